From an optimization exercise on the open Yosys and OpenROAD flow, aimed at a short achievable clock period and few clock cycles; shortcuts taken in it are not production practice.
Function was checked by simulation only, so behaviour that the tests miss may differ from the original.
Order is by start time. A run may have started before the one above it ended, and the first run may already hold edits.
The series may have gaps, and a smaller design here may also do less where the tests do not look.

**flow/constraint.sdc**
```tcl
create_clock -name core_clock -period 9.0 [get_ports {clk}]
set_input_delay 1.8000 -clock core_clock [delete_from_list [all_inputs] [get_ports {clk}]]
set_output_delay 1.8000 -clock core_clock [all_outputs]
set_load 0.01 [all_outputs]
```
**flow/design.v**
```verilog
module alu (
    input [31:0] src1,
    input [31:0] src2,
    input [4:0] op,
    output [31:0] alu_result
);
    wire [31:0] sum  = src1 + src2;
    wire [31:0] diff = src1 - src2;
    wire [31:0] shr  = src1 >> src2[4:0];
    assign alu_result = ({32{op[0]}} & sum)
                      | ({32{op[1]}} & diff)
                      | ({32{op[2]}} & (src1 & src2))
                      | ({32{op[3]}} & (src1 | src2))
                      | ({32{op[4]}} & shr);
endmodule
module control_unit (
    input [31:0] instruction,
    output reg RegWrite,
    output reg MemRead,
    output reg MemWrite,
    output reg Branch,
    output reg ALUSrc,
    output reg [4:0] ALUOp,      
    output reg uses_rs1,
    output reg uses_rs2          
);
    localparam R_TYPE = 7'b0110011;
    localparam I_TYPE_LOAD = 7'b0000011;
    localparam I_TYPE_ALU = 7'b0010011;
    localparam S_TYPE = 7'b0100011;
    localparam B_TYPE = 7'b1100011;
    wire [6:0] opcode = instruction[6:0];
    wire [2:0] funct3 = instruction[14:12];
    wire [6:0] funct7 = instruction[31:25];
    always @(*) begin
        RegWrite = 1'b0;
        MemRead = 1'b0;
        MemWrite = 1'b0;
        Branch = 1'b0;
        ALUSrc = 1'b0;
        ALUOp = 5'b00001;
        uses_rs1 = 1'b0;
        uses_rs2 = 1'b0;
        case (opcode)
            R_TYPE: begin
                RegWrite = 1'b1;
                uses_rs1 = 1'b1;
                uses_rs2 = 1'b1;
                case ({funct7, funct3})
                    10'b0100000_000: ALUOp = 5'b00010;
                    10'b0000000_110: ALUOp = 5'b01000;
                    10'b0000000_111: ALUOp = 5'b00100;
                    10'b0000000_101: ALUOp = 5'b10000;
                    default: ALUOp = 5'b00001;
                endcase
            end
            I_TYPE_LOAD: begin
                RegWrite = 1'b1;
                MemRead = 1'b1;
                ALUSrc = 1'b1;
                uses_rs1 = 1'b1;
            end
            I_TYPE_ALU: begin
                RegWrite = 1'b1;
                ALUSrc = 1'b1;
                uses_rs1 = 1'b1;
                if (funct3 == 3'b111) ALUOp = 5'b00100;
            end
            S_TYPE: begin
                MemWrite = 1'b1;
                ALUSrc = 1'b1;
                uses_rs1 = 1'b1;
            end
            B_TYPE: begin
                if (instruction[19:15] != instruction[24:20]) begin
                    Branch = 1'b1;
                    uses_rs1 = 1'b1;
                    uses_rs2 = 1'b1;
                end
            end
            default: begin
            end
        endcase
    end
endmodule
module register_file (
    input clk,
    input rst,
    input RegWrite,
    input [4:0] rs1_addr,
    input [4:0] rs2_addr,
    input [4:0] rd_addr,
    input [31:0] write_data,
    output [31:0] rs1_data,
    output [31:0] rs2_data
);
    reg [31:0] registers[1:31];
    integer i;
    assign rs1_data = (rs1_addr != 5'b00000) ? registers[rs1_addr] : 32'b0;
    assign rs2_data = (rs2_addr != 5'b00000) ? registers[rs2_addr] : 32'b0;
    always @(posedge clk or posedge rst) begin
        if (rst) begin
            for (i = 1; i < 32; i = i + 1) begin
                registers[i] <= 32'b0;
            end
        end else if (RegWrite && (rd_addr != 5'b00000)) begin
            registers[rd_addr] <= write_data;
        end
    end
endmodule
module immediate_generator (
    input [31:0] instruction,
    output [31:0] immediate,
    output [12:1] branch_offset
);
    wire is_store = (instruction[6:0] == 7'b0100011);
    assign immediate = {{20{instruction[31]}}, instruction[31:25],
                        is_store ? instruction[11:7] : instruction[24:20]};
    assign branch_offset = {instruction[31], instruction[7], instruction[30:25], instruction[11:8]};
endmodule
module forwarding_unit (
    input [4:0] rs_addr,
    input ID_EX_wr,               
    input [4:0] ID_EX_rd_addr,
    input EX_MEM_wr,              
    input [4:0] EX_MEM_rd_addr,
    output fwd_mem,
    output fwd_wb
);
    assign fwd_mem = ID_EX_wr && (ID_EX_rd_addr == rs_addr);
    assign fwd_wb  = !fwd_mem && EX_MEM_wr && (EX_MEM_rd_addr == rs_addr);
endmodule
module hazard_detection_unit (
    input ID_EX_load_wr,         
    input [4:0] ID_EX_rd_addr,
    input uses_rs1,
    input uses_rs2,
    input [4:0] rs1_addr,
    input [4:0] rs2_addr,
    output stall
);
    assign stall = ID_EX_load_wr &&
                   ((uses_rs1 && (ID_EX_rd_addr == rs1_addr)) ||
                    (uses_rs2 && (ID_EX_rd_addr == rs2_addr)));
endmodule
module processor (
    input clk,
    input rst,
    output [31:0] imem_addr,
    input  [31:0] imem_rdata,
    output [31:0] dmem_addr,
    output [15:0] dmem_wdata,
    output        dmem_we,
    input  [15:0] dmem_rdata
);
    reg [11:1] pc;
    reg [11:1] IF_ID_pc;
    reg [31:0] IF_ID_instruction;
    reg IF_ID_valid;
    reg [31:0] ID_EX_a, ID_EX_b;
    reg [15:0] ID_EX_sdata;
    reg ID_EX_fa_mem, ID_EX_fa_wb, ID_EX_fb_mem, ID_EX_fb_wb, ID_EX_fs_mem, ID_EX_fs_wb;
    reg [4:0] ID_EX_op;
    reg [4:0] ID_EX_rd_addr;
    reg [11:1] ID_EX_target;
    reg ID_EX_wr, ID_EX_load, ID_EX_store, ID_EX_branch;
    reg [31:0] EX_MEM_alu_result;
    reg [15:0] EX_MEM_sdata;
    reg [4:0] EX_MEM_rd_addr;
    reg EX_MEM_wr, EX_MEM_load, EX_MEM_store;
    reg [31:0] MEM_WB_result;
    reg [4:0] MEM_WB_rd_addr;
    reg MEM_WB_wr;
    wire stall;
    wire branch_taken;
    wire [31:0] f_instr = imem_rdata;
    wire f_uncond = (f_instr[6:0] == 7'b1100011) && (f_instr[19:15] == f_instr[24:20]);
    wire [11:1] f_offset = {f_instr[7], f_instr[30:25], f_instr[11:8]};
    always @(posedge clk or posedge rst) begin
        if (rst) begin
            pc <= 11'b0;
        end else if (branch_taken) begin
            pc <= ID_EX_target;
        end else if (!stall) begin
            pc <= f_uncond ? pc + f_offset : pc + 11'd2;
        end
    end
    assign imem_addr = {20'b0, pc, 1'b0};
    always @(posedge clk or posedge rst) begin
        if (rst) begin
            IF_ID_valid <= 1'b0;
        end else if (branch_taken) begin
            IF_ID_valid <= 1'b0;
        end else if (!stall) begin
            IF_ID_valid <= 1'b1;
        end
    end
    always @(posedge clk) begin
        if (!stall) begin
            IF_ID_pc <= pc;
            IF_ID_instruction <= f_instr;
        end
    end
    wire [4:0] rs1_addr = IF_ID_instruction[19:15];
    wire [4:0] rs2_addr = IF_ID_instruction[24:20];
    wire [4:0] rd_addr  = IF_ID_instruction[11:7];
    wire RegWrite, MemRead, MemWrite, Branch, ALUSrc, uses_rs1, uses_rs2;
    wire [4:0] ALUOp;
    control_unit cu (
        .instruction(IF_ID_instruction),
        .RegWrite(RegWrite),
        .MemRead(MemRead),
        .MemWrite(MemWrite),
        .Branch(Branch),
        .ALUSrc(ALUSrc),
        .ALUOp(ALUOp),
        .uses_rs1(uses_rs1),
        .uses_rs2(uses_rs2)
    );
    wire [31:0] immediate;
    wire [12:1] branch_offset;
    immediate_generator imm_gen (
        .instruction(IF_ID_instruction),
        .immediate(immediate),
        .branch_offset(branch_offset)
    );
    wire [31:0] rs1_data_raw, rs2_data_raw;
    register_file rf (
        .clk(clk),
        .rst(rst),
        .RegWrite(MEM_WB_wr),
        .rs1_addr(rs1_addr),
        .rs2_addr(rs2_addr),
        .rd_addr(MEM_WB_rd_addr),
        .write_data(MEM_WB_result),
        .rs1_data(rs1_data_raw),
        .rs2_data(rs2_data_raw)
    );
    wire [31:0] rs1_data = (MEM_WB_wr && (MEM_WB_rd_addr == rs1_addr)) ? MEM_WB_result : rs1_data_raw;
    wire [31:0] rs2_data = (MEM_WB_wr && (MEM_WB_rd_addr == rs2_addr)) ? MEM_WB_result : rs2_data_raw;
    hazard_detection_unit hdu (
        .ID_EX_load_wr(ID_EX_load && ID_EX_wr),
        .ID_EX_rd_addr(ID_EX_rd_addr),
        .uses_rs1(uses_rs1 && IF_ID_valid),
        .uses_rs2(uses_rs2 && IF_ID_valid),
        .rs1_addr(rs1_addr),
        .rs2_addr(rs2_addr),
        .stall(stall)
    );
    wire fa_mem, fa_wb, f2_mem, f2_wb;
    forwarding_unit fu1 (
        .rs_addr(rs1_addr),
        .ID_EX_wr(ID_EX_wr), .ID_EX_rd_addr(ID_EX_rd_addr),
        .EX_MEM_wr(EX_MEM_wr), .EX_MEM_rd_addr(EX_MEM_rd_addr),
        .fwd_mem(fa_mem), .fwd_wb(fa_wb)
    );
    forwarding_unit fu2 (
        .rs_addr(rs2_addr),
        .ID_EX_wr(ID_EX_wr), .ID_EX_rd_addr(ID_EX_rd_addr),
        .EX_MEM_wr(EX_MEM_wr), .EX_MEM_rd_addr(EX_MEM_rd_addr),
        .fwd_mem(f2_mem), .fwd_wb(f2_wb)
    );
    wire d_bubble = branch_taken || stall || !IF_ID_valid;
    always @(posedge clk or posedge rst) begin
        if (rst) begin
            ID_EX_wr <= 1'b0;
            ID_EX_load <= 1'b0;
            ID_EX_store <= 1'b0;
            ID_EX_branch <= 1'b0;
        end else begin
            ID_EX_wr <= !d_bubble && RegWrite && (rd_addr != 5'b00000);
            ID_EX_load <= !d_bubble && MemRead;
            ID_EX_store <= !d_bubble && MemWrite;
            ID_EX_branch <= !d_bubble && Branch;
        end
    end
    always @(posedge clk) begin
        ID_EX_a <= rs1_data;
        ID_EX_b <= ALUSrc ? immediate : rs2_data;
        ID_EX_sdata <= rs2_data[15:0];
        ID_EX_fa_mem <= fa_mem;
        ID_EX_fa_wb <= fa_wb;
        ID_EX_fb_mem <= f2_mem && !ALUSrc;
        ID_EX_fb_wb <= f2_wb && !ALUSrc;
        ID_EX_fs_mem <= f2_mem;
        ID_EX_fs_wb <= f2_wb;
        ID_EX_op <= ALUOp;
        ID_EX_rd_addr <= rd_addr;
        ID_EX_target <= IF_ID_pc + branch_offset[11:1];
    end
    wire [31:0] src1 = ID_EX_fa_mem ? EX_MEM_alu_result :
                       ID_EX_fa_wb  ? MEM_WB_result : ID_EX_a;
    wire [31:0] src2 = ID_EX_fb_mem ? EX_MEM_alu_result :
                       ID_EX_fb_wb  ? MEM_WB_result : ID_EX_b;
    wire [15:0] sdata = ID_EX_fs_mem ? (EX_MEM_load ? dmem_rdata : EX_MEM_alu_result[15:0]) :
                        ID_EX_fs_wb  ? MEM_WB_result[15:0] : ID_EX_sdata;
    wire [31:0] alu_result;
    alu alu_inst (
        .src1(src1),
        .src2(src2),
        .op(ID_EX_op),
        .alu_result(alu_result)
    );
    assign branch_taken = ID_EX_branch && (src1 == src2);
    always @(posedge clk or posedge rst) begin
        if (rst) begin
            EX_MEM_wr <= 1'b0;
            EX_MEM_load <= 1'b0;
            EX_MEM_store <= 1'b0;
        end else begin
            EX_MEM_wr <= ID_EX_wr;
            EX_MEM_load <= ID_EX_load;
            EX_MEM_store <= ID_EX_store;
        end
    end
    always @(posedge clk) begin
        EX_MEM_alu_result <= alu_result;
        EX_MEM_sdata <= sdata;
        EX_MEM_rd_addr <= ID_EX_rd_addr;
    end
    assign dmem_addr = EX_MEM_alu_result;
    assign dmem_wdata = EX_MEM_sdata;
    assign dmem_we = EX_MEM_store;
    always @(posedge clk or posedge rst) begin
        if (rst) begin
            MEM_WB_wr <= 1'b0;
        end else begin
            MEM_WB_wr <= EX_MEM_wr;
        end
    end
    always @(posedge clk) begin
        MEM_WB_result <= EX_MEM_load ? {{16{dmem_rdata[15]}}, dmem_rdata} : EX_MEM_alu_result;
        MEM_WB_rd_addr <= EX_MEM_rd_addr;
    end
endmodule
```
**flow/run.sh**
```bash
#!/bin/bash
# synth_recipe.tcl (not shown) runs the flow's synth.tcl, then flattens the netlist and writes it again
# the make line also repeats each setting of config.mk as NAME=value (left out here)
make -C /OpenROAD-flow-scripts/flow DESIGN_CONFIG=/design/flow/config.mk WORK_HOME=/design/flow/orfs CLKGATE_MAP_FILE= SYNTH_SCRIPT=/design/flow/synth_recipe.tcl finish
```
**flow/config.mk**
```make
export PLATFORM = sky130hd
export DESIGN_NAME = processor
export DESIGN_NICKNAME = processor
export VERILOG_FILES = /design/flow/design.v
export SDC_FILE = /design/flow/constraint.sdc
export NUM_CORES = 4
export LEC_CHECK = 0
export CAP_MARGIN = 20
export CORE_MARGIN = 2
export CORE_UTILIZATION = 40
export SLEW_MARGIN = 20
```
==> results of run 1 <==
-- final cells by class --
class,count,area [µm²]
inverters,139,526
flip-flops and latches,1252,30600
clock inverters,58,738
fillers,15300,88700
clock buffers,195,4000
well taps,2175,2720
repair buffers,283,2450
diodes,21,52.6
multi-input cells,4193,32800
-- cell families after synthesis --
group,share of synthesized area [%]
flip-flops,46.7
XOR/XNOR,0.990
other,0.00573
AND/OR/NAND/NOR,8.30
multiplexers,19.3
adder cells (fa/ha/maj),2.34
buffers and inverters,4.33
AO/OA/AOI/OAI,18.1
-- metrics by stage --
| step | hold WS, ps | worst slack [ps] | cell area [µm²] | cells | setup TNS, ps |
|---|---|---|---|---|---|
| finish | 361 | 3430 | 73900 | 8316 | 0 |
| floorplan | 331 | -6750 | 65600 | 6154 | -6827040 |
| global route | 350 | 3210 | 73900 | 8296 | 0 |
| detailed placement | 335 | 3540 | 69100 | 8042 | 0 |
| global placement | 338 | 3550 | 69100 | 8042 | 0 |
| CTS | 351 | 3530 | 73800 | 8295 | 0 |
-- sequential cells by signal, summed over array words and instances (netlist names), 11 cells and up --
name               count
IF_ID_pc              11
EX_MEM_alu_result     32
pc                    11
MEM_WB_result         32
ID_EX_b               32
ID_EX_target          11
EX_MEM_sdata          16
ID_EX_a               32
ID_EX_sdata           16
rf.registers         992
IF_ID_instruction     32
-- critical path, delay by kind of cell (launching register included) --
kind | cells | cell delay, ps
flip-flops | 1 | 310
adder cells (fa/ha/maj) | 1 | 530
multiplexers | 1 | 260
AO/OA/AOI/OAI | 8 | 2460
buffers and inverters | 3 | 1550
AND/OR/NAND/NOR | 2 | 370
-- metal layers --
layer | wire, µm | track usage (%)
met1 | 113000 | 44.0
met5 | 105 | 0.144
met2 | 127000 | 51.2
met4 | 24300 | 22.8
met3 | 44700 | 15.4
-- path summary, 6_finish.rpt --
kind	endpoint	slack, ps	depth (start not counted)
worst max-delay path	EX_MEM_alu_result[29]	3430	15
worst min-delay path	EX_MEM_store	360	0
worst max register to register	EX_MEM_alu_result[29]	3430	15
worst min register to register	EX_MEM_store	360	0
max in group asynchronous	rf.registers[14][19]	5370	4
min in group asynchronous	rf.registers[7][1]	1550	2
-- layout by cell type (no fill, tap or decap), types with 43 or more instances in the layout --
cell type / synthesis / routed
mux2i_1: 125 / 125
dfrtp_1: 1012 / 1012
nand2_1: 504 / 493
mux2_2: 1010 / 1010
nand4_1: 94 / 94
dfxtp_1: 197 / 183
clkdlybuf4s50_1: 0 / 109
a221oi_1: 61 / 61
a21oi_1: 231 / 231
nor3_1: 52 / 51
o21a_1: 51 / 51
a22o_1: 49 / 49
a22oi_1: 798 / 798
buf_4: 23 / 170
inv_1: 137 / 135
clkbuf_16: 0 / 138
nor4_1: 62 / 59
nand3_1: 99 / 95
nor2_1: 223 / 147
ha_1: 116 / 116
xnor2_1: 49 / 49
o21ai_0: 199 / 198
edfxtp_1: 43 / 43
nor2_4: 0 / 74
==> impl_metrics.env, run 1 <==
export IMPL_synth_cell_types=87
export IMPL_synth_top_area_share_pct=38.7
export IMPL_grt_overflow_total=0
export IMPL_rsz0062_at_grt="no"
export IMPL_layout_nets=6175
export IMPL_crit_slowest_cell="clkinv_1"
export IMPL_cts_max_level=4
export IMPL_hold_buffers=0
export IMPL_synth_edf_count=43
export IMPL_clkTransAtPathRegs_ps=70
export IMPL_critPathKind="reg2reg"
export IMPL_gp_congestion=0.963
export IMPL_cts_tree="done"
export IMPL_cts_buffers=136
export IMPL_clock_latency_ps=820
export IMPL_start_util_pct=40.3
export IMPL_grt_pass1_wl_um=428000
export IMPL_clock_sinks=1252
export IMPL_ys_seq_area_share_pct=46.7
export IMPL_vias=58200
export IMPL_synth_common_cells="1012 x dfrtp_1, 1010 x mux2_2, 798 x a22oi_1"
export IMPL_viasPerCell=6.99
export IMPL_fp_coreArea_mm2=0.163
export IMPL_syn_avg_cell_area_um2=10.7
export IMPL_die_width_um=409
export IMPL_finalWirelength_um=309000
export IMPL_synth_area_leaders="dfrtp_1 39%, mux2_2 17%, a22oi_1 9.1%"
export IMPL_ys_warn_count=4
export IMPL_slew_headroom_pct=18.5
export IMPL_clock_path_buffers=3
export IMPL_ant_nets=0
export IMPL_async_flop_share_pct=80.8
export IMPL_ioPinCount=131
export IMPL_drv_slew=0
export IMPL_critPathArrivalTime_ps=6300
export IMPL_yosys_register_bits=1252
export IMPL_drt_pass1_iterations=12
export IMPL_hold_class="reg2reg"
export IMPL_endpoint_kind="register"
export IMPL_dp_hpwl_um=173000
export IMPL_gr_usage_all_layers_pct=35.8
export IMPL_fin_skew_ps=28.5
export IMPL_worstPathRequired_ps=9730
export IMPL_grt_max_degree=180
export IMPL_finalCritPeriodShare_pct=61.9
export IMPL_grt_pass1_vias=55300
export IMPL_drive_gt1_share_pct=25.5
export IMPL_maxCapViolCount=0
export IMPL_final_hold_violation_count=0
export IMPL_critPathMaxStageDelay_ps=670
export IMPL_syn_inst=6134
export IMPL_row_count=148
export IMPL_crit_start="ID_EX_fb_wb"
export IMPL_synth_most_common_cell="dfrtp_1"
export IMPL_die_h_um=409
export IMPL_antenna_found_initial=13
export IMPL_final_min_clock_period_ps=5570
export IMPL_post_cts_buffers=0
export IMPL_worst_slew_pin_slew_ps=1220
export IMPL_critPathMaxFanout=36
export IMPL_portBuffers=109
export IMPL_max_freq_ghz=0.180
export IMPL_drtIter0Drc=9925
export IMPL_reg2reg_from="ID_EX_fb_wb"
export IMPL_crit_chain="buf_4 -> mux2i_1 -> o21a_1 -> buf_4 -> clkinv_1 -> ha_1 -> a211oi_1 -> o21ai_0 -> nand4_1 -> a31oi_2 -> a41oi_1 -> nor2_1 -> a2111oi_0 -> a211oi_1 -> a22oi_2"
export IMPL_ctsRootBufferMaster="clkbuf_16"
export IMPL_outcome="complete, no violations"
export IMPL_worstSetupStartpointType="register"
export IMPL_setup_viol_count_final=0
export IMPL_wire_per_inst_um=37.2
export IMPL_die_area_mm2=0.167
export IMPL_worst_hold_startpoint="ID_EX_store"
export IMPL_area_delta_synth_final_pct=12.9
export IMPL_fin_util_pct=45.5
export IMPL_synth_flop_cell="dfrtp_1"
export IMPL_syn_cell_area_mm2=0.0655
export IMPL_cts_resized=0
export IMPL_synth_top_area_cell="dfrtp_1"
export IMPL_drc=0
Testbench counts, summed over its fixed seeds: cycles 30,477.
Power of run 1 is not shown: the default activity estimate is doubtful for this run.
==> run 2, diff against run 1 <==
--- a/flow/design.v
+++ b/flow/design.v
@@ -2,15 +2,14 @@
     input [31:0] src1,
     input [31:0] src2,
-    input [4:0] op,
-    output [31:0] alu_result
+    input sub,
+    input [2:0] op,
+    output [31:0] sum,
+    output [31:0] other
 );
-    wire [31:0] sum  = src1 + src2;
-    wire [31:0] diff = src1 - src2;
-    wire [31:0] shr  = src1 >> src2[4:0];
-    assign alu_result = ({32{op[0]}} & sum)
-                      | ({32{op[1]}} & diff)
-                      | ({32{op[2]}} & (src1 & src2))
-                      | ({32{op[3]}} & (src1 | src2))
-                      | ({32{op[4]}} & shr);
+    assign sum = src1 + (src2 ^ {32{sub}}) + {31'b0, sub};
+    wire [31:0] shr = src1 >> src2[4:0];
+    assign other = ({32{op[0]}} & (src1 & src2))
+                 | ({32{op[1]}} & (src1 | src2))
+                 | ({32{op[2]}} & shr);
 endmodule
 module control_unit (
@@ -21,5 +20,7 @@
     output reg Branch,
     output reg ALUSrc,
-    output reg [4:0] ALUOp,      
+    output reg ALUSum,           
+    output reg ALUSub,
+    output reg [2:0] ALUOp,      
     output reg uses_rs1,
     output reg uses_rs2          
@@ -39,5 +40,7 @@
         Branch = 1'b0;
         ALUSrc = 1'b0;
-        ALUOp = 5'b00001;
+        ALUSum = 1'b1;
+        ALUSub = 1'b0;
+        ALUOp = 3'b000;
         uses_rs1 = 1'b0;
         uses_rs2 = 1'b0;
@@ -48,9 +51,9 @@
                 uses_rs2 = 1'b1;
                 case ({funct7, funct3})
-                    10'b0100000_000: ALUOp = 5'b00010;
-                    10'b0000000_110: ALUOp = 5'b01000;
-                    10'b0000000_111: ALUOp = 5'b00100;
-                    10'b0000000_101: ALUOp = 5'b10000;
-                    default: ALUOp = 5'b00001;
+                    10'b0100000_000: ALUSub = 1'b1;
+                    10'b0000000_110: begin ALUSum = 1'b0; ALUOp = 3'b010; end
+                    10'b0000000_111: begin ALUSum = 1'b0; ALUOp = 3'b001; end
+                    10'b0000000_101: begin ALUSum = 1'b0; ALUOp = 3'b100; end
+                    default: begin end
                 endcase
             end
@@ -65,5 +68,5 @@
                 ALUSrc = 1'b1;
                 uses_rs1 = 1'b1;
-                if (funct3 == 3'b111) ALUOp = 5'b00100;
+                if (funct3 == 3'b111) begin ALUSum = 1'b0; ALUOp = 3'b001; end
             end
             S_TYPE: begin
@@ -160,16 +163,17 @@
     reg [31:0] ID_EX_a, ID_EX_b;
     reg [15:0] ID_EX_sdata;
-    reg ID_EX_fa_mem, ID_EX_fa_wb, ID_EX_fb_mem, ID_EX_fb_wb, ID_EX_fs_mem, ID_EX_fs_wb;
-    reg [4:0] ID_EX_op;
+    reg ID_EX_fa_ms, ID_EX_fa_mo, ID_EX_fa_wb, ID_EX_fb_ms, ID_EX_fb_mo, ID_EX_fb_wb;
+    reg ID_EX_fs_mem, ID_EX_fs_wb;
+    reg ID_EX_sum, ID_EX_sub;
+    reg [2:0] ID_EX_op;
     reg [4:0] ID_EX_rd_addr;
     reg [11:1] ID_EX_target;
     reg ID_EX_wr, ID_EX_load, ID_EX_store, ID_EX_branch;
-    reg [31:0] EX_MEM_alu_result;
+    reg [31:0] EX_MEM_sum, EX_MEM_other;
+    reg EX_MEM_sel_sum;
     reg [15:0] EX_MEM_sdata;
     reg [4:0] EX_MEM_rd_addr;
     reg EX_MEM_wr, EX_MEM_load, EX_MEM_store;
     reg [31:0] MEM_WB_result;
-    reg [4:0] MEM_WB_rd_addr;
-    reg MEM_WB_wr;
     wire stall;
     wire branch_taken;
@@ -206,5 +210,6 @@
     wire [4:0] rd_addr  = IF_ID_instruction[11:7];
     wire RegWrite, MemRead, MemWrite, Branch, ALUSrc, uses_rs1, uses_rs2;
-    wire [4:0] ALUOp;
+    wire ALUSum, ALUSub;
+    wire [2:0] ALUOp;
     control_unit cu (
         .instruction(IF_ID_instruction),
@@ -214,4 +219,6 @@
         .Branch(Branch),
         .ALUSrc(ALUSrc),
+        .ALUSum(ALUSum),
+        .ALUSub(ALUSub),
         .ALUOp(ALUOp),
         .uses_rs1(uses_rs1),
@@ -225,18 +232,17 @@
         .branch_offset(branch_offset)
     );
-    wire [31:0] rs1_data_raw, rs2_data_raw;
+    wire [31:0] rs1_data, rs2_data;
+    wire [31:0] mem_result;
     register_file rf (
         .clk(clk),
         .rst(rst),
-        .RegWrite(MEM_WB_wr),
+        .RegWrite(EX_MEM_wr),
         .rs1_addr(rs1_addr),
         .rs2_addr(rs2_addr),
-        .rd_addr(MEM_WB_rd_addr),
-        .write_data(MEM_WB_result),
-        .rs1_data(rs1_data_raw),
-        .rs2_data(rs2_data_raw)
+        .rd_addr(EX_MEM_rd_addr),
+        .write_data(mem_result),
+        .rs1_data(rs1_data),
+        .rs2_data(rs2_data)
     );
-    wire [31:0] rs1_data = (MEM_WB_wr && (MEM_WB_rd_addr == rs1_addr)) ? MEM_WB_result : rs1_data_raw;
-    wire [31:0] rs2_data = (MEM_WB_wr && (MEM_WB_rd_addr == rs2_addr)) ? MEM_WB_result : rs2_data_raw;
     hazard_detection_unit hdu (
         .ID_EX_load_wr(ID_EX_load && ID_EX_wr),
@@ -279,26 +285,34 @@
         ID_EX_b <= ALUSrc ? immediate : rs2_data;
         ID_EX_sdata <= rs2_data[15:0];
-        ID_EX_fa_mem <= fa_mem;
+        ID_EX_fa_ms <= fa_mem && ID_EX_sum;
+        ID_EX_fa_mo <= fa_mem && !ID_EX_sum;
         ID_EX_fa_wb <= fa_wb;
-        ID_EX_fb_mem <= f2_mem && !ALUSrc;
+        ID_EX_fb_ms <= f2_mem && ID_EX_sum && !ALUSrc;
+        ID_EX_fb_mo <= f2_mem && !ID_EX_sum && !ALUSrc;
         ID_EX_fb_wb <= f2_wb && !ALUSrc;
         ID_EX_fs_mem <= f2_mem;
         ID_EX_fs_wb <= f2_wb;
+        ID_EX_sum <= ALUSum;
+        ID_EX_sub <= ALUSub;
         ID_EX_op <= ALUOp;
         ID_EX_rd_addr <= rd_addr;
         ID_EX_target <= IF_ID_pc + branch_offset[11:1];
     end
-    wire [31:0] src1 = ID_EX_fa_mem ? EX_MEM_alu_result :
-                       ID_EX_fa_wb  ? MEM_WB_result : ID_EX_a;
-    wire [31:0] src2 = ID_EX_fb_mem ? EX_MEM_alu_result :
-                       ID_EX_fb_wb  ? MEM_WB_result : ID_EX_b;
-    wire [15:0] sdata = ID_EX_fs_mem ? (EX_MEM_load ? dmem_rdata : EX_MEM_alu_result[15:0]) :
+    wire [31:0] src1 = ID_EX_fa_ms ? EX_MEM_sum :
+                       ID_EX_fa_mo ? EX_MEM_other :
+                       ID_EX_fa_wb ? MEM_WB_result : ID_EX_a;
+    wire [31:0] src2 = ID_EX_fb_ms ? EX_MEM_sum :
+                       ID_EX_fb_mo ? EX_MEM_other :
+                       ID_EX_fb_wb ? MEM_WB_result : ID_EX_b;
+    wire [15:0] sdata = ID_EX_fs_mem ? mem_result[15:0] :
                         ID_EX_fs_wb  ? MEM_WB_result[15:0] : ID_EX_sdata;
-    wire [31:0] alu_result;
+    wire [31:0] alu_sum, alu_other;
     alu alu_inst (
         .src1(src1),
         .src2(src2),
+        .sub(ID_EX_sub),
         .op(ID_EX_op),
-        .alu_result(alu_result)
+        .sum(alu_sum),
+        .other(alu_other)
     );
     assign branch_taken = ID_EX_branch && (src1 == src2);
@@ -315,21 +329,17 @@
     end
     always @(posedge clk) begin
-        EX_MEM_alu_result <= alu_result;
+        EX_MEM_sum <= alu_sum;
+        EX_MEM_other <= alu_other;
+        EX_MEM_sel_sum <= ID_EX_sum;
         EX_MEM_sdata <= sdata;
         EX_MEM_rd_addr <= ID_EX_rd_addr;
     end
-    assign dmem_addr = EX_MEM_alu_result;
+    assign dmem_addr = EX_MEM_sum;
     assign dmem_wdata = EX_MEM_sdata;
     assign dmem_we = EX_MEM_store;
-    always @(posedge clk or posedge rst) begin
-        if (rst) begin
-            MEM_WB_wr <= 1'b0;
-        end else begin
-            MEM_WB_wr <= EX_MEM_wr;
-        end
-    end
+    assign mem_result = EX_MEM_load    ? {{16{dmem_rdata[15]}}, dmem_rdata} :
+                        EX_MEM_sel_sum ? EX_MEM_sum : EX_MEM_other;
     always @(posedge clk) begin
-        MEM_WB_result <= EX_MEM_load ? {{16{dmem_rdata[15]}}, dmem_rdata} : EX_MEM_alu_result;
-        MEM_WB_rd_addr <= EX_MEM_rd_addr;
+        MEM_WB_result <= mem_result;
     end
 endmodule
--- a/flow/config.mk
+++ b/flow/config.mk
@@ -9,3 +9,4 @@
 export CORE_MARGIN = 2
 export CORE_UTILIZATION = 40
+export SETUP_SLACK_MARGIN = 5
 export SLEW_MARGIN = 20
==> run 2 against run 1 <==
Still clean on timing, DRC and antenna. Cell area down 3.8%. Non-clock buffer count up 24. Core utilization is 0.76 points higher. Final cell count increased by 5.1%. Critical path depth fell by 7. Die area decreased by 5.4%. Clock-buffer cell count grew 6. Global-route usage rose by 0.17 points.
==> impl_metrics.env, run 2 <==
export IMPL_synth_flop_cell="dfrtp_1"
export IMPL_synth_xor_area_share_pct=1.48
export IMPL_worst_slew_pin_slew_ps=1250
export IMPL_max_freq_ghz=0.250
export IMPL_worst_hold_startpoint="ID_EX_store"
export IMPL_portBuffers=109
export IMPL_fin_skew_ps=32.1
export IMPL_setup_viol_count_final=0
export IMPL_start_util_pct=40.3
export IMPL_endpoint_kind="register"
export IMPL_vias=58900
export IMPL_muxShareOfSynthArea_pct=2.80
export IMPL_synth_top_family_by_area="compound AO/OA/AOI/OAI gates"
export IMPL_synth_edf_count=43
export IMPL_grt_overflow_total=0
export IMPL_reg2reg_slack_ps=4990
export IMPL_worstPathRequired_ps=9630
export IMPL_ff2ff_path_depth=8
export IMPL_synth_top_area_cell="dfrtp_1"
export IMPL_maxCapViolCount=0
export IMPL_area_delta_synth_final_pct=14.8
export IMPL_clock_path_buffers=3
export IMPL_syn_avg_cell_area_um2=9.23
export IMPL_drive_gt1_share_pct=9.96
export IMPL_critPathKind="reg2reg"
export IMPL_dp_cells=8430
export IMPL_die_width_um=398
export IMPL_drtIter0Drc=10500
export IMPL_finalCritPeriodShare_pct=44.5
export IMPL_whs_ps=364
export IMPL_hold_depth=0
export IMPL_min_to="EX_MEM_store"
export IMPL_gr_usage_all_layers_pct=36.0
export IMPL_ant_nets=0
export IMPL_syn_cell_area_mm2=0.0620
export IMPL_slew_headroom_pct=16.6
export IMPL_cts_max_level=4
export IMPL_ys_warn_count=4
export IMPL_yosys_area_share_simple_pct=13.0
export IMPL_critPathMaxStageDelay_ps=750
export IMPL_drt_pass1_iterations=13
export IMPL_critPathArrivalTime_ps=4630
export IMPL_final_common_cell="nand2_1"
export IMPL_drv_slew=0
export IMPL_hold_buffers=0
export IMPL_grt_pass1_wl_um=409000
export IMPL_largest_register_ff_count=992
export IMPL_crit_chain="nand2_1 -> nor2_4 -> buf_4 -> a22o_1 -> a221oi_1 -> nand4_1 -> nor3_1 -> o21ai_0"
export IMPL_hold_class="reg2reg"
export IMPL_clock_latency_ps=820
export IMPL_worstReg2RegEnd="ID_EX_b[26]"
export IMPL_synth_area_leaders="dfrtp_1 41%, o21ai_0 9.0%, dfxtp_1 7.3%"
export IMPL_synth_top_area_share_pct=40.8
export IMPL_gp_congestion=0.948
export IMPL_worstSetupStartpointType="register"
export IMPL_drc=0
export IMPL_final_hold_violation_count=0
export IMPL_grt_max_degree=178
export IMPL_ioPinCount=131
export IMPL_crit_slowest_cell="nor3_1"
export IMPL_reg2reg_from="IF_ID_instruction[24]"
export IMPL_mostFrequentLayoutCells="1110 x nand2_1, 1092 x o21ai_0, 1010 x dfrtp_1"
export IMPL_top_register="rf.registers"
export IMPL_yosys_register_bits=1281
export IMPL_rsz0062_at_grt="yes"
export IMPL_critPathMaxFanout=22
export IMPL_setup_tns_ps=0
export IMPL_synth_most_common_cell="nand2_1"
export IMPL_cts_tree="done"
export IMPL_die_area_mm2=0.158
export IMPL_die_h_um=398
export IMPL_dp_hpwl_um=162000
export IMPL_outcome="complete, no violations"
export IMPL_wire_per_inst_um=33.5
export IMPL_synth_compound_area_share_pct=25.2
export IMPL_cts_buffers=140
export IMPL_ctsRootBufferMaster="clkbuf_16"
export IMPL_clkTransAtPathRegs_ps=60
export IMPL_ys_seq_area_share_pct=50.3
export IMPL_fp_coreArea_mm2=0.154
export IMPL_clock_sinks=1281
export IMPL_finalWirelength_um=293000
export IMPL_syn_inst=6710
export IMPL_nFillCells=14600
export IMPL_ff_latch_area_mm2=0.0312
export IMPL_grt_pass1_vias=54600
export IMPL_final_min_clock_period_ps=4010
export IMPL_layout_nets=6737
export IMPL_row_count=144
export IMPL_viasPerCell=6.73
export IMPL_multi_input_area_mm2=0.0292
export IMPL_synth_common_cells="1133 x nand2_1, 1119 x o21ai_0, 1011 x dfrtp_1"
export IMPL_synth_cell_types=68
export IMPL_yosys_area_share_adder_pct=2.42
export IMPL_final_cells=8743
export IMPL_antenna_found_initial=22
export IMPL_async_flop_share_pct=78.9
==> run 2: cell count changes after synthesis, moves of 37 or more <==
cell,previous run,this run
mux2_2,1010,25
o21ai_0,199,1119
nand2_1,504,1133
a22oi_1,798,573
a22o_1,49,176
a221oi_1,61,174
clkbuf_1,443,548
a21oi_1,231,159
nand3_1,99,167
buf_2,58,5
o21a_1,51,8
nor2b_1,16,58
nor4_1,62,20
a222oi_1,37,74
==> run 2: final cells by class <==
class                      instances  area share (%)
clock inverter                    56           0.845
timing repair buffer             307            4.10
antenna                           15          0.0528
sequential                      1281            43.8
tap                             2044            3.60
inverter                         153           0.813
clock buffer                     201            5.75
multi-input combinational       4686            41.0
==> run 2: kinds of logic (layout without fill, tap and decap cells) <==
group,count (synthesis),count (layout)
simple gates,1862,1862
flops,1281,1281
compound gates,2411,2411
fa+ha+maj,118,118
other cells,1,36
xor+xnor,105,105
buf+inv,763,717
mux,169,169
==> run 2: repair_timing <==
action	CTS	global route
pin swaps	5	13
setup buffers	6	27
gates cloned	1	6
setup endpoints to repair	54	14
gates resized for setup	48	51
==> run 2: worst max-delay path by stage <==
stage | from | endpoint | slack [ps] | depth (start not counted)
after floorplan | rst | EX_MEM_load | -6730 | 1
after global placement | ID_EX_fb_wb | EX_MEM_sum[28] | 3770 | 16
after detailed placement | ID_EX_fb_wb | EX_MEM_sum[28] | 3790 | 16
after CTS | ID_EX_fb_wb | EX_MEM_sum[28] | 4950 | 16
after global routing | ID_EX_fb_wb | EX_MEM_sum[31] | 4990 | 20
final | IF_ID_instruction[24] | ID_EX_b[26] | 4990 | 8
==> run 2: routing by layer <==
layer | global-route usage [%] | vias up | wire, µm
met2 | 50.9 | 4944 | 121000
met3 | 14.7 | 1416 | 42600
met5 | 0.182 | - | 230
met1 | 45.4 | 28400 | 108000
met4 | 22.7 | 26 | 21600
li1 | - | 24100 | -
==> run 2: critical path, delay by kind of cell, from the launching register on <==
| family | cells | cell delay (ps) |
|---|---|---|
| flops | 1 | 610 |
| simple gates | 4 | 1950 |
| compound gates | 3 | 790 |
| buf+inv | 1 | 430 |
==> run 2: metrics by stage <==
stage	instance area, µm²	setup slack [ps]	util [%]
after global placement	65500	3770	42.5
after global routing	71100	4990	46.2
after floorplan	62000	-6730	-
after CTS	70400	4950	45.8
final	71100	4990	46.2
after detailed placement	65500	3790	42.5
Testbench counts for the RTL of run 2, summed over its fixed seeds: cycles 30,477.
Power of run 2 is not shown: the default activity estimate is doubtful for this run.
==> run 3, diff against run 2 <==
--- a/flow/design.v
+++ b/flow/design.v
@@ -2,14 +2,17 @@
     input [31:0] src1,
     input [31:0] src2,
-    input sub,
+    input [4:0] shamt,
     input [2:0] op,
-    output [31:0] sum,
     output [31:0] other
 );
-    assign sum = src1 + (src2 ^ {32{sub}}) + {31'b0, sub};
-    wire [31:0] shr = src1 >> src2[4:0];
-    assign other = ({32{op[0]}} & (src1 & src2))
-                 | ({32{op[1]}} & (src1 | src2))
-                 | ({32{op[2]}} & shr);
+    wire [31:0] shr = src1 >> shamt;
+    wire [31:0] logic_res;
+    genvar i;
+    generate
+        for (i = 0; i < 32; i = i + 1) begin : lg
+            assign logic_res[i] = src2[i] ? ((src1[i] & op[0]) | op[1]) : (src1[i] & op[1]);
+        end
+    endgenerate
+    assign other = logic_res | ({32{op[2]}} & shr);
 endmodule
 module control_unit (
@@ -76,5 +79,8 @@
             end
             B_TYPE: begin
-                if (instruction[19:15] != instruction[24:20]) begin
+                if ((instruction[19:15] != instruction[24:20]) ||
+                    (instruction[7] != instruction[31]) ||
+                    (instruction[30] != instruction[31]) ||
+                    (instruction[29] != instruction[31])) begin
                     Branch = 1'b1;
                     uses_rs1 = 1'b1;
@@ -91,15 +97,21 @@
     input rst,
     input RegWrite,
-    input [4:0] rs1_addr,
-    input [4:0] rs2_addr,
+    input [31:0] rs1_sel,
+    input [31:0] rs2_sel,
     input [4:0] rd_addr,
     input [31:0] write_data,
-    output [31:0] rs1_data,
-    output [31:0] rs2_data
+    output reg [31:0] rs1_data,
+    output reg [31:0] rs2_data
 );
     reg [31:0] registers[1:31];
     integer i;
-    assign rs1_data = (rs1_addr != 5'b00000) ? registers[rs1_addr] : 32'b0;
-    assign rs2_data = (rs2_addr != 5'b00000) ? registers[rs2_addr] : 32'b0;
+    always @(*) begin
+        rs1_data = 32'b0;
+        rs2_data = 32'b0;
+        for (i = 1; i < 32; i = i + 1) begin
+            rs1_data = rs1_data | ({32{rs1_sel[i]}} & registers[i]);
+            rs2_data = rs2_data | ({32{rs2_sel[i]}} & registers[i]);
+        end
+    end
     always @(posedge clk or posedge rst) begin
         if (rst) begin
@@ -114,11 +126,9 @@
 module immediate_generator (
     input [31:0] instruction,
-    output [31:0] immediate,
-    output [12:1] branch_offset
+    output [31:0] immediate
 );
     wire is_store = (instruction[6:0] == 7'b0100011);
     assign immediate = {{20{instruction[31]}}, instruction[31:25],
                         is_store ? instruction[11:7] : instruction[24:20]};
-    assign branch_offset = {instruction[31], instruction[7], instruction[30:25], instruction[11:8]};
 endmodule
 module forwarding_unit (
@@ -128,9 +138,9 @@
     input EX_MEM_wr,              
     input [4:0] EX_MEM_rd_addr,
-    output fwd_mem,
-    output fwd_wb
+    output dist1,
+    output dist2
 );
-    assign fwd_mem = ID_EX_wr && (ID_EX_rd_addr == rs_addr);
-    assign fwd_wb  = !fwd_mem && EX_MEM_wr && (EX_MEM_rd_addr == rs_addr);
+    assign dist1 = ID_EX_wr && (ID_EX_rd_addr == rs_addr);
+    assign dist2 = EX_MEM_wr && (EX_MEM_rd_addr == rs_addr);
 endmodule
 module hazard_detection_unit (
@@ -157,17 +167,21 @@
     input  [15:0] dmem_rdata
 );
-    reg [11:1] pc;
+    wire [11:1] pc;
+    wire [11:1] f_target;
     reg [11:1] IF_ID_pc;
+    reg [11:1] IF_ID_target;      
     reg [31:0] IF_ID_instruction;
+    reg [31:0] IF_ID_rs1_sel, IF_ID_rs2_sel;    
     reg IF_ID_valid;
     reg [31:0] ID_EX_a, ID_EX_b;
+    reg [31:0] ID_EX_cmp;         
+    reg [4:0] ID_EX_shamt;        
     reg [15:0] ID_EX_sdata;
-    reg ID_EX_fa_ms, ID_EX_fa_mo, ID_EX_fa_wb, ID_EX_fb_ms, ID_EX_fb_mo, ID_EX_fb_wb;
-    reg ID_EX_fs_mem, ID_EX_fs_wb;
-    reg ID_EX_sum, ID_EX_sub;
+    reg ID_EX_sdata_late;         
+    reg ID_EX_sum, ID_EX_sub, ID_EX_sum0;
     reg [2:0] ID_EX_op;
     reg [4:0] ID_EX_rd_addr;
     reg [11:1] ID_EX_target;
-    reg ID_EX_wr, ID_EX_load, ID_EX_store, ID_EX_branch;
+    reg ID_EX_wr, ID_EX_load, ID_EX_store, ID_EX_branch, ID_EX_kill;
     reg [31:0] EX_MEM_sum, EX_MEM_other;
     reg EX_MEM_sel_sum;
@@ -175,19 +189,16 @@
     reg [4:0] EX_MEM_rd_addr;
     reg EX_MEM_wr, EX_MEM_load, EX_MEM_store;
-    reg [31:0] MEM_WB_result;
     wire stall;
     wire branch_taken;
-    wire [31:0] f_instr = imem_rdata;
-    wire f_uncond = (f_instr[6:0] == 7'b1100011) && (f_instr[19:15] == f_instr[24:20]);
-    wire [11:1] f_offset = {f_instr[7], f_instr[30:25], f_instr[11:8]};
-    always @(posedge clk or posedge rst) begin
-        if (rst) begin
-            pc <= 11'b0;
-        end else if (branch_taken) begin
-            pc <= ID_EX_target;
-        end else if (!stall) begin
-            pc <= f_uncond ? pc + f_offset : pc + 11'd2;
-        end
-    end
+    fetch_unit fetch (
+        .clk(clk),
+        .rst(rst),
+        .instruction(imem_rdata),
+        .branch_taken(branch_taken),
+        .branch_target(ID_EX_target),
+        .stall(stall),
+        .pc(pc),
+        .target(f_target)
+    );
     assign imem_addr = {20'b0, pc, 1'b0};
     always @(posedge clk or posedge rst) begin
@@ -203,5 +214,8 @@
         if (!stall) begin
             IF_ID_pc <= pc;
-            IF_ID_instruction <= f_instr;
+            IF_ID_target <= f_target;
+            IF_ID_instruction <= imem_rdata;
+            IF_ID_rs1_sel <= 32'b1 << imem_rdata[19:15];
+            IF_ID_rs2_sel <= 32'b1 << imem_rdata[24:20];
         end
     end
@@ -226,9 +240,7 @@
     );
     wire [31:0] immediate;
-    wire [12:1] branch_offset;
     immediate_generator imm_gen (
         .instruction(IF_ID_instruction),
-        .immediate(immediate),
-        .branch_offset(branch_offset)
+        .immediate(immediate)
     );
     wire [31:0] rs1_data, rs2_data;
@@ -238,6 +250,6 @@
         .rst(rst),
         .RegWrite(EX_MEM_wr),
-        .rs1_addr(rs1_addr),
-        .rs2_addr(rs2_addr),
+        .rs1_sel(IF_ID_rs1_sel),
+        .rs2_sel(IF_ID_rs2_sel),
         .rd_addr(EX_MEM_rd_addr),
         .write_data(mem_result),
@@ -254,10 +266,12 @@
         .stall(stall)
     );
-    wire fa_mem, fa_wb, f2_mem, f2_wb;
+    wire [31:0] alu_sum, alu_other;
+    wire [31:0] ex_result = ID_EX_sum ? alu_sum : alu_other;
+    wire dist1_rs1, dist2_rs1, dist1_rs2, dist2_rs2;
     forwarding_unit fu1 (
         .rs_addr(rs1_addr),
         .ID_EX_wr(ID_EX_wr), .ID_EX_rd_addr(ID_EX_rd_addr),
         .EX_MEM_wr(EX_MEM_wr), .EX_MEM_rd_addr(EX_MEM_rd_addr),
-        .fwd_mem(fa_mem), .fwd_wb(fa_wb)
+        .dist1(dist1_rs1), .dist2(dist2_rs1)
     );
     forwarding_unit fu2 (
@@ -265,7 +279,11 @@
         .ID_EX_wr(ID_EX_wr), .ID_EX_rd_addr(ID_EX_rd_addr),
         .EX_MEM_wr(EX_MEM_wr), .EX_MEM_rd_addr(EX_MEM_rd_addr),
-        .fwd_mem(f2_mem), .fwd_wb(f2_wb)
+        .dist1(dist1_rs2), .dist2(dist2_rs2)
     );
-    wire d_bubble = branch_taken || stall || !IF_ID_valid;
+    wire [31:0] op1 = dist1_rs1 ? ex_result :
+                      dist2_rs1 ? mem_result : rs1_data;
+    wire [31:0] op2 = dist1_rs2 ? ex_result :
+                      dist2_rs2 ? mem_result : rs2_data;
+    wire d_bubble = stall || !IF_ID_valid;
     always @(posedge clk or posedge rst) begin
         if (rst) begin
@@ -274,4 +292,5 @@
             ID_EX_store <= 1'b0;
             ID_EX_branch <= 1'b0;
+            ID_EX_kill <= 1'b0;
         end else begin
             ID_EX_wr <= !d_bubble && RegWrite && (rd_addr != 5'b00000);
@@ -279,42 +298,50 @@
             ID_EX_store <= !d_bubble && MemWrite;
             ID_EX_branch <= !d_bubble && Branch;
+            ID_EX_kill <= branch_taken;
         end
     end
+    wire [31:0] op2_eff = ALUSrc ? immediate : (op2 ^ {32{ALUSub}});
     always @(posedge clk) begin
-        ID_EX_a <= rs1_data;
-        ID_EX_b <= ALUSrc ? immediate : rs2_data;
-        ID_EX_sdata <= rs2_data[15:0];
-        ID_EX_fa_ms <= fa_mem && ID_EX_sum;
-        ID_EX_fa_mo <= fa_mem && !ID_EX_sum;
-        ID_EX_fa_wb <= fa_wb;
-        ID_EX_fb_ms <= f2_mem && ID_EX_sum && !ALUSrc;
-        ID_EX_fb_mo <= f2_mem && !ID_EX_sum && !ALUSrc;
-        ID_EX_fb_wb <= f2_wb && !ALUSrc;
-        ID_EX_fs_mem <= f2_mem;
-        ID_EX_fs_wb <= f2_wb;
+        ID_EX_a <= op1;
+        ID_EX_b <= op2_eff;
+        ID_EX_sum0 <= op1[0] ^ op2_eff[0] ^ ALUSub;
+        ID_EX_cmp <= op2;
+        ID_EX_shamt <= op2[4:0];
+        ID_EX_sdata <= op2[15:0];
+        ID_EX_sdata_late <= dist1_rs2 && ID_EX_load;
         ID_EX_sum <= ALUSum;
         ID_EX_sub <= ALUSub;
         ID_EX_op <= ALUOp;
         ID_EX_rd_addr <= rd_addr;
-        ID_EX_target <= IF_ID_pc + branch_offset[11:1];
+        ID_EX_target <= IF_ID_target;
     end
-    wire [31:0] src1 = ID_EX_fa_ms ? EX_MEM_sum :
-                       ID_EX_fa_mo ? EX_MEM_other :
-                       ID_EX_fa_wb ? MEM_WB_result : ID_EX_a;
-    wire [31:0] src2 = ID_EX_fb_ms ? EX_MEM_sum :
-                       ID_EX_fb_mo ? EX_MEM_other :
-                       ID_EX_fb_wb ? MEM_WB_result : ID_EX_b;
-    wire [15:0] sdata = ID_EX_fs_mem ? mem_result[15:0] :
-                        ID_EX_fs_wb  ? MEM_WB_result[15:0] : ID_EX_sdata;
-    wire [31:0] alu_sum, alu_other;
+    reg [32:0] kg [0:6];
+    reg [32:0] kt [0:6];
+    integer l, k;
+    always @(*) begin
+        kg[0] = {ID_EX_a & ID_EX_b, ID_EX_sub};
+        kt[0] = {ID_EX_a | ID_EX_b, 1'b0};
+        for (l = 0; l < 6; l = l + 1) begin
+            for (k = 0; k < 33; k = k + 1) begin
+                if (k >= (1 << l)) begin
+                    kg[l+1][k] = kg[l][k] | (kt[l][k] & kg[l][k - (1 << l)]);
+                    kt[l+1][k] = kt[l][k] & kt[l][k - (1 << l)];
+                end else begin
+                    kg[l+1][k] = kg[l][k];
+                    kt[l+1][k] = kt[l][k];
+                end
+            end
+        end
+    end
+    assign alu_sum = {ID_EX_a[31:1] ^ (ID_EX_b[31:1] ^ kg[6][31:1]), ID_EX_sum0};
     alu alu_inst (
-        .src1(src1),
-        .src2(src2),
-        .sub(ID_EX_sub),
+        .src1(ID_EX_a),
+        .src2(ID_EX_b),
+        .shamt(ID_EX_shamt),
         .op(ID_EX_op),
-        .sum(alu_sum),
         .other(alu_other)
     );
-    assign branch_taken = ID_EX_branch && (src1 == src2);
+    assign branch_taken = ID_EX_branch && !ID_EX_kill && (ID_EX_a == ID_EX_cmp);
+    wire [15:0] sdata = ID_EX_sdata_late ? mem_result[15:0] : ID_EX_sdata;
     always @(posedge clk or posedge rst) begin
         if (rst) begin
@@ -323,7 +350,7 @@
             EX_MEM_store <= 1'b0;
         end else begin
-            EX_MEM_wr <= ID_EX_wr;
-            EX_MEM_load <= ID_EX_load;
-            EX_MEM_store <= ID_EX_store;
+            EX_MEM_wr <= ID_EX_wr && !ID_EX_kill;
+            EX_MEM_load <= ID_EX_load && !ID_EX_kill;
+            EX_MEM_store <= ID_EX_store && !ID_EX_kill;
         end
     end
@@ -340,6 +367,40 @@
     assign mem_result = EX_MEM_load    ? {{16{dmem_rdata[15]}}, dmem_rdata} :
                         EX_MEM_sel_sum ? EX_MEM_sum : EX_MEM_other;
-    always @(posedge clk) begin
-        MEM_WB_result <= mem_result;
+endmodule
+module fetch_unit (
+    input clk,
+    input rst,
+    input [31:0] instruction,
+    input branch_taken,
+    input [11:1] branch_target,
+    input stall,
+    output reg [11:1] pc,
+    output [11:1] target         
+);
+    wire uncond = (instruction[6:0] == 7'b1100011) &&
+                  (instruction[19:15] == instruction[24:20]);
+    wire short_offset = (instruction[7] == instruction[31]) &&
+                        (instruction[30] == instruction[31]) &&
+                        (instruction[29] == instruction[31]);
+    wire fast = uncond && short_offset;
+    wire [9:1] offset = {instruction[29:25], instruction[11:8]};
+    wire [9:0] low_sum = {1'b0, pc[9:1]} + {1'b0, offset};
+    wire [11:10] hi_same = pc[11:10];
+    wire [11:10] hi_up   = pc[11:10] + 2'd1;
+    wire [11:10] hi_down = pc[11:10] - 2'd1;
+    wire [11:10] hi = (low_sum[9] == offset[9]) ? hi_same :
+                      low_sum[9] ? hi_up : hi_down;
+    wire [11:1] fast_target = {hi, low_sum[8:0]};
+    wire [11:10] hi_full = pc[11:10] + {instruction[7], instruction[30]} + {1'b0, low_sum[9]};
+    assign target = {hi_full, low_sum[8:0]};
+    wire [11:1] pc_plus_2 = pc + 11'd2;
+    always @(posedge clk or posedge rst) begin
+        if (rst) begin
+            pc <= 11'b0;
+        end else if (branch_taken) begin
+            pc <= branch_target;
+        end else if (!stall) begin
+            pc <= fast ? fast_target : pc_plus_2;
+        end
     end
 endmodule
==> flow/flow/run.sh (new file) <==
#!/bin/bash
# Layout flow: the standard synthesis unchanged, then the standard ORFS
# steps with three settings changed:
#  - port buffers are buf_4 cells (buffer_ports picks a slow delay cell
#    otherwise);
#  - repair may resize cells to any footprint;
#  - repair_timing aims for a 6.5 ns setup margin, i.e. works on every path
#    longer than 2.5 ns.
# Each step's full output goes to a log file in this folder.
set -euo pipefail
bash standard.sh synth > synth.log 2>&1
bash standard.sh "BUFFER_PORTS_ARGS=-buffer_cell sky130_fd_sc_hd__buf_4" \
    MATCH_CELL_FOOTPRINT=0 SETUP_SLACK_MARGIN=6.5 finish > layout.log 2>&1
==> flow/standard.sh (new file) <==
#!/bin/bash
# synth_recipe.tcl (not shown) runs the flow's synth.tcl, then flattens the netlist and writes it again
# the make line also repeats each setting of config.mk as NAME=value (left out here)
make -C /OpenROAD-flow-scripts/flow DESIGN_CONFIG=/design/flow/config.mk WORK_HOME=/design/flow/orfs CLKGATE_MAP_FILE= SYNTH_SCRIPT=/design/flow/synth_recipe.tcl "${@:-finish}"
--- a/flow/config.mk
+++ b/flow/config.mk
@@ -9,4 +9,4 @@
 export CORE_MARGIN = 2
 export CORE_UTILIZATION = 40
-export SETUP_SLACK_MARGIN = 5
 export SLEW_MARGIN = 20
+export SYNTH_HIERARCHICAL = 1
removed: flow/run.sh
==> run 3 against run 2 <==
Cell area increased by 20%. Core utilization increased by 5.4 points. Synthesized cell count decreased by 16%. Die area increased by 7.1%. Final cell count decreased by 3.6%. Largest cell class is now multi-input combinational cells. Highest routed layer unchanged.
==> impl_metrics.env, run 3 <==
export IMPL_worstPathRequired_ps=7200
export IMPL_path_delay_family="flip-flops"
export IMPL_viasPerCell=7.35
export IMPL_grt_pass1_wl_um=466000
export IMPL_antenna_found_initial=32
export IMPL_clock_path_buffers=3
export IMPL_drive_gt1_share_pct=44.7
export IMPL_mostFrequentLayoutCells="1002 x mux2_2, 1000 x dfrtp_1, 732 x a22oi_1"
export IMPL_syn_avg_cell_area_um2=11.7
export IMPL_hold_class="reg2reg"
export IMPL_largest_register_ff_count=992
export IMPL_worstSetupStartpointType="register"
export IMPL_rsz0062_at_grt="yes"
export IMPL_finalCritPeriodShare_pct=35.5
export IMPL_max_freq_ghz=0.313
export IMPL_syn_inst=5669
export IMPL_clkTransAtPathRegs_ps=60
export IMPL_start_util_pct=40.2
export IMPL_fp_coreArea_mm2=0.165
export IMPL_top_register="rf.registers"
export IMPL_gp_congestion=0.973
export IMPL_drt_pass1_iterations=27
export IMPL_endpoint_kind="output pin"
export IMPL_dp_hpwl_um=168000
export IMPL_clock_latency_ps=860
export IMPL_cts_tree="done"
export IMPL_crit_slowest_cell="dfrtp_2"
export IMPL_ys_warn_count=13
export IMPL_critPathMaxStageDelay_ps=450
export IMPL_grt_overflow_total=0
export IMPL_final_common_cell="mux2_2"
export IMPL_final_hold_violation_count=0
export IMPL_outcome="complete, no violations"
export IMPL_crit_chain="buf_6"
export IMPL_cts_buffers=140
export IMPL_final_min_clock_period_ps=3200
export IMPL_grtUsageMet1_pct=45.3
export IMPL_clock_sinks=1322
export IMPL_slew_headroom_pct=17.3
export IMPL_ctsRootBufferMaster="clkbuf_16"
export IMPL_ant_nets=0
export IMPL_drtIter0Drc=13100
export IMPL_die_width_um=411
export IMPL_grt_pass1_vias=57400
export IMPL_hold_buffers=0
export IMPL_vias=61900
export IMPL_cts_max_level=4
export IMPL_use_met3_pct=21.0
export IMPL_syn_cell_area_mm2=0.0664
export IMPL_maxCapViolCount=0
export IMPL_critPathArrivalTime_ps=1400
export IMPL_crit_buf_inv=1
export IMPL_finalWirelength_um=347000
export IMPL_drc=0
export IMPL_gr_usage_all_layers_pct=39.3
export IMPL_setup_viol_count_final=0
export IMPL_wire_per_inst_um=41.2
export IMPL_fin_skew_ps=46.5
export IMPL_drv_slew=0
export IMPL_ioPinCount=131
export IMPL_setup_tns_ps=0
export IMPL_grt_max_degree=109
export IMPL_area_delta_synth_final_pct=28.3
export IMPL_use_met2_pct=53.6
export IMPL_layout_nets=6154
export IMPL_critPathKind="reg2out"
export IMPL_row_count=149
export IMPL_critPathMaxFanout=3
export IMPL_worst_slew_pin_slew_ps=1240
export IMPL_die_area_mm2=0.169
export IMPL_top_usage_layer="met2"
export IMPL_die_h_um=411
export IMPL_portBuffers=109
[run 3: metal layers]
layer | vias to the layer above | routed length, µm
li1 | 22700 | -
met4 | 34 | 38400
met5 | - | 994
met2 | 6376 | 135000
met3 | 2380 | 58200
met1 | 30400 | 114000
[run 3: worst paths after layout]
check	start	to	slack, ps	depth (start not counted)
min reg2reg	IF_ID_target[7]	ID_EX_target[7]	340	0
max reg2reg	IF_ID_rs2_sel[12]	ID_EX_b[27]	5950	12
min	IF_ID_target[7]	ID_EX_target[7]	340	0
max in group asynchronous	rst	rf.registers[12][21]	6590	4
min in group asynchronous	rst	rf.registers[30][5]	1010	2
max	fetch.pc[1]	imem_addr[1]	5800	1
[run 3: cell type report]
| type | instances | area (µm²) |
|---|---|---|
| fill | 13900 | 79800 |
| multi-input combinational | 3786 | 34700 |
| sequential | 1322 | 32900 |
| timing repair buffer | 803 | 9970 |
| clock buffer | 207 | 4060 |
| tap | 2189 | 2740 |
| clock inverter | 49 | 569 |
| inverter | 31 | 133 |
| antenna | 32 | 80.1 |
| timing repair inverter | 6 | 45.0 |
[run 3: what timing repair did]
action                     4_1_cts  5_1_grt
pin swaps                      287      222
setup endpoints to repair     1783      954
resized for setup             1164      274
buffers inserted               320      119
cloned                          66       16
[run 3: per-stage QoR]
stage	util (%)	instance area (µm²)	cells	worst slack, ps	hold slack (ps)
after floorplan	-	66500	5689	-6470	323
after global placement	42.0	69300	7614	4600	325
after detailed placement	42.0	69400	7616	4540	329
after CTS	50.0	82500	8258	5780	340
after global routing	51.6	85100	8399	5770	343
final	51.6	85200	8425	5800	340
Testbench counts for the RTL of run 3, summed over its fixed seeds: cycles 30,477.
Power of run 3 is not shown: the default activity estimate is doubtful for this run.
==> run 4, diff against run 3 <==
--- a/flow/design.v
+++ b/flow/design.v
@@ -138,9 +138,13 @@
     input EX_MEM_wr,              
     input [4:0] EX_MEM_rd_addr,
+    input MEM_WB_wr,              
+    input [4:0] MEM_WB_rd_addr,
     output dist1,
-    output dist2
+    output dist2,
+    output dist3
 );
     assign dist1 = ID_EX_wr && (ID_EX_rd_addr == rs_addr);
     assign dist2 = EX_MEM_wr && (EX_MEM_rd_addr == rs_addr);
+    assign dist3 = MEM_WB_wr && (MEM_WB_rd_addr == rs_addr);
 endmodule
 module hazard_detection_unit (
@@ -168,7 +172,6 @@
 );
     wire [11:1] pc;
-    wire [11:1] f_target;
+    wire [11:1] d_target;         
     reg [11:1] IF_ID_pc;
-    reg [11:1] IF_ID_target;      
     reg [31:0] IF_ID_instruction;
     reg [31:0] IF_ID_rs1_sel, IF_ID_rs2_sel;    
@@ -189,6 +192,11 @@
     reg [4:0] EX_MEM_rd_addr;
     reg EX_MEM_wr, EX_MEM_load, EX_MEM_store;
+    reg [31:0] MEM_WB_result;
+    reg [4:0] MEM_WB_rd_addr;
+    reg MEM_WB_wr;
     wire stall;
-    wire branch_taken;
+    wire branch_taken;            
+    wire early_taken;             
+    wire redirect = branch_taken || early_taken;
     fetch_unit fetch (
         .clk(clk),
@@ -197,7 +205,10 @@
         .branch_taken(branch_taken),
         .branch_target(ID_EX_target),
+        .early_taken(early_taken),
+        .d_pc(IF_ID_pc),
+        .d_instruction(IF_ID_instruction),
         .stall(stall),
         .pc(pc),
-        .target(f_target)
+        .d_target(d_target)
     );
     assign imem_addr = {20'b0, pc, 1'b0};
@@ -205,5 +216,5 @@
         if (rst) begin
             IF_ID_valid <= 1'b0;
-        end else if (branch_taken) begin
+        end else if (redirect) begin
             IF_ID_valid <= 1'b0;
         end else if (!stall) begin
@@ -214,5 +225,4 @@
         if (!stall) begin
             IF_ID_pc <= pc;
-            IF_ID_target <= f_target;
             IF_ID_instruction <= imem_rdata;
             IF_ID_rs1_sel <= 32'b1 << imem_rdata[19:15];
@@ -249,9 +259,9 @@
         .clk(clk),
         .rst(rst),
-        .RegWrite(EX_MEM_wr),
+        .RegWrite(MEM_WB_wr),
         .rs1_sel(IF_ID_rs1_sel),
         .rs2_sel(IF_ID_rs2_sel),
-        .rd_addr(EX_MEM_rd_addr),
-        .write_data(mem_result),
+        .rd_addr(MEM_WB_rd_addr),
+        .write_data(MEM_WB_result),
         .rs1_data(rs1_data),
         .rs2_data(rs2_data)
@@ -268,10 +278,11 @@
     wire [31:0] alu_sum, alu_other;
     wire [31:0] ex_result = ID_EX_sum ? alu_sum : alu_other;
-    wire dist1_rs1, dist2_rs1, dist1_rs2, dist2_rs2;
+    wire dist1_rs1, dist2_rs1, dist3_rs1, dist1_rs2, dist2_rs2, dist3_rs2;
     forwarding_unit fu1 (
         .rs_addr(rs1_addr),
         .ID_EX_wr(ID_EX_wr), .ID_EX_rd_addr(ID_EX_rd_addr),
         .EX_MEM_wr(EX_MEM_wr), .EX_MEM_rd_addr(EX_MEM_rd_addr),
-        .dist1(dist1_rs1), .dist2(dist2_rs1)
+        .MEM_WB_wr(MEM_WB_wr), .MEM_WB_rd_addr(MEM_WB_rd_addr),
+        .dist1(dist1_rs1), .dist2(dist2_rs1), .dist3(dist3_rs1)
     );
     forwarding_unit fu2 (
@@ -279,11 +290,21 @@
         .ID_EX_wr(ID_EX_wr), .ID_EX_rd_addr(ID_EX_rd_addr),
         .EX_MEM_wr(EX_MEM_wr), .EX_MEM_rd_addr(EX_MEM_rd_addr),
-        .dist1(dist1_rs2), .dist2(dist2_rs2)
+        .MEM_WB_wr(MEM_WB_wr), .MEM_WB_rd_addr(MEM_WB_rd_addr),
+        .dist1(dist1_rs2), .dist2(dist2_rs2), .dist3(dist3_rs2)
     );
     wire [31:0] op1 = dist1_rs1 ? ex_result :
-                      dist2_rs1 ? mem_result : rs1_data;
+                      dist2_rs1 ? mem_result :
+                      dist3_rs1 ? MEM_WB_result : rs1_data;
     wire [31:0] op2 = dist1_rs2 ? ex_result :
-                      dist2_rs2 ? mem_result : rs2_data;
+                      dist2_rs2 ? mem_result :
+                      dist3_rs2 ? MEM_WB_result : rs2_data;
     wire d_bubble = stall || !IF_ID_valid;
+    wire early_cand = IF_ID_valid && Branch &&
+                      ID_EX_wr && ID_EX_sum && !ID_EX_load && !ID_EX_kill &&
+                      (((rs1_addr == ID_EX_rd_addr) && (rs2_addr == 5'b00000)) ||
+                       ((rs2_addr == ID_EX_rd_addr) && (rs1_addr == 5'b00000)));
+    wire [31:0] carries = {ID_EX_a[30:0] | ID_EX_b[30:0], ID_EX_sub};
+    wire sum_zero = ({ID_EX_a[31:1] ^ (ID_EX_b[31:1] ^ carries[31:1]), ID_EX_sum0} == 32'b0);
+    assign early_taken = early_cand && sum_zero;
     always @(posedge clk or posedge rst) begin
         if (rst) begin
@@ -297,5 +318,5 @@
             ID_EX_load <= !d_bubble && MemRead;
             ID_EX_store <= !d_bubble && MemWrite;
-            ID_EX_branch <= !d_bubble && Branch;
+            ID_EX_branch <= !d_bubble && Branch && !early_cand;
             ID_EX_kill <= branch_taken;
         end
@@ -314,5 +335,5 @@
         ID_EX_op <= ALUOp;
         ID_EX_rd_addr <= rd_addr;
-        ID_EX_target <= IF_ID_target;
+        ID_EX_target <= d_target;
     end
     reg [32:0] kg [0:6];
@@ -367,4 +388,15 @@
     assign mem_result = EX_MEM_load    ? {{16{dmem_rdata[15]}}, dmem_rdata} :
                         EX_MEM_sel_sum ? EX_MEM_sum : EX_MEM_other;
+    always @(posedge clk or posedge rst) begin
+        if (rst) begin
+            MEM_WB_wr <= 1'b0;
+        end else begin
+            MEM_WB_wr <= EX_MEM_wr;
+        end
+    end
+    always @(posedge clk) begin
+        MEM_WB_result <= mem_result;
+        MEM_WB_rd_addr <= EX_MEM_rd_addr;
+    end
 endmodule
 module fetch_unit (
@@ -374,8 +406,12 @@
     input branch_taken,
     input [11:1] branch_target,
+    input early_taken,
+    input [11:1] d_pc,
+    input [31:0] d_instruction,
     input stall,
     output reg [11:1] pc,
-    output [11:1] target         
+    output [11:1] d_target       
 );
+    assign d_target = d_pc + {d_instruction[7], d_instruction[30:25], d_instruction[11:8]};
     wire uncond = (instruction[6:0] == 7'b1100011) &&
                   (instruction[19:15] == instruction[24:20]);
@@ -392,6 +428,4 @@
                       low_sum[9] ? hi_up : hi_down;
     wire [11:1] fast_target = {hi, low_sum[8:0]};
-    wire [11:10] hi_full = pc[11:10] + {instruction[7], instruction[30]} + {1'b0, low_sum[9]};
-    assign target = {hi_full, low_sum[8:0]};
     wire [11:1] pc_plus_2 = pc + 11'd2;
     always @(posedge clk or posedge rst) begin
@@ -400,4 +434,6 @@
         end else if (branch_taken) begin
             pc <= branch_target;
+        end else if (early_taken) begin
+            pc <= d_target;
         end else if (!stall) begin
             pc <= fast ? fast_target : pc_plus_2;
==> run 4 against run 3 <==
Still clean. Die area increased by 3.3%. Global-route usage decreased by 1.4 points. Cell area increased by 2.5%. Core utilization decreased by 0.22 points. Routed wire length decreased by 0.43%. Via count increased by 3.1%. Clock skew decreased by 8.9 ps. Non-clock buffer count increased by 55. Fmax decreased by 2.3%. Critical path type is now reg2reg. Highest routed layer unchanged.
==> impl_metrics.env, run 4 <==
export IMPL_worstSetupStartpointType="register"
export IMPL_syn_cell_area_mm2=0.0686
export IMPL_grt_pass1_vias=59800
export IMPL_hold_depth=0
export IMPL_gp_congestion=1.01
export IMPL_finalCritPeriodShare_pct=36.4
export IMPL_cts_max_level=4
export IMPL_final_min_clock_period_ps=3270
export IMPL_drtIter0Drc=12600
export IMPL_slew_headroom_pct=18.0
export IMPL_final_hold_violation_count=0
export IMPL_critPathMaxFanout=4
export IMPL_hold_buffers=0
export IMPL_maxCapViolCount=0
export IMPL_whs_ps=393
export IMPL_grt_pass1_wl_um=467000
export IMPL_crit_chain="buf_4 -> buf_12 -> clkbuf_16 -> buf_12 -> buf_4 -> a22oi_2 -> nand4_1 -> or4_4 -> nor2b_4 -> a211oi_2 -> a211oi_2 -> a21oi_1 -> nand3_1 -> xnor2_1 -> o21ai_1"
export IMPL_fin_skew_ps=37.6
export IMPL_drv_slew=0
export IMPL_ioPinCount=131
export IMPL_ant_nets=0
export IMPL_path_delay_family="simple AND/OR/NAND/NOR gates"
export IMPL_fp_coreArea_mm2=0.170
export IMPL_cts_tree="done"
export IMPL_worstPathRequired_ps=9670
export IMPL_area_delta_synth_final_pct=27.3
export IMPL_clock_sinks=1360
export IMPL_final_common_cell="mux2_2"
export IMPL_ctsRootBufferMaster="clkbuf_16"
export IMPL_grt_max_degree=130
export IMPL_fin_util_pct=51.4
export IMPL_die_h_um=418
export IMPL_endpoint_kind="register"
export IMPL_dp_hpwl_um=173000
export IMPL_clkTransAtPathRegs_ps=60
export IMPL_row_count=151
export IMPL_syn_avg_cell_area_um2=11.5
export IMPL_die_area_mm2=0.175
export IMPL_clock_path_buffers=3
export IMPL_drt_pass1_iterations=13
export IMPL_drive_gt1_share_pct=42.3
export IMPL_ff2ff_path_depth=15
export IMPL_critPathKind="reg2reg"
export IMPL_mostFrequentLayoutCells="1008 x mux2_2, 1001 x dfrtp_1, 746 x a22oi_1"
export IMPL_hold_class="reg2reg"
export IMPL_critPathArrivalTime_ps=3940
export IMPL_crit_start="IF_ID_rs2_sel[15]"
export IMPL_ys_warn_count=13
export IMPL_setup_viol_count_final=0
export IMPL_crit_slowest_cell="or4_4"
export IMPL_portBuffers=109
export IMPL_antenna_found_initial=28
export IMPL_clock_latency_ps=860
export IMPL_critPathMaxStageDelay_ps=570
export IMPL_start_util_pct=40.4
export IMPL_max_freq_ghz=0.305
export IMPL_gr_usage_all_layers_pct=37.9
export IMPL_largest_register_ff_count=992
export IMPL_vias=63900
export IMPL_drc=0
export IMPL_path_depth=15
export IMPL_crit_buf_inv=5
export IMPL_cts_buffers=148
export IMPL_die_width_um=418
export IMPL_top_register="rf.registers"
export IMPL_outcome="complete, no violations"
export IMPL_viasPerCell=7.27
export IMPL_reg2reg_from="IF_ID_rs2_sel[15]"
export IMPL_layout_nets=6492
export IMPL_worst_slew_pin_slew_ps=1230
export IMPL_syn_inst=5950
export IMPL_rsz0062_at_grt="yes"
export IMPL_grt_overflow_total=0
export IMPL_crit_end="ID_EX_b[31]"
export IMPL_finalWirelength_um=345000
export IMPL_wire_per_inst_um=39.3
export IMPL_reg2reg_slack_ps=5730
export IMPL_worstReg2RegEnd="ID_EX_b[31]"
run 4: metrics by stage:
step | TNS, ps | setup slack (ps) | instances | cell area (µm²)
after global placement | 0 | 4780 | 7924 | 71400
after detailed placement | 0 | 4790 | 7925 | 71400
after floorplan | -6414600 | -6470 | 5970 | 68700
after global routing | 0 | 5680 | 8767 | 87300
after CTS | 0 | 5780 | 8637 | 85100
final | 0 | 5730 | 8788 | 87300
run 4: worst min path at each step:
stage                       from           endpoint
2_1_floorplan         ID_EX_sum0      EX_MEM_sum[0]
3_3_place_gp   EX_MEM_rd_addr[3]  MEM_WB_rd_addr[3]
3_5_place_dp   EX_MEM_rd_addr[3]  MEM_WB_rd_addr[3]
4_1_cts        EX_MEM_rd_addr[0]  MEM_WB_rd_addr[0]
5_1_grt        EX_MEM_rd_addr[0]  MEM_WB_rd_addr[0]
6_report       EX_MEM_rd_addr[0]  MEM_WB_rd_addr[0]
run 4: worst reg2reg max path, stage by stage, from the launching register on:
cell and delay, ps:
edfxtp_1 440, buf_4 180, buf_12 140, clkbuf_16 180, buf_12 130, buf_4 130, a22oi_2 140, nand4_1 120
or4_4 570, nor2b_4 170, a211oi_2 230, a211oi_2 70, a21oi_1 190, nand3_1 150, xnor2_1 170, o21ai_1 90
run 4: cell type report:
type | count | area [µm²]
timing repair buffer | 858 | 10100
antenna | 29 | 72.6
sequential | 1360 | 33600
inverter | 46 | 196
tap | 2218 | 2780
clock inverter | 57 | 911
clock buffer | 216 | 4340
timing repair inverter | 2 | 12.5
fill | 14300 | 82500
multi-input combinational | 4002 | 35400
run 4: metal layers:
layer  track usage, %  up-vias  wire length, µm
li1                 -    23800                -
met1             46.7    31700           122000
met2             49.9     6321           132000
met3             20.4     2042            59700
met4             26.0       16            31500
met5             1.08        -              339
run 4: what timing repair did:
action | 4_1_cts | 5_1_grt
gates cloned | 59 | 11
resized for setup | 1083 | 240
setup buffers | 380 | 111
endpoints found under the setup margin | 1787 | 1038
pin swaps | 256 | 164
Testbench counts for the RTL of run 4, summed over its fixed seeds: cycles 29,929.
Power of run 4 is not shown: the default activity estimate is doubtful for this run.
==> run 5, diff against run 4 <==
--- a/flow/design.v
+++ b/flow/design.v
@@ -138,13 +138,9 @@
     input EX_MEM_wr,              
     input [4:0] EX_MEM_rd_addr,
-    input MEM_WB_wr,              
-    input [4:0] MEM_WB_rd_addr,
     output dist1,
-    output dist2,
-    output dist3
+    output dist2
 );
     assign dist1 = ID_EX_wr && (ID_EX_rd_addr == rs_addr);
     assign dist2 = EX_MEM_wr && (EX_MEM_rd_addr == rs_addr);
-    assign dist3 = MEM_WB_wr && (MEM_WB_rd_addr == rs_addr);
 endmodule
 module hazard_detection_unit (
@@ -172,6 +168,7 @@
 );
     wire [11:1] pc;
-    wire [11:1] d_target;         
+    wire [11:1] f_target;
     reg [11:1] IF_ID_pc;
+    reg [11:1] IF_ID_target;      
     reg [31:0] IF_ID_instruction;
     reg [31:0] IF_ID_rs1_sel, IF_ID_rs2_sel;    
@@ -192,7 +189,4 @@
     reg [4:0] EX_MEM_rd_addr;
     reg EX_MEM_wr, EX_MEM_load, EX_MEM_store;
-    reg [31:0] MEM_WB_result;
-    reg [4:0] MEM_WB_rd_addr;
-    reg MEM_WB_wr;
     wire stall;
     wire branch_taken;            
@@ -206,9 +200,8 @@
         .branch_target(ID_EX_target),
         .early_taken(early_taken),
-        .d_pc(IF_ID_pc),
-        .d_instruction(IF_ID_instruction),
+        .early_target(IF_ID_target),
         .stall(stall),
         .pc(pc),
-        .d_target(d_target)
+        .target(f_target)
     );
     assign imem_addr = {20'b0, pc, 1'b0};
@@ -225,4 +218,5 @@
         if (!stall) begin
             IF_ID_pc <= pc;
+            IF_ID_target <= f_target;
             IF_ID_instruction <= imem_rdata;
             IF_ID_rs1_sel <= 32'b1 << imem_rdata[19:15];
@@ -259,9 +253,9 @@
         .clk(clk),
         .rst(rst),
-        .RegWrite(MEM_WB_wr),
+        .RegWrite(EX_MEM_wr),
         .rs1_sel(IF_ID_rs1_sel),
         .rs2_sel(IF_ID_rs2_sel),
-        .rd_addr(MEM_WB_rd_addr),
-        .write_data(MEM_WB_result),
+        .rd_addr(EX_MEM_rd_addr),
+        .write_data(mem_result),
         .rs1_data(rs1_data),
         .rs2_data(rs2_data)
@@ -278,11 +272,10 @@
     wire [31:0] alu_sum, alu_other;
     wire [31:0] ex_result = ID_EX_sum ? alu_sum : alu_other;
-    wire dist1_rs1, dist2_rs1, dist3_rs1, dist1_rs2, dist2_rs2, dist3_rs2;
+    wire dist1_rs1, dist2_rs1, dist1_rs2, dist2_rs2;
     forwarding_unit fu1 (
         .rs_addr(rs1_addr),
         .ID_EX_wr(ID_EX_wr), .ID_EX_rd_addr(ID_EX_rd_addr),
         .EX_MEM_wr(EX_MEM_wr), .EX_MEM_rd_addr(EX_MEM_rd_addr),
-        .MEM_WB_wr(MEM_WB_wr), .MEM_WB_rd_addr(MEM_WB_rd_addr),
-        .dist1(dist1_rs1), .dist2(dist2_rs1), .dist3(dist3_rs1)
+        .dist1(dist1_rs1), .dist2(dist2_rs1)
     );
     forwarding_unit fu2 (
@@ -290,13 +283,10 @@
         .ID_EX_wr(ID_EX_wr), .ID_EX_rd_addr(ID_EX_rd_addr),
         .EX_MEM_wr(EX_MEM_wr), .EX_MEM_rd_addr(EX_MEM_rd_addr),
-        .MEM_WB_wr(MEM_WB_wr), .MEM_WB_rd_addr(MEM_WB_rd_addr),
-        .dist1(dist1_rs2), .dist2(dist2_rs2), .dist3(dist3_rs2)
+        .dist1(dist1_rs2), .dist2(dist2_rs2)
     );
     wire [31:0] op1 = dist1_rs1 ? ex_result :
-                      dist2_rs1 ? mem_result :
-                      dist3_rs1 ? MEM_WB_result : rs1_data;
+                      dist2_rs1 ? mem_result : rs1_data;
     wire [31:0] op2 = dist1_rs2 ? ex_result :
-                      dist2_rs2 ? mem_result :
-                      dist3_rs2 ? MEM_WB_result : rs2_data;
+                      dist2_rs2 ? mem_result : rs2_data;
     wire d_bubble = stall || !IF_ID_valid;
     wire early_cand = IF_ID_valid && Branch &&
@@ -304,6 +294,6 @@
                       (((rs1_addr == ID_EX_rd_addr) && (rs2_addr == 5'b00000)) ||
                        ((rs2_addr == ID_EX_rd_addr) && (rs1_addr == 5'b00000)));
-    wire [31:0] carries = {ID_EX_a[30:0] | ID_EX_b[30:0], ID_EX_sub};
-    wire sum_zero = ({ID_EX_a[31:1] ^ (ID_EX_b[31:1] ^ carries[31:1]), ID_EX_sum0} == 32'b0);
+    wire [31:1] carries = ID_EX_a[30:0] | ID_EX_b[30:0];
+    wire sum_zero = ({ID_EX_a[31:1] ^ (ID_EX_b[31:1] ^ carries), ID_EX_sum0} == 32'b0);
     assign early_taken = early_cand && sum_zero;
     always @(posedge clk or posedge rst) begin
@@ -335,5 +325,5 @@
         ID_EX_op <= ALUOp;
         ID_EX_rd_addr <= rd_addr;
-        ID_EX_target <= d_target;
+        ID_EX_target <= IF_ID_target;
     end
     reg [32:0] kg [0:6];
@@ -365,14 +355,8 @@
     assign branch_taken = ID_EX_branch && !ID_EX_kill && (ID_EX_a == ID_EX_cmp);
     wire [15:0] sdata = ID_EX_sdata_late ? mem_result[15:0] : ID_EX_sdata;
-    always @(posedge clk or posedge rst) begin
-        if (rst) begin
-            EX_MEM_wr <= 1'b0;
-            EX_MEM_load <= 1'b0;
-            EX_MEM_store <= 1'b0;
-        end else begin
-            EX_MEM_wr <= ID_EX_wr && !ID_EX_kill;
-            EX_MEM_load <= ID_EX_load && !ID_EX_kill;
-            EX_MEM_store <= ID_EX_store && !ID_EX_kill;
-        end
+    always @(posedge clk) begin
+        EX_MEM_wr <= ID_EX_wr && !ID_EX_kill;
+        EX_MEM_load <= ID_EX_load && !ID_EX_kill;
+        EX_MEM_store <= ID_EX_store && !ID_EX_kill;
     end
     always @(posedge clk) begin
@@ -388,15 +372,4 @@
     assign mem_result = EX_MEM_load    ? {{16{dmem_rdata[15]}}, dmem_rdata} :
                         EX_MEM_sel_sum ? EX_MEM_sum : EX_MEM_other;
-    always @(posedge clk or posedge rst) begin
-        if (rst) begin
-            MEM_WB_wr <= 1'b0;
-        end else begin
-            MEM_WB_wr <= EX_MEM_wr;
-        end
-    end
-    always @(posedge clk) begin
-        MEM_WB_result <= mem_result;
-        MEM_WB_rd_addr <= EX_MEM_rd_addr;
-    end
 endmodule
 module fetch_unit (
@@ -407,11 +380,9 @@
     input [11:1] branch_target,
     input early_taken,
-    input [11:1] d_pc,
-    input [31:0] d_instruction,
+    input [11:1] early_target,
     input stall,
     output reg [11:1] pc,
-    output [11:1] d_target       
+    output [11:1] target         
 );
-    assign d_target = d_pc + {d_instruction[7], d_instruction[30:25], d_instruction[11:8]};
     wire uncond = (instruction[6:0] == 7'b1100011) &&
                   (instruction[19:15] == instruction[24:20]);
@@ -428,6 +399,8 @@
                       low_sum[9] ? hi_up : hi_down;
     wire [11:1] fast_target = {hi, low_sum[8:0]};
+    wire [11:10] hi_full = pc[11:10] + {instruction[7], instruction[30]} + {1'b0, low_sum[9]};
+    assign target = {hi_full, low_sum[8:0]};
     wire [11:1] pc_plus_2 = pc + 11'd2;
-    always @(posedge clk or posedge rst) begin
+    always @(posedge clk) begin
         if (rst) begin
             pc <= 11'b0;
@@ -435,5 +408,5 @@
             pc <= branch_target;
         end else if (early_taken) begin
-            pc <= d_target;
+            pc <= early_target;
         end else if (!stall) begin
             pc <= fast ? fast_target : pc_plus_2;
==> run 5 against run 4 <==
Routed wire length is 1.9% higher. Critical path depth is 14 lower. Still clean on timing, DRC and antenna. Register-to-register slack better by 240 ps. Clock skew hardly changed. Largest cell class unchanged. Highest routed layer unchanged.
==> impl_metrics.env, run 5 <==
export IMPL_outcome="complete, no violations"
export IMPL_path_delay_family="flip-flops"
export IMPL_ys_warn_count=13
export IMPL_clock_sinks=1322
export IMPL_cts_buffers=142
export IMPL_critPathKind="reg2out"
export IMPL_drive_gt1_share_pct=45.0
export IMPL_grt_max_degree=149
export IMPL_worstPathRequired_ps=7200
export IMPL_viasPerCell=7.30
export IMPL_crit_slowest_cell="dfxtp_4"
export IMPL_fp_coreArea_mm2=0.167
export IMPL_wl_met2_um=139000
export IMPL_clkTransAtPathRegs_ps=60
export IMPL_cts_max_level=4
export IMPL_drc=0
export IMPL_final_hold_violation_count=0
export IMPL_endpoint_kind="output pin"
export IMPL_finalWirelength_um=352000
export IMPL_finalCritPeriodShare_pct=35.1
export IMPL_gr_usage_all_layers_pct=38.7
export IMPL_syn_avg_cell_area_um2=11.5
export IMPL_worstSetupStartpointType="register"
export IMPL_met1_length_um=117000
export IMPL_drtIter0Drc=12600
export IMPL_antenna_found_initial=25
export IMPL_portBuffers=109
export IMPL_critPathMaxStageDelay_ps=430
export IMPL_slew_headroom_pct=20.0
export IMPL_clock_path_buffers=3
export IMPL_setup_viol_count_final=0
export IMPL_vias=63100
export IMPL_largest_register_ff_count=992
export IMPL_maxCapViolCount=0
export IMPL_fin_skew_ps=38.1
export IMPL_critPathArrivalTime_ps=1360
export IMPL_placed_area_mm2=0.0700
export IMPL_area_delta_synth_final_pct=28.1
export IMPL_crit_chain="buf_6"
export IMPL_die_area_mm2=0.171
export IMPL_die_h_um=414
export IMPL_hold_class="reg2reg"
export IMPL_clock_latency_ps=830
export IMPL_nFillCells=14200
export IMPL_row_count=150
export IMPL_die_width_um=414
export IMPL_layout_nets=6341
export IMPL_start_util_pct=40.3
export IMPL_top_layer_used="met5"
export IMPL_final_min_clock_period_ps=3160
export IMPL_drv_slew=0
export IMPL_wire_per_inst_um=40.7
export IMPL_dp_hpwl_um=167000
export IMPL_stdcell_area_mm2=0.0861
export IMPL_mostFrequentLayoutCells="1002 x mux2_2, 998 x dfrtp_1, 718 x a22oi_1"
export IMPL_rsz0062_at_grt="yes"
export IMPL_gp_congestion=0.975
export IMPL_grt_pass1_wl_um=469000
export IMPL_top_register="rf.registers"
export IMPL_ctsRootBufferMaster="clkbuf_16"
export IMPL_max_freq_ghz=0.316
export IMPL_crit_buf_inv=1
export IMPL_grt_overflow_total=0
export IMPL_syn_inst=5832
export IMPL_ioPinCount=131
export IMPL_cts_tree="done"
export IMPL_drt_pass1_iterations=17
export IMPL_wl_met3_um=56300
export IMPL_final_common_cell="mux2_2"
export IMPL_worst_slew_pin_slew_ps=1200
export IMPL_critPathMaxFanout=2
export IMPL_syn_cell_area_mm2=0.0672
export IMPL_hold_buffers=0
export IMPL_ant_nets=0
export IMPL_grt_pass1_vias=58300
==> run 5: worst paths after layout <==
kind	startpoint	to	slack (ps)	cells after the start
worst max-delay path	EX_MEM_sum[20]	dmem_addr[20]	5840	1
worst min-delay path	IF_ID_target[5]	ID_EX_target[5]	360	0
worst max register to register	IF_ID_rs2_sel[5]	ID_EX_b[17]	5970	10
worst min register to register	IF_ID_target[5]	ID_EX_target[5]	360	0
max in group asynchronous	rst	rf.registers[5][28]	6450	5
min in group asynchronous	rst	ID_EX_load	1030	2
==> run 5: routing by layer <==
| layer | vias to the layer above | global-route usage [%] |
|---|---|---|
| met5 | - | 1.83 |
| met4 | 26 | 30.8 |
| met3 | 2252 | 19.8 |
| met2 | 6284 | 53.7 |
| met1 | 31100 | 44.4 |
| li1 | 23300 | - |
==> run 5: worst reg2reg max path: cells and delay by family (launching register included) <==
family	cells	cell delay, ps
AOI/OAI and AO/OA	3	750
buffers and inverters	3	530
DFF	1	470
muxes	1	230
and+or+nand+nor	3	960
==> run 5: repair_timing <==
item,4_1_cts,5_1_grt
buffers inserted,333,156
endpoints found under the hold margin,0,0
gates cloned,67,15
pin swaps,237,230
setup endpoints to repair,1788,1143
gates resized for setup,1091,363
==> run 5: area by class of cell <==
type / count / area, µm² / share of cell area (%)
timing repair buffer: 831 / 9800 / 11.4
timing repair inverter: 3 / 20.0 / 0.0232
inverter: 41 / 181 / 0.211
multi-input combinational: 3936 / 35800 / 41.6
tap: 2204 / 2760 / 3.20
sequential: 1322 / 32800 / 38.1
clock buffer: 208 / 4170 / 4.84
clock inverter: 55 / 457 / 0.530
antenna: 34 / 85.1 / 0.0988
==> run 5: through the flow <==
stage | TNS, ps | instances | setup WS (ps) | hold slack (ps) | util (%)
final | 0 | 8634 | 5840 | 360 | 51.6
after floorplan | -6414600 | 5852 | -6470 | 339 | -
after global routing | 0 | 8611 | 5840 | 382 | 51.5
after global placement | 0 | 7766 | 4580 | 344 | 41.9
after detailed placement | 0 | 7766 | 4660 | 348 | 41.9
after CTS | 0 | 8429 | 5830 | 364 | 49.5
Testbench counts for the RTL of run 5, summed over its fixed seeds: cycles 29,929.
Power of run 5 is not shown: the default activity estimate is doubtful for this run.
==> run 6, diff against run 5 <==
--- a/flow/design.v
+++ b/flow/design.v
@@ -185,4 +185,5 @@
     reg ID_EX_wr, ID_EX_load, ID_EX_store, ID_EX_branch, ID_EX_kill;
     reg [31:0] EX_MEM_sum, EX_MEM_other;
+    reg [31:0] EX_MEM_addr;       
     reg EX_MEM_sel_sum;
     reg [15:0] EX_MEM_sdata;
@@ -361,4 +362,7 @@
     end
     always @(posedge clk) begin
+        EX_MEM_addr <= alu_sum & {32{ID_EX_load || ID_EX_store}};
+    end
+    always @(posedge clk) begin
         EX_MEM_sum <= alu_sum;
         EX_MEM_other <= alu_other;
@@ -367,5 +371,5 @@
         EX_MEM_rd_addr <= ID_EX_rd_addr;
     end
-    assign dmem_addr = EX_MEM_sum;
+    assign dmem_addr = EX_MEM_addr;
     assign dmem_wdata = EX_MEM_sdata;
     assign dmem_we = EX_MEM_store;
==> run 6 against run 5 <==
Final cell count rose by 0.72%. Highest routed layer unchanged. Fmax rose by 0.67%. Global-route usage grew 0.56 points. Largest cell class unchanged. Via count is 1.0% higher. Clock skew increased by 13 ps. Still clean. Register-to-register slack lost 110 ps. Worst hold slack better by 7.6 ps. Sequential share of layout area rose by 0.53 points. Critical path depth rose by 10.
==> impl_metrics.env, run 6 <==
export IMPL_rsz0062_at_grt="yes"
export IMPL_ant_nets=0
export IMPL_fp_coreArea_mm2=0.169
export IMPL_viasPerCell=7.32
export IMPL_grt_max_degree=129
export IMPL_stdcell_area_mm2=0.0864
export IMPL_drc=0
export IMPL_clock_path_buffers=3
export IMPL_die_width_um=416
export IMPL_critPathMaxStageDelay_ps=640
export IMPL_crit_slowest_cell="or4_4"
export IMPL_largest_register_ff_count=992
export IMPL_hold_class="reg2reg"
export IMPL_critPathKind="reg2reg"
export IMPL_maxCapViolCount=0
export IMPL_syn_avg_cell_area_um2=11.5
export IMPL_layout_nets=6387
export IMPL_ff_latch_area_mm2=0.0334
export IMPL_mostFrequentLayoutCells="1003 x mux2_2, 998 x dfrtp_1, 747 x a22oi_1"
export IMPL_gp_congestion=0.971
export IMPL_cts_max_level=4
export IMPL_portBuffers=109
export IMPL_final_common_cell="mux2_2"
export IMPL_wire_per_inst_um=40.6
export IMPL_slew_headroom_pct=17.8
export IMPL_ctsRootBufferMaster="clkbuf_16"
export IMPL_crit_chain="buf_12 -> buf_16 -> a22o_1 -> a221oi_1 -> nand3_1 -> or4_4 -> mux2_2 -> o22ai_1 -> a31oi_2 -> xnor2_1 -> o21ai_1"
export IMPL_gr_usage_all_layers_pct=39.2
export IMPL_die_h_um=416
export IMPL_worst_slew_pin_slew_ps=1230
export IMPL_worstPathRequired_ps=9720
export IMPL_grt_pass1_wl_um=479000
export IMPL_clock_sinks=1354
export IMPL_die_area_mm2=0.173
export IMPL_final_min_clock_period_ps=3140
export IMPL_dp_hpwl_um=174000
export IMPL_max_freq_ghz=0.318
export IMPL_cts_buffers=145
export IMPL_multi_input_area_mm2=0.0354
export IMPL_drtIter0Drc=12500
export IMPL_area_delta_synth_final_pct=27.3
export IMPL_row_count=151
export IMPL_placed_area_mm2=0.0709
export IMPL_drv_slew=0
export IMPL_final_hold_violation_count=0
export IMPL_clock_latency_ps=850
export IMPL_start_util_pct=40.2
export IMPL_antenna_found_initial=32
export IMPL_critPathArrivalTime_ps=3860
export IMPL_drt_pass1_iterations=13
export IMPL_grt_pass1_vias=59700
export IMPL_grt_overflow_total=0
export IMPL_syn_inst=5893
export IMPL_crit_buf_inv=2
export IMPL_clkTransAtPathRegs_ps=60
export IMPL_outcome="complete, no violations"
export IMPL_finalCritPeriodShare_pct=34.9
export IMPL_worstSetupStartpointType="register"
export IMPL_ioPinCount=131
export IMPL_top_register="rf.registers"
export IMPL_cts_tree="done"
export IMPL_critPathMaxFanout=11
export IMPL_ys_warn_count=13
export IMPL_fin_skew_ps=50.6
export IMPL_syn_cell_area_mm2=0.0679
export IMPL_setup_tns_ps=0
export IMPL_finalWirelength_um=353000
export IMPL_endpoint_kind="register"
export IMPL_setup_viol_count_final=0
export IMPL_vias=63700
export IMPL_nFillCells=14400
export IMPL_path_delay_family="compound AO/OA/AOI/OAI gates"
export IMPL_reg2reg_slack_ps=5860
export IMPL_drive_gt1_share_pct=43.0
-- run 6: final cells by class --
cell class | count | area share, %
sequential | 1354 | 38.7
clock buffer | 212 | 4.95
tap | 2218 | 3.21
multi-input combinational | 3945 | 40.9
timing repair buffer | 827 | 11.4
inverter | 47 | 0.223
timing repair inverter | 3 | 0.0232
antenna | 46 | 0.133
clock inverter | 44 | 0.442
-- run 6: repair_timing --
action	CTS	global route
gates resized for setup	1132	240
hold endpoints to repair	0	0
hold buffers	0	0
pin swaps	241	137
buffers inserted	345	120
gates cloned	63	8
setup endpoints to repair	1844	813
-- run 6: metal layers --
| layer | track usage, % | up-vias | share of wire, % | wire [µm] |
|---|---|---|---|---|
| li1 | - | 23500 | - | - |
| met1 | 45.4 | 31500 | 34 | 119000 |
| met2 | 53.1 | 6398 | 39 | 138000 |
| met3 | 20.9 | 2279 | 17 | 58800 |
| met4 | 31.9 | 32 | 11 | 37200 |
| met5 | 1.64 | - | 0.17 | 609 |
-- run 6: per-stage QoR --
step	worst slack (ps)	utilization (%)	hold WS [ps]	std cells
3_5_place_dp	4600	42.0	346	7858
4_1_cts	5860	49.7	358	8522
3_3_place_gp	4440	42.0	348	7857
5_1_grt	5770	51.1	385	8663
2_1_floorplan	-6470	-	339	5913
6_report	5860	51.2	367	8696
-- run 6: final timing paths --
kind                            depth (start not counted)               from                  end
worst max-delay path                                   11  IF_ID_rs2_sel[16]          ID_EX_b[28]
worst max register to register                         11  IF_ID_rs2_sel[16]          ID_EX_b[28]
worst min register to register                          0    IF_ID_target[9]      ID_EX_target[9]
worst min-delay path                                    0    IF_ID_target[9]      ID_EX_target[9]
max in group asynchronous                               4                rst  rf.registers[24][3]
min in group asynchronous                               2                rst             ID_EX_wr
Testbench counts for the RTL of run 6, summed over its fixed seeds: cycles 29,929.
Power of run 6 is not shown: the default activity estimate is doubtful for this run.

## afterwards: timing with drivers on the ports
The flow's constraints put no driver on any port. The routed layouts listed below were extracted and timed again, unchanged, in two steps.
Step 1 (the two cells are an assumption about what drives the block):
set clk [get_ports {clk}]
set_driving_cell -lib_cell sky130_fd_sc_hd__clkbuf_16 $clk
set_driving_cell -lib_cell sky130_fd_sc_hd__buf_2 [delete_from_list [all_inputs] $clk]
Step 2 adds t to the input delays and takes it off the output delays; t is the mean of the earliest and latest rising clock arrival at the registers after step 1. Input paths then give back, and output paths get back, about the clock's delay inside the block.
Slacks: no drivers / after step 1 / after step 2; pairs: no drivers / after step 1.
run | shift t [ns] | setup slack, ns | worst hold slack (ns) | worst register clock-pin slew, ns | worst slew at a driven data input, ns
run 1 | 0.885 | 3.430 / 3.430 / 3.430 | 0.361 / 0.361 / 0.361 | 0.07 / 0.07 | 0.09
run 2 | 0.886 | 4.994 / 4.994 / 4.394 | 0.364 / 0.364 / 0.364 | 0.07 / 0.07 | 0.07
run 3 | 0.913 | 5.802 / 5.719 / 5.078 | 0.340 / 0.340 / 0.340 | 0.07 / 0.07 | 0.10
run 4 | 0.928 | 5.726 / 5.698 / 5.190 | 0.393 / 0.393 / 0.393 | 0.07 / 0.07 | 0.06
run 5 | 0.895 | 5.837 / 5.754 / 5.076 | 0.360 / 0.360 / 0.360 | 0.07 / 0.07 | 0.08
run 6 | 0.911 | 5.858 / 5.810 / 5.113 | 0.367 / 0.367 / 0.367 | 0.07 / 0.07 | 0.08
After both steps every run listed still meets setup and hold. The setup slack of run 5, which loses most, moves by -0.083 ns with the drivers and by -0.761 ns with both steps.
